What follows belongs to an exercise in optimizing a design on an open flow for a short achievable clock period and few clock cycles; a production flow would make more cautious choices. RTL that was checked went through simulation tests only; none was proved equivalent to the original. Runs are listed by start time; runs that overlapped did not see each other's results, and the first one shown may already differ from the original design. Not every run is shown, and edits may drop behaviour that the tests do not exercise. For run 1, only the layout was checked, not whether the RTL still works. Power and IR drop assume default switching activity.

===== flow/constraint.sdc =====
create_clock -name core_clock -period 50.0 [get_ports {clk}]
set_input_delay 10.0000 -clock core_clock [delete_from_list [all_inputs] [get_ports {clk}]]
set_output_delay 10.0000 -clock core_clock [all_outputs]
set_load 0.01 [all_outputs]

===== flow/design.v =====
`timescale 1ns / 10ps
module y86_seq(
    input clk,
    input rst,
    output [63:0] imem_addr,
    input [79:0] imem_rdata,
    output [63:0] dmem_addr,
    output [63:0] dmem_wdata,
    output dmem_we,
    input [63:0] dmem_rdata,
    output halted
);
reg [63:0] PC;
reg halted_r;
wire [3:0] icode, ifun, rA, rB;
wire [63:0] valA, valB, valC, valP, valE, valF;
wire cnd, halt;
wire [63:0] nPC;
assign imem_addr = PC;
assign halted = halted_r;
fetch fetch_insta(
    .PC(PC),
    .imem_rdata(imem_rdata),
    .icode(icode),
    .ifun(ifun),
    .rA(rA),
    .rB(rB),
    .valC(valC),
    .valP(valP),
    .halt(halt)
);
decode decode_instb(
    .clk(clk),
    .cnd(cnd),
    .halted(halted_r | rst),
    .rA(rA),
    .rB(rB),
    .valE(valE),
    .valF(valF),
    .icode(icode),
    .ifun(ifun),
    .valA(valA),
    .valB(valB)
);
execute execute_instc(
    .clk(clk),
    .rst(rst),
    .halted(halted_r),
    .icode(icode),
    .ifun(ifun),
    .valA(valA),
    .valB(valB),
    .valC(valC),
    .valE(valE),
    .cnd(cnd)
);
memory memory_instd(
    .rst(rst),
    .halted(halted_r),
    .icode(icode),
    .ifun(ifun),
    .valA(valA),
    .valB(valB),
    .valE(valE),
    .valP(valP),
    .dmem_rdata(dmem_rdata),
    .valF(valF),
    .dmem_addr(dmem_addr),
    .dmem_wdata(dmem_wdata),
    .dmem_we(dmem_we)
);
pc_update pc_update_inste(
    .cnd(cnd),
    .icode(icode),
    .ifun(ifun),
    .valC(valC),
    .valP(valP),
    .valF(valF),
    .PC(PC),
    .nPC(nPC)
);
always @(posedge clk)
begin
    if (rst)
    begin
        PC <= 64'd0;
        halted_r <= 1'b0;
    end
    else if (!halted_r)
    begin
        PC <= nPC;
        if (halt)
            halted_r <= 1'b1;
    end
end
endmodule
`timescale 1ns / 10ps
module fetch(PC, imem_rdata, icode, ifun, rA, rB, valC, valP, halt);
input [63:0] PC;
input [79:0] imem_rdata;
output reg [3:0] icode;
output reg [3:0] ifun;
output reg [3:0] rA;
output reg [3:0] rB;
output reg [63:0] valC;
output reg [63:0] valP;
output reg halt;
parameter HALT = 4'b0000;
parameter NOP = 4'b0001;
parameter CMOVXX = 4'b0010;
parameter IRMOVQ = 4'b0011;
parameter RMMOVQ = 4'b0100;
parameter MRMOVQ = 4'b0101;
parameter OPQ = 4'b0110;
parameter JXX = 4'b0111;
parameter CALL = 4'b1000;
parameter RET = 4'b1001;
parameter PUSHQ = 4'b1010;
parameter POPQ = 4'b1011;
wire [7:0] mem [0:9];
genvar gi;
generate for (gi = 0; gi < 10; gi = gi + 1) begin : bytes
    assign mem[gi] = imem_rdata[8*gi+7:8*gi];
end
endgenerate
always @ (*)
    begin
        ifun = mem[0][3:0];
        icode = mem[0][7:4];
        rA = 4'hF;
        rB = 4'hF;
        valC = 64'd0;
        valP = PC + 1;
        halt = 0;
        if (icode == HALT)
        begin
        halt = 1;
        valP = PC + 1;
        end
        else if (icode == NOP)
        begin
        valP = PC + 1;
        end
        else if (icode == CMOVXX)
        begin
        rA = mem[1][7:4];
        rB = mem[1][3:0];
        valP = PC + 2;
        end
        else if (icode == IRMOVQ)
        begin
        rA = mem[1][7:4];
        rB = mem[1][3:0];
        valC = {mem[9], mem[8], mem[7], mem[6], mem[5], mem[4], mem[3], mem[2]};
        valP = PC + 10;
        end
        else if (icode == RMMOVQ)
        begin
        rA = mem[1][7:4];
        rB = mem[1][3:0];
        valC = {mem[9], mem[8], mem[7], mem[6], mem[5], mem[4], mem[3], mem[2]};
        valP = PC + 10;
        end
        else if (icode == MRMOVQ)
        begin
        rA = mem[1][7:4];
        rB = mem[1][3:0];
        valC = {mem[9], mem[8], mem[7], mem[6], mem[5], mem[4], mem[3], mem[2]};
        valP = PC + 10;
        end
        else if (icode == OPQ)
        begin
        rA = mem[1][7:4];
        rB = mem[1][3:0];
        valP = PC + 2;
        end
        else if (icode == JXX)
        begin
        valC = {mem[8], mem[7], mem[6], mem[5], mem[4], mem[3], mem[2], mem[1]};
        valP = PC + 9;
        end
        else if (icode == CALL)
        begin
        valC = {mem[8], mem[7], mem[6], mem[5], mem[4], mem[3], mem[2], mem[1]};
        valP = PC + 9;
        end
        else if (icode == RET)
        begin
        valP = PC + 1;
        end
        else if (icode == PUSHQ)
        begin
        rA = mem[1][7:4];
        rB = mem[1][3:0];
        valP = PC + 2;
        end
        else if (icode == POPQ)
        begin
        rA = mem[1][7:4];
        rB = mem[1][3:0];
        valP = PC + 2;
        end
    end
endmodule
`timescale 1ns/10ps
module decode(
    input clk,
    input cnd,
    input halted,
    input [3:0] rA,
    input [3:0] rB,
    input [63:0] valE,
    input [63:0] valF,
    input [3:0] icode,
    input [3:0] ifun,
    output reg [63:0] valA,
    output reg [63:0] valB
);
reg [63:0]rm[0:14];
parameter HALT = 4'b0000;
parameter NOP = 4'b0001;
parameter CMOVXX = 4'b0010;
parameter IRMOVQ = 4'b0011;
parameter RMMOVQ = 4'b0100;
parameter MRMOVQ = 4'b0101;
parameter OPQ = 4'b0110;
parameter JXX = 4'b0111;
parameter CALL = 4'b1000;
parameter RET = 4'b1001;
parameter PUSHQ = 4'b1010;
parameter POPQ = 4'b1011;
reg [3:0] srcA, srcB, dstE, dstM;
always @(*) begin
    srcA = 4'hF;
    srcB = 4'hF;
    dstE = 4'hF;
    dstM = 4'hF;
    case(icode)
    CMOVXX:
    begin
    srcA = rA;
    if (cnd) dstE = rB;
    end
    IRMOVQ:
    begin
    dstE = rB;
    end
    RMMOVQ:
    begin
    srcA = rA;
    srcB = rB;
    end
    MRMOVQ:
    begin
    srcB = rB;
    dstM = rA;
    end
    OPQ:
    begin
    srcA = rA;
    srcB = rB;
    dstE = rB;
    end
    CALL:
    begin
    srcB = 4'd4;
    dstE = 4'd4;
    end
    RET:
    begin
    srcA = 4'd4;
    srcB = 4'd4;
    dstE = 4'd4;
    end
    PUSHQ:
    begin
    srcA = rA;
    srcB = 4'd4;
    dstE = 4'd4;
    end
    POPQ:
    begin
    srcA = 4'd4;
    srcB = 4'd4;
    dstE = 4'd4;
    dstM = rA;
    end
    default: ;
    endcase
    valA = (srcA == 4'hF) ? 64'd0 : rm[srcA];
    valB = (srcB == 4'hF) ? 64'd0 : rm[srcB];
end
integer i;
always @ (posedge clk)
    begin
        if (!halted)
        begin
            for (i = 0; i < 15; i = i + 1)
            begin
                if (dstM == i)
                    rm[i] <= valF;
                else if (dstE == i)
                    rm[i] <= valE;
            end
        end
   end
endmodule
`timescale 1ns / 10ps
module execute(
    input clk,
    input rst,
    input halted,
    input [3:0]icode,
    input [3:0]ifun,
    input [63:0]valA,
    input [63:0]valB,
    input [63:0]valC,
    output reg signed [63:0] valE,
    output reg cnd
);
parameter HALT = 4'b0000;
parameter NOP = 4'b0001;
parameter CMOVXX = 4'b0010;
parameter IRMOVQ = 4'b0011;
parameter RMMOVQ = 4'b0100;
parameter MRMOVQ = 4'b0101;
parameter OPQ = 4'b0110;
parameter JXX = 4'b0111;
parameter CALL = 4'b1000;
parameter RET = 4'b1001;
parameter PUSHQ = 4'b1010;
parameter POPQ = 4'b1011;
parameter FRRMOVQ = 4'b0000;
parameter FCMOVLE = 4'b0001;
parameter FCMOVL = 4'b0010;
parameter FCMOVE = 4'b0011;
parameter FCMOVNE = 4'b0100;
parameter FCMOVGE = 4'b0101;
parameter FCMOVG = 4'b0110;
parameter FOPADD = 4'b0000;
parameter FOPSUB = 4'b0001;
parameter FOPAND = 4'b0010;
parameter FOPXOR = 4'b0011;
parameter OPAND = 2'b00;
parameter OPXOR = 2'b01;
parameter OPADD = 2'b10;
parameter OPSUB = 2'b11;
reg z, s, o;
reg [1:0] select;
wire signed [63:0] p;
wire signed [63:0] q;
wire signed [63:0] r;
wire ofw;
assign p = valB;
assign q = valA;
alu inst1(
    .select(select),
    .p(p),
    .q(q),
    .r(r),
    .ofw(ofw)
);
always @(*)
begin
    case(ifun)
        FOPAND: select = OPAND;
        FOPXOR: select = OPXOR;
        FOPSUB: select = OPSUB;
        default: select = OPADD;
    endcase
end
wire new_z, new_s, new_o;
assign new_z = (r == 64'd0);
assign new_s = r[63];
assign new_o = (select == OPADD) ? ((p[63] == q[63]) && (r[63] != p[63])) :
               (select == OPSUB) ? ((p[63] != q[63]) && (r[63] != p[63])) : 1'b0;
always @(posedge clk)
begin
    if (rst)
    begin
        z <= 1'b1;
        s <= 1'b0;
        o <= 1'b0;
    end
    else if (icode == OPQ && !halted)
    begin
        z <= new_z;
        s <= new_s;
        o <= new_o;
    end
end
reg cc;
always @(*)
begin
    case(ifun)
        4'd0: cc = 1'b1;
        4'd1: cc = (s ^ o) | z;
        4'd2: cc = s ^ o;
        4'd3: cc = z;
        4'd4: cc = ~z;
        4'd5: cc = ~(s ^ o);
        4'd6: cc = ~(s ^ o) & ~z;
        default: cc = 1'b0;
    endcase
end
always @(*)
begin
    cnd = 0;
    valE = 64'd0;
    if(icode == CMOVXX)
    begin
        cnd = cc;
        valE = 64'd0 + valA;
    end
    else if(icode == IRMOVQ)
    begin
        valE = 64'd0 + valC;
    end
    else if(icode == RMMOVQ)
    begin
        valE = valB + valC;
    end
    else if(icode == MRMOVQ)
    begin
        valE = valB + valC;
    end
    else if(icode == OPQ)
    begin
        valE = r;
    end
    else if(icode == JXX)
    begin
        cnd = cc;
    end
    else if(icode == CALL)
    begin
        valE = -64'd8 + valB;
    end
    else if(icode == RET)
    begin
        valE = 64'd8 + valB;
    end
    else if(icode == PUSHQ)
    begin
        valE = -64'd8 + valB;
    end
    else if(icode == POPQ)
    begin
        valE = 64'd8 + valB;
    end
end
endmodule
`timescale 1ns / 10ps
module memory(
    input rst,
    input halted,
    input [3:0] icode,
    input [3:0] ifun,
    input [63:0] valA,
    input [63:0] valB,
    input [63:0] valE,
    input [63:0] valP,
    input [63:0] dmem_rdata,
    output reg [63:0] valF,
    output reg [63:0] dmem_addr,
    output reg [63:0] dmem_wdata,
    output reg dmem_we
);
parameter HALT = 4'b0000;
parameter NOP = 4'b0001;
parameter CMOVXX = 4'b0010;
parameter IRMOVQ = 4'b0011;
parameter RMMOVQ = 4'b0100;
parameter MRMOVQ = 4'b0101;
parameter OPQ = 4'b0110;
parameter JXX = 4'b0111;
parameter CALL = 4'b1000;
parameter RET = 4'b1001;
parameter PUSHQ = 4'b1010;
parameter POPQ = 4'b1011;
always @(*)
begin
    dmem_addr = valE;
    dmem_wdata = valA;
    dmem_we = 1'b0;
    valF = dmem_rdata;
    case(icode)
    RMMOVQ:
    begin
        dmem_we = 1'b1;
    end
    CALL:
    begin
        dmem_wdata = valP;
        dmem_we = 1'b1;
    end
    RET:
    begin
        dmem_addr = valA;
    end
    PUSHQ:
    begin
        dmem_we = 1'b1;
    end
    POPQ:
    begin
        dmem_addr = valA;
    end
    default: ;
    endcase
    if (rst || halted)
        dmem_we = 1'b0;
end
endmodule
`timescale 1ns / 10ps
module pc_update(
    input cnd,
    input [3:0]icode,
    input [3:0]ifun,
    input [63:0]valC,
    input [63:0]valP,
    input [63:0]valF,
    input [63:0]PC,
    output reg [63:0]nPC
);
parameter HALT = 4'b0000;
parameter NOP = 4'b0001;
parameter CMOVXX = 4'b0010;
parameter IRMOVQ = 4'b0011;
parameter RMMOVQ = 4'b0100;
parameter MRMOVQ = 4'b0101;
parameter OPQ = 4'b0110;
parameter JXX = 4'b0111;
parameter CALL = 4'b1000;
parameter RET = 4'b1001;
parameter PUSHQ = 4'b1010;
parameter POPQ = 4'b1011;
always @(*)
begin
    case(icode)
    HALT:
    begin
        nPC = PC;
    end
    JXX:
    begin
        if(cnd == 1)
        begin
            nPC = valC;
        end
        else
        begin
            nPC = valP;
        end
    end
    CALL:
    begin
        nPC = valC;
    end
    RET:
    begin
        nPC = valF;
    end
    default:
    begin
        nPC = valP;
    end
    endcase
end
endmodule
`timescale 1ns / 1ps
module alu(select, p, q, r, ofw);
input [1:0] select;
input signed [63:0] p, q;
output reg signed [63:0] r;
output reg ofw;
wire signed [63:0] and_out, xor_out, add_out, sub_out;
wire and_ofw, xor_ofw, add_ofw, sub_ofw;
and64 sel_and(p, q, and_out);
xor64 sel_xor(p, q, xor_out);
add64 sel_add(p, q, add_out, add_ofw);
subg sel_sub(p, q, sub_out, sub_ofw);
always @(*)
begin
if (select == 2'b00) begin
    r = and_out;
    ofw = 0;
end
else if(select == 2'b01) begin
    r = xor_out;
    ofw = 0;
end
else if(select == 2'b10) begin
    r = add_out;
    ofw = add_ofw;
end
else begin
    r = sub_out;
    ofw = sub_ofw;
end
end
endmodule
`timescale 1ns / 1ps
module add64(p,q,r,ofw);
input signed [63:0]p, q;
output signed [63:0]r;
output ofw;
wire [64:0]c;
assign c[0] = 0;
genvar idx;
generate for(idx = 0; idx < 64; idx = idx + 1) begin
addg gate1(p[idx], q[idx], c[idx], r[idx], c[idx + 1]);
end
endgenerate
xor gate2(ofw, c[63], c[64]);
endmodule
`timescale 1ns / 1ps
module addg(p,q,c,r,carry);
input p;
input q;
input c;
output r;
output carry;
wire w1, w2, w3;
xor gate1(r, p, q, c);
and gate2(w1, p, q);
and gate3(w2, p, c);
and gate4(w3, q, c);
or gate5(carry, w1, w2, w3);
endmodule
`timescale 1ns / 1ps
module subg (p,q,r,ofw);
input signed [63:0] p, q;
output ofw;
output signed [63:0] r;
wire [63:0]c;
genvar idx;
for (idx = 0; idx < 64; idx = idx + 1) begin
    not gate1 (c[idx],q[idx]);
end
wire [63:0]ob;
assign ob = 1;
wire [63:0]def;
wire dummy;
add64 gate2(c, ob, def, dummy);
add64 gate3(p, def, r, ofw);
endmodule
`timescale 1ns / 1ps
module and64(p,q,r);
input signed [63:0]p, q;
output signed [63:0]r;
genvar idx;
generate for(idx = 0; idx < 64; idx = idx + 1) begin
  andg gate1(p[idx], q[idx], r[idx]);
end
endgenerate
endmodule
`timescale 1ns / 1ps
module andg(p,q,r);
input p;
input q;
output r;
and gate1(r,p,q);
endmodule
`timescale 1ns / 1ps
module xor64(p,q,r);
input signed [63:0]p;
input signed [63:0]q;
output signed [63:0]r;
genvar idx;
generate for(idx = 0; idx < 64; idx = idx + 1) begin
  xorg gate1(p[idx], q[idx], r[idx]);
end
endgenerate
endmodule
`timescale 1ns / 1ps
module xorg(p,q,r);
input p;
input q;
output r;
xor gate1(r, p, q);
endmodule

===== flow/config.mk =====
export PLATFORM = sky130hd
export DESIGN_NAME = y86_seq
export DESIGN_NICKNAME = y86_seq
export VERILOG_FILES = /design/flow/design.v
export SDC_FILE = /design/flow/constraint.sdc
export NUM_CORES = 4
export LEC_CHECK = 0
export CAP_MARGIN = 20
export CORE_MARGIN = 2
export CORE_UTILIZATION = 22
export PLACE_DENSITY = 0.3
export SLEW_MARGIN = 20

===== flow/run.sh =====
#!/bin/bash
# synth_recipe.tcl (not shown) runs the flow's synth.tcl, then flattens the netlist and writes it again
# the make line also repeats each setting of config.mk as NAME=value (left out here)
make -C /OpenROAD-flow-scripts/flow DESIGN_CONFIG=/design/flow/config.mk WORK_HOME=/design/flow/orfs CLKGATE_MAP_FILE= SYNTH_SCRIPT=/design/flow/synth_recipe.tcl finish

==> out/metrics.yaml, run 1 <==
outcome:
  outcome: "timing/DRC/antenna clean"
worst_setup_path:
  crit_path_start_kind: "input pin"
  cp_common_cell: "fa_1"
  cp-end-kind: "primary output"
  reg2reg_depth: 80
  critPathMaxFanout: 37
  timing.rr.end: "execute_instc.z"
  r2r_slack_ns: 19.55
  cp_slowest_cell: "fa_2"
  cp.arrival_ns: 39.23
  crit_type: "in -> out"
  slowest_delay_ns: 0.54
  worst_ep_required_time_ns: 40.00
  r2r_start: "decode_instb.rm[5][0]"
timing:
  final.min_clock_period_ns: 49.23
  hold_ws_ns: 0.470
  max_clock_freq_mhz: 20.3
  tightest_slew_ns: 1.39
  final_max_slew_viol_count: 0
  fin_crit_sh_pct: 98.5
  slew_headroom_pct: 6.94
  rsz0062_at_grt: "no"
  final.setup_skew_ns: 0.0703
  finalHoldViolations: 0
  setup_viol: 0
  fin_setup_tns_ns: 0
floorplanning:
  core-area_mm2: 0.362
  die_w_um: 607
  die_y_um: 607
  start_util_pct: 22.1
  io_pins: 340
  dieArea_mm2: 0.368
  fp-row-count: 221
finish:
  nets: 10300
  fillers: 38900
  area_delta_synth_final_pct: 22.7
  layout-drive-gt1-share_pct: 15.0
  finalNonFillerCells: 14800
  final_util_pct: 27.1
power:
  p_comb_share_pct: 31.8
  pwr_density_cell_mw_per_mm2: 30.8
  p_seq_share_pct: 33.3
  finalPower_w: 0.00302
  leakage_nw: 34.9
  peakVddDrop_mv: 0.0228
  switching_share_pct: 38.7
  intPower_w: 0.00185
  p_sw_w: 0.00117
  clockPowerShare_pct: 34.9
cts:
  cts_root_buf: "clkbuf_16"
  clock_latency_ns: 0.92
  cts.sinks: 1028
  htreeDepth: 4
  cts_tree: "yes"
  path_clk_slew_ns: 0.08
  cts-buffers-inserted: 146
  cts_hold_buf: 0
  clock_path_buffers: 4
yosys:
  ys_ff_latch: 1028
  yosysMostFrequentCell: "a21oi_1"
  synth_top_area_share_pct: 36.1
  synth_common_cells: "a21oi_1 (1296), nor2_1 (1154), edfxtp_1 (960), nand2_1 (960), clkbuf_1 (715)"
  synth_async_sr_flop_share_pct: 0
  synthAdderAreaFrac_pct: 6.13
  ys.flop_type: "edfxtp_1"
  synthSimpleGateAreaFrac_pct: 16.6
  synth.largest_area_cell: "edfxtp_1"
  ys_types: 113
  ys_seq_area_share_pct: 37.8
  muxShareOfSynthArea_pct: 1.72
  yosys-top-cells-area: "edfxtp_1 (36%), a21oi_1 (8.1%), nor2_1 (5.4%)"
  synth_top_family_by_area: "compound AO/OA/AOI/OAI gates"
  synth_xor_area_share_pct: 2.20
  synth_edf_count: 960
  synth_area_mm2: 0.0799
  syn_area_per_cell_um2: 8.39
  synthCells: 9523
  synth-compound-area-share_pct: 29.5
  ys.warnings.count: 8
  synth.net_count: 9986
global_route:
  antenna_found_initial: 75
  grt_pass1_vias: 84100
  grt_pass1_wl_mm: 898
  grt_max_degree: 65
  gr-total-overflow: 0
  gr-usage-all-layers_pct: 36.9
routing:
  routed_wl_mm: 703
  vias: 90800
  first_iter_violations: 14800
  ant_nets: 0
  drc: 0
  viasPerCell: 6.14
  route.detailed.wl_per_inst_um: 47.5
  drt_first_pass_iters: 9
place:
  dp_hpwl_mm: 523
  io_buffers: 339
  place_inst: 14500
  gp_congestion: 1.01
hold_path:
  worstHoldStart: "execute_instc.o"
  holdPathStages: 2
  holdPathEnd: "execute_instc.o"
  hp-class: "reg -> reg"
run:
  maxCapViolCount: 0
## cell usage in the layout, fill, tap and decap left out, types with 71 or more instances in the layout
master           instances
edfxtp_1               960
inv_1                  239
clkbuf_16              146
ha_1                   192
mux2i_1                 82
a21oi_1               1257
a21o_1                  83
nand2_1                935
nor3_1                 100
a211oi_1               118
nor2_1                1102
fa_2                    71
a222oi_1                95
clkdlybuf4s50_1        303
a31oi_1                 72
a22o_1                 146
nand4_1                167
xnor2_1                136
buf_4                  798
nand3_1                193
a221oi_1               141
o21ai_0                671
a22oi_1                421
## final cells by class
class,count,area [um2],area share (%)
flip-flops and latches,1028,30200,30.8
inverters,252,946,0.965
clock inverters,73,667,0.680
repair buffers,1159,9690,9.88
multi-input cells,7277,46700,47.6
diodes,36,90.1,0.0919
well taps,4794,6000,6.12
clock buffers,178,3770,3.85
## per-layer routing
| layer | wire length (um) | vias up | track usage (%) |
|---|---|---|---|
| li1 | - | 36600 | - |
| met1 | 294000 | 46500 | 48.9 |
| met2 | 298000 | 6381 | 55.3 |
| met3 | 60900 | 1420 | 7.40 |
| met4 | 50100 | 16 | 22.2 |
| met5 | 101 | - | 0 |
## sequential cells by signal, summed over array words and instances (netlist names)
name             flops
execute_instc.s      1
execute_instc.z      1
decode_instb.rm    960
execute_instc.o      1
halted_r             1
PC                  64
## repair_timing
item,CTS,global route
setup endpoints to repair,7,4
gates resized for setup,84,27
setup buffers,7,3
cloned,1,0
pin swaps,13,6
## kinds of logic (layout without fill, tap and decap cells)
family,count (synthesis),after routing
AND/OR/NAND/NOR,2974,2975
buffers and inverters,1219,1662
AO/OA/AOI/OAI,3656,3656
multiplexers,127,127
XOR/XNOR,201,201
other,0,36
adder cells (fa/ha/maj),318,318
flip-flops,1028,1028
## power groups by stage
stage          sequential (W)  clock [W]  combinational [W]
2_1_floorplan         0.00101          0           0.000436
3_3_place_gp          0.00102          0           0.000920
3_5_place_dp          0.00102          0           0.000921
4_1_cts               0.00100    0.00107           0.000930
5_1_grt               0.00100    0.00109           0.000997
6_report              0.00101    0.00105           0.000959
## worst max-delay path: cells and delay by family
family	cells	cell delay (ns)
buf+inv	12	2.54
fa+ha+maj	59	23.68
compound gates	13	2.32
simple gates	4	0.53
## through the flow
step / cell area [um2] / worst slack, ns
final: 98100 / 0.775
after CTS: 97900 / 0.00854
after global placement: 93000 / -2.56
after floorplan: 80100 / 0.0374
after global routing: 98000 / 0.0335
after detailed placement: 93100 / -2.55
## worst max path at each step
stage | from | end | slack (ns)
3_5_place_dp | imem_rdata[7] | dmem_addr[62] | -2.55
3_3_place_gp | imem_rdata[7] | dmem_addr[62] | -2.56
5_1_grt | imem_rdata[15] | dmem_addr[62] | 0.03
2_1_floorplan | imem_rdata[6] | dmem_addr[62] | 0.04
6_report | imem_rdata[15] | dmem_addr[61] | 0.77
4_1_cts | imem_rdata[15] | dmem_addr[62] | 0.009
==> inputs of run 2 (changes only) <==
==> flow/design.v (replaced) <==
`timescale 1ns / 10ps
module y86_seq(
    input clk,
    input rst,
    output [63:0] imem_addr,
    input [79:0] imem_rdata,
    output [63:0] dmem_addr,
    output [63:0] dmem_wdata,
    output dmem_we,
    input [63:0] dmem_rdata,
    output halted
);
localparam HALT = 4'h0, NOP = 4'h1, CMOVXX = 4'h2, IRMOVQ = 4'h3,
           RMMOVQ = 4'h4, MRMOVQ = 4'h5, OPQ = 4'h6, JXX = 4'h7,
           CALL = 4'h8, RET = 4'h9, PUSHQ = 4'hA, POPQ = 4'hB;
reg [79:0] ir;           
reg        xvalid;       
reg [63:0] xpc;          
reg [63:0] fpc;          
reg        halted_r;
reg        zf, sf, of;
reg [63:0] rf [0:14];
reg [63:0] ras [0:7];
reg [2:0]  ras_sp;       
wire [3:0] icode = ir[7:4];
wire [3:0] ifun  = ir[3:0];
wire [3:0] rA    = ir[15:12];
wire [3:0] rB    = ir[11:8];
wire [63:0] valC_r = ir[79:16];    
wire [63:0] valC_j = ir[71:8];     
reg [3:0] len;
always @(*) begin
    case (icode)
        CMOVXX, OPQ, PUSHQ, POPQ: len = 4'd2;
        IRMOVQ, RMMOVQ, MRMOVQ:   len = 4'd10;
        JXX, CALL:                len = 4'd9;
        default:                  len = 4'd1;
    endcase
end
wire [63:0] valP = xpc + {60'd0, len};
reg cc;
always @(*) begin
    case (ifun)
        4'd0: cc = 1'b1;
        4'd1: cc = (sf ^ of) | zf;
        4'd2: cc = sf ^ of;
        4'd3: cc = zf;
        4'd4: cc = ~zf;
        4'd5: cc = ~(sf ^ of);
        4'd6: cc = ~(sf ^ of) & ~zf;
        default: cc = 1'b0;
    endcase
end
wire run = xvalid & ~halted_r;
wire is_ret  = run & (icode == RET);
wire is_call = run & (icode == CALL);
wire is_halt = run & (icode == HALT);
wire [63:0] ras_top = ras[ras_sp];
wire stack_op = (icode == CALL) | (icode == RET) | (icode == PUSHQ) | (icode == POPQ);
wire [3:0] srcA = (icode == RET || icode == POPQ) ? 4'd4 : rA;
wire [3:0] srcB = stack_op ? 4'd4 : rB;
wire [63:0] valA = (srcA == 4'hF) ? 64'd0 : rf[srcA];
wire [63:0] valB = (srcB == 4'hF) ? 64'd0 : rf[srcB];
wire [63:0] sum  = valB + valA;
wire [63:0] diff = valB - valA;
reg  [63:0] opres;
always @(*) begin
    case (ifun[1:0])
        2'd0: opres = sum;
        2'd1: opres = diff;
        2'd2: opres = valB & valA;
        default: opres = valB ^ valA;
    endcase
end
wire new_zf = (opres == 64'd0);
wire new_sf = opres[63];
wire new_of = (ifun[1:0] == 2'd0) ? ((valB[63] == valA[63]) && (sum[63] != valB[63])) :
              (ifun[1:0] == 2'd1) ? ((valB[63] != valA[63]) && (diff[63] != valB[63])) : 1'b0;
wire [63:0] maddr = valB + valC_r;
wire [63:0] sp_dec = valB - 64'd8;
wire [63:0] sp_inc = valB + 64'd8;
reg [63:0] daddr, dwdata;
reg        dwe;
always @(*) begin
    daddr  = maddr;
    dwdata = valA;
    dwe    = 1'b0;
    case (icode)
        RMMOVQ: dwe = 1'b1;
        PUSHQ:  begin daddr = sp_dec; dwe = 1'b1; end
        CALL:   begin daddr = sp_dec; dwdata = valP; dwe = 1'b1; end
        RET, POPQ: daddr = valB;
        default: ;
    endcase
end
assign dmem_addr  = daddr;
assign dmem_wdata = dwdata;
assign dmem_we    = dwe & run & ~rst;
reg [3:0]  dstE, dstM;
reg [63:0] valE;
always @(*) begin
    dstE = 4'hF;
    dstM = 4'hF;
    valE = opres;
    case (icode)
        CMOVXX: begin if (cc) dstE = rB; valE = valA; end
        IRMOVQ: begin dstE = rB; valE = valC_r; end
        OPQ:    dstE = rB;
        MRMOVQ: dstM = rA;
        CALL, PUSHQ: begin dstE = 4'd4; valE = sp_dec; end
        RET:    begin dstE = 4'd4; valE = sp_inc; end
        POPQ:   begin dstE = 4'd4; valE = sp_inc; dstM = rA; end
        default: ;
    endcase
end
integer i;
always @(posedge clk) begin
    if (run) begin
        for (i = 0; i < 15; i = i + 1) begin
            if (dstM == i)
                rf[i] <= dmem_rdata;
            else if (dstE == i)
                rf[i] <= valE;
        end
    end
end
reg [63:0] npc;
always @(*) begin
    if (!xvalid)
        npc = fpc;
    else begin
        case (icode)
            HALT: npc = xpc;
            JXX:  npc = cc ? valC_j : valP;
            CALL: npc = valC_j;
            RET:  npc = ras_top;
            default: npc = valP;
        endcase
    end
end
assign imem_addr = npc;
wire ret_miss = is_ret & (dmem_rdata != ras_top);
always @(posedge clk) begin
    if (rst) begin
        xvalid   <= 1'b0;
        fpc      <= 64'd0;
        halted_r <= 1'b0;
        zf <= 1'b1; sf <= 1'b0; of <= 1'b0;
        ras_sp   <= 3'd0;
    end
    else if (!halted_r) begin
        ir  <= imem_rdata;
        xpc <= npc;
        xvalid <= ~is_halt & ~ret_miss;
        fpc <= dmem_rdata;
        if (is_halt)
            halted_r <= 1'b1;
        if (run && icode == OPQ) begin
            zf <= new_zf; sf <= new_sf; of <= new_of;
        end
        if (is_call) begin
            ras[ras_sp + 3'd1] <= valP;
            ras_sp <= ras_sp + 3'd1;
        end
        else if (is_ret)
            ras_sp <= ras_sp - 3'd1;
    end
end
assign halted = halted_r | is_halt;
endmodule
==> run 2 against run 1 <==
Compared with the run above: via count is 5.4% higher; sequential power is 66% higher; cell count is 13% higher; hold slack better by 0.0083 ns; clock power is 56% higher; first-iteration DRC count is 6.0% lower; clock skew is 0.060 ns higher; clock-buffer cell count is 101 higher; power is 61% higher; core utilization is 0.87 points lower; non-clock buffer count is 324 lower; fmax is 120% higher.
==> out/metrics.yaml, run 2 <==
outcome:
  outcome: "timing/DRC/antenna clean"
timing:
  rsz0062_at_grt: "no"
  final.setup_skew_ns: 0.131  # +0.0604 ns
  slew_headroom_pct: 12.2  # +5.3 points
  finalHoldViolations: 0  # unchanged
  max_clock_freq_mhz: 45.6  # +120%
  final.min_clock_period_ns: 21.94  # -27.29 ns
  fin_crit_sh_pct: 43.9  # -55 points
  setup_viol: 0  # unchanged
  final_max_slew_viol_count: 0  # unchanged
  fin_setup_tns_ns: 0  # unchanged
  tightest_slew_ns: 1.30  # -0.0880 ns
  setup_slack_ns: 28.06  # +27.29 ns
yosys:
  synth_async_sr_flop_share_pct: 0  # unchanged
  synth-compound-area-share_pct: 22.3  # -7.3 points
  synth_top_area_share_pct: 47.6  # +12 points
  ys_types: 111  # -1.8%
  ys_seq_area_share_pct: 49.2  # +11 points
  synth.largest_area_cell: "edfxtp_1"
  synth.net_count: 10700  # +6.9%
  ys.warnings.count: 2  # -6
  ys.flop_type: "edfxtp_1"
  syn_area_per_cell_um2: 9.85  # +17%
  synth_area_mm2: 0.102  # +27%
  synth_edf_count: 1616  # +68%
  synthSimpleGateAreaFrac_pct: 13.1  # -3.5 points
  muxShareOfSynthArea_pct: 4.74  # +3.0 points
  synth_common_cells: "edfxtp_1 (1616), nand2_1 (1193), o21ai_0 (1155)"
  yosys-top-cells-area: "edfxtp_1 (48%), o21ai_0 (5.7%), a22oi_1 (4.7%)"
  yosysMostFrequentCell: "edfxtp_1"
  synth_top_family_by_area: "compound AO/OA/AOI/OAI gates"
  synthCells: 10300  # +8.7%
  synthAdderAreaFrac_pct: 2.40  # -3.7 points
  synth_xor_area_share_pct: 3.19  # +0.99 points
  ys_ff_latch: 1694  # +65%
routing:
  route.detailed.wl_per_inst_um: 42.4  # -11%
  routed_wl_mm: 710  # +1.0%
  drc: 0  # unchanged
  viasPerCell: 5.72  # -6.9%
  drt_first_pass_iters: 10  # +1
  vias: 95800  # +5.4%
  ant_nets: 0  # unchanged
  first_iter_violations: 13900  # -6.0%
finish:
  area_delta_synth_final_pct: 18.5
  largest_register_ffs: 960  # unchanged
  top_regs: "rf: 960 flops, ras: 512 flops, ir: 80 flops"
  multi_input_area_mm2: 0.0476  # +1.9%
  regMostFlops: "rf"
  nets: 10700  # +3.9%
  layout-drive-gt1-share_pct: 12.0  # -3.0 points
  fillers: 48900  # +26%
  layout_common_cells: "edfxtp_1 (1616), nand2_1 (1187), o21ai_0 (1137)"
  regArea_mm2: 0.0501  # +66%
  final_common_cell: "edfxtp_1"
global_route:
  gr-total-overflow: 0  # unchanged
  grt_pass1_vias: 90900  # +8.1%
  gr-usage-all-layers_pct: 29.1  # -7.8 points
  grt_max_degree: 69  # +6.2%
  antenna_found_initial: 86  # +15%
  grt_pass1_wl_mm: 917  # +2.2%
cts:
  cts.sinks: 1694  # +65%
  path_clk_slew_ns: 0.06  # -0.02 ns
  cts_root_buf: "clkbuf_16"
  clock_latency_ns: 1.01  # +0.09 ns
  cts_tree: "yes"
  clock_path_buffers: 4  # unchanged
  post_cts_buffers: 0  # -7
  cts_hold_buf: 0  # unchanged
  htreeDepth: 4  # unchanged
  cts-resized-gates: 0  # -100%
  cts-buffers-inserted: 217  # +49%
worst_setup_path:
  cp.arrival_ns: 11.94  # -27.29 ns
  cp-end-kind: "primary output"
  timing.rr.end: "zf"
  crit_type: "in -> out"
  r2r_start: "ir[6]"
  r2r_slack_ns: 37.29  # +17.74 ns
  critPathMaxFanout: 22  # -41%
  crit_path_start_kind: "input pin"
  worst_ep_required_time_ns: 40.00  # about the same
  startpoint: "rst"
  reg2reg_depth: 29  # -64%
  cp-endpoint: "dmem_we"
place:
  io_buffers: 339  # unchanged
  gp_congestion: 0.952  # -5.9%
  dp_hpwl_mm: 485  # -7.2%
  place_ws_ns: 28.04  # +30.59 ns
floorplanning:
  dieArea_mm2: 0.469  # +27%
  core-area_mm2: 0.460  # +27%
  start_util_pct: 22.1  # +0.044 points
  io_pins: 340  # unchanged
  die_y_um: 685  # +13%
  fp-row-count: 249  # +13%
  die_w_um: 685  # +13%
power:
  p_sw_w: 0.00183  # +57%
  leakage_nw: 38.3  # +9.8%
  intPower_w: 0.00303  # +64%
  peakVddDrop_mv: 0.0277  # +22%
  switching_share_pct: 37.7  # -1.0 points
  p_comb_share_pct: 31.8  # about the same
  pwr_density_cell_mw_per_mm2: 40.3  # +31%
  p_seq_share_pct: 34.6  # +1.3 points
  clockPowerShare_pct: 33.6  # -1.3 points
hold_path:
  hp-class: "reg -> reg"
run:
  maxCapViolCount: 0  # unchanged
[run 2: cell count changes after synthesis, sizes merged, moves of 125 or more]
| cell | before | now |
|---|---|---|
| mux4 | 4 | 129 |
| nand2 | 961 | 1194 |
| edfxtp | 960 | 1616 |
| a22oi | 421 | 643 |
| nor2 | 1154 | 907 |
| a22o | 146 | 19 |
| o21ai | 706 | 1221 |
| a21oi | 1308 | 769 |
[run 2: worst max-delay path, stage by stage]
cell and delay, ns:
buf_4 0.20, nor2_4 0.81, o2111a_1 0.31, clkdlybuf4s50_1 0.55
[run 2: cell families (layout without fill, tap and decap cells)]
family	count (synthesis)	count (layout)
muxes	320	320
and+or+nand+nor	2969	2969
AOI/OAI and AO/OA	3548	3548
buffers and inverters	1252	1472
adders and majority gates	195	195
DFF	1694	1694
xor gates and xnor gates	371	371
other	0	27
[run 2: layout make-up]
type,instances,share of cell area [%]
multi-input cells,7403,39.4
repair buffers,835,6.01
diodes,27,0.0560
clock inverters,113,1.12
clock buffers,279,4.74
well taps,6149,6.37
flip-flops and latches,1694,41.5
inverters,245,0.762
[run 2: through the flow]
step                      hold WS [ns]  utilization [%]  area [um2]  cells  total power (W)
after floorplan                  0.449                -      102000  10300          0.00245
after global placement           0.462             24.6      113000  16300          0.00321
after detailed placement         0.469             24.6      113000  16300          0.00322
after CTS                        0.478             26.2      121000  16700          0.00486
after global routing             0.492             26.2      121000  16700          0.00500
final                            0.478             26.2      121000  16700          0.00487
[run 2: metal layers]
metal / vias up / GRT usage, % / share of wire, %
li1: 39300 / - / -
met1: 49700 / 39.0 / 42
met2: 5611 / 44.1 / 43
met3: 1149 / 4.23 / 7.1
met4: 16 / 18.3 / 7.4
met5: - / 0 / 0.015
[run 2: power by group through the flow]
stage / sequential, W / combinational (W) / clock (W)
after floorplan: 0.00170 / 0.000757 / 0
after global placement: 0.00171 / 0.00150 / 0
after detailed placement: 0.00171 / 0.00151 / 0
after CTS: 0.00168 / 0.00151 / 0.00167
after global routing: 0.00169 / 0.00160 / 0.00171
final: 0.00168 / 0.00155 / 0.00164
[run 2: how the worst min path moves through the flow]
stage          startpoint  end  slack, ns  cells after the start
6_report               of   of       0.48                      2
5_1_grt                of   of       0.49                      2
4_1_cts                sf   sf       0.48                      2
3_5_place_dp           sf   sf       0.47                      2
3_3_place_gp           of   of       0.46                      2
2_1_floorplan          of   of       0.45                      2
Testbench counts for the RTL of run 2, summed over its fixed seeds: cycles 19,925.
==> inputs of run 3 (changes only) <==
==> flow/design.v (replaced) <==
`timescale 1ns / 10ps
module y86_dec(
    input  [79:0] b,
    output [3:0]  icode,
    output [3:0]  ifun,
    output [3:0]  rA,
    output [3:0]  rB,
    output [63:0] valC,
    output reg [3:0] len,
    output [3:0]  srcA,
    output [3:0]  srcB,
    output        is_mem,
    output        is_store
);
    localparam CMOVXX = 4'h2, IRMOVQ = 4'h3, RMMOVQ = 4'h4, MRMOVQ = 4'h5,
               OPQ = 4'h6, JXX = 4'h7, CALL = 4'h8, RET = 4'h9,
               PUSHQ = 4'hA, POPQ = 4'hB;
    assign icode = b[7:4];
    assign ifun  = b[3:0];
    assign rA    = b[15:12];
    assign rB    = b[11:8];
    assign valC  = (icode == JXX || icode == CALL) ? b[71:8] : b[79:16];
    always @(*) begin
        case (icode)
            CMOVXX, OPQ, PUSHQ, POPQ: len = 4'd2;
            IRMOVQ, RMMOVQ, MRMOVQ:   len = 4'd10;
            JXX, CALL:                len = 4'd9;
            default:                  len = 4'd1;
        endcase
    end
    wire stack_op = (icode == CALL) | (icode == RET) | (icode == PUSHQ) | (icode == POPQ);
    assign srcA = (icode == RET || icode == POPQ) ? 4'd4 :
                  (icode == CMOVXX || icode == RMMOVQ || icode == OPQ || icode == PUSHQ) ? rA : 4'hF;
    assign srcB = stack_op ? 4'd4 :
                  (icode == RMMOVQ || icode == MRMOVQ || icode == OPQ) ? rB : 4'hF;
    assign is_mem   = (icode == RMMOVQ) | (icode == MRMOVQ) | stack_op;
    assign is_store = (icode == RMMOVQ) | (icode == CALL) | (icode == PUSHQ);
endmodule
module y86_cond(
    input [3:0] ifun,
    input zf, sf, of,
    output reg cc
);
    always @(*) begin
        case (ifun)
            4'd0: cc = 1'b1;
            4'd1: cc = (sf ^ of) | zf;
            4'd2: cc = sf ^ of;
            4'd3: cc = zf;
            4'd4: cc = ~zf;
            4'd5: cc = ~(sf ^ of);
            4'd6: cc = ~(sf ^ of) & ~zf;
            default: cc = 1'b0;
        endcase
    end
endmodule
module y86_alu(
    input  [1:0]  fn,
    input  [63:0] a,       
    input  [63:0] b,       
    output reg [63:0] r,   
    output zf, sf, of
);
    wire [63:0] sum  = b + a;
    wire [63:0] diff = b - a;
    always @(*) begin
        case (fn)
            2'd0: r = sum;
            2'd1: r = diff;
            2'd2: r = b & a;
            default: r = b ^ a;
        endcase
    end
    assign zf = (r == 64'd0);
    assign sf = r[63];
    assign of = (fn == 2'd0) ? ((b[63] == a[63]) && (sum[63] != b[63])) :
                (fn == 2'd1) ? ((b[63] != a[63]) && (diff[63] != b[63])) : 1'b0;
endmodule
module y86_seq(
    input clk,
    input rst,
    output [63:0] imem_addr,
    input [79:0] imem_rdata,
    output [63:0] dmem_addr,
    output [63:0] dmem_wdata,
    output dmem_we,
    input [63:0] dmem_rdata,
    output halted
);
localparam HALT = 4'h0, NOP = 4'h1, CMOVXX = 4'h2, IRMOVQ = 4'h3,
           RMMOVQ = 4'h4, MRMOVQ = 4'h5, OPQ = 4'h6, JXX = 4'h7,
           CALL = 4'h8, RET = 4'h9, PUSHQ = 4'hA, POPQ = 4'hB;
localparam Q = 24;             
reg [8*Q-1:0] q;               
reg [5:0]     qcnt;            
reg [63:0]    qpc;             
reg [63:0]    tpc;             
reg           halted_r;
reg           zf, sf, of;
reg [63:0]    rf [0:14];
reg [63:0]    ras [0:7];
reg [2:0]     ras_sp;          
wire [63:0]   ras_top = ras[ras_sp];
wire run = ~halted_r;
wire [79:0] b1 = q[79:0];
wire [3:0] ic1, fn1, rA1, rB1, len1, srcA1, srcB1;
wire [63:0] C1;
wire mem1, st1;
y86_dec dec1(.b(b1), .icode(ic1), .ifun(fn1), .rA(rA1), .rB(rB1), .valC(C1),
             .len(len1), .srcA(srcA1), .srcB(srcB1), .is_mem(mem1), .is_store(st1));
reg [79:0] b2;
always @(*) begin
    case (len1)
        4'd2:    b2 = q[16 +: 80];
        4'd9:    b2 = q[72 +: 80];
        4'd10:   b2 = q[80 +: 80];
        default: b2 = q[8 +: 80];
    endcase
end
wire [3:0] ic2, fn2, rA2, rB2, len2, srcA2, srcB2;
wire [63:0] C2;
wire mem2, st2;
y86_dec dec2(.b(b2), .icode(ic2), .ifun(fn2), .rA(rA2), .rB(rB2), .valC(C2),
             .len(len2), .srcA(srcA2), .srcB(srcB2), .is_mem(mem2), .is_store(st2));
wire [63:0] pc1  = qpc;
wire [63:0] valP1 = qpc + {60'd0, len1};
wire [63:0] valP2 = valP1 + {60'd0, len2};
wire [63:0] A1 = (srcA1 == 4'hF) ? 64'd0 : rf[srcA1];
wire [63:0] B1 = (srcB1 == 4'hF) ? 64'd0 : rf[srcB1];
wire [63:0] r1;
wire nz1, ns1, no1;
y86_alu alu1(.fn(fn1[1:0]), .a(A1), .b(B1), .r(r1), .zf(nz1), .sf(ns1), .of(no1));
wire cc1;
y86_cond cnd1(.ifun(fn1), .zf(zf), .sf(sf), .of(of), .cc(cc1));
wire v1 = run & (qcnt >= {2'd0, len1});
wire taken1 = (ic1 == JXX & cc1) | (ic1 == CALL) | (ic1 == RET);
wire halt1 = (ic1 == HALT);
reg [3:0]  dstE1, dstM1;
reg [63:0] valE1;
always @(*) begin
    dstE1 = 4'hF;
    dstM1 = 4'hF;
    valE1 = r1;
    case (ic1)
        CMOVXX: begin if (cc1) dstE1 = rB1; valE1 = A1; end
        IRMOVQ: begin dstE1 = rB1; valE1 = C1; end
        OPQ:    dstE1 = rB1;
        MRMOVQ: dstM1 = rA1;
        CALL, PUSHQ: begin dstE1 = 4'd4; valE1 = B1 - 64'd8; end
        RET:    begin dstE1 = 4'd4; valE1 = B1 + 64'd8; end
        POPQ:   begin dstE1 = 4'd4; valE1 = B1 + 64'd8; dstM1 = rA1; end
        default: ;
    endcase
end
reg [63:0] addr1, data1;
always @(*) begin
    addr1 = B1 + C1;
    data1 = A1;
    case (ic1)
        PUSHQ: addr1 = B1 - 64'd8;
        CALL:  begin addr1 = B1 - 64'd8; data1 = valP1; end
        RET, POPQ: addr1 = B1;
        default: ;
    endcase
end
wire [63:0] rfA2 = (srcA2 == 4'hF) ? 64'd0 : rf[srcA2];
wire [63:0] rfB2 = (srcB2 == 4'hF) ? 64'd0 : rf[srcB2];
wire fA2E = (srcA2 != 4'hF) & (srcA2 == dstE1);
wire fB2E = (srcB2 != 4'hF) & (srcB2 == dstE1);
wire fA2M = (srcA2 != 4'hF) & (srcA2 == dstM1);
wire fB2M = (srcB2 != 4'hF) & (srcB2 == dstM1);
wire [63:0] A2n = fA2E ? valE1 : rfA2;
wire [63:0] A2  = fA2M ? dmem_rdata : A2n;
wire [63:0] B2  = fB2M ? dmem_rdata : fB2E ? valE1 : rfB2;
wire [63:0] r2;
wire nz2, ns2, no2;
y86_alu alu2(.fn(fn2[1:0]), .a(A2), .b(B2), .r(r2), .zf(nz2), .sf(ns2), .of(no2));
wire op1 = (ic1 == OPQ);
wire zf1 = op1 ? nz1 : zf;
wire sf1 = op1 ? ns1 : sf;
wire of1 = op1 ? no1 : of;
wire cc2;
y86_cond cnd2(.ifun(fn2), .zf(zf1), .sf(sf1), .of(of1), .cc(cc2));
wire wr1 = (ic1 == CMOVXX) | (ic1 == IRMOVQ) | (ic1 == OPQ);
wire adep = mem2 & wr1 & (srcB2 == rB1);
wire fit2 = qcnt >= ({2'd0, len1} + {2'd0, len2});
wire v2 = v1 & ~taken1 & ~halt1 & fit2 & ~(mem1 & mem2) & ~adep
        & ~((ic2 == HALT) & st1);
wire taken2 = (ic2 == JXX & cc2) | (ic2 == CALL) | (ic2 == RET);
wire halt2 = (ic2 == HALT);
reg [3:0]  dstE2, dstM2;
reg [63:0] valE2;
always @(*) begin
    dstE2 = 4'hF;
    dstM2 = 4'hF;
    valE2 = r2;
    case (ic2)
        CMOVXX: begin if (cc2) dstE2 = rB2; valE2 = A2; end
        IRMOVQ: begin dstE2 = rB2; valE2 = C2; end
        OPQ:    dstE2 = rB2;
        MRMOVQ: dstM2 = rA2;
        CALL, PUSHQ: begin dstE2 = 4'd4; valE2 = rfB2 - 64'd8; end
        RET:    begin dstE2 = 4'd4; valE2 = rfB2 + 64'd8; end
        POPQ:   begin dstE2 = 4'd4; valE2 = rfB2 + 64'd8; dstM2 = rA2; end
        default: ;
    endcase
end
reg [63:0] addr2, data2;
always @(*) begin
    addr2 = rfB2 + C2;
    data2 = A2n;
    case (ic2)
        PUSHQ: addr2 = rfB2 - 64'd8;
        CALL:  begin addr2 = rfB2 - 64'd8; data2 = valP2; end
        RET, POPQ: addr2 = rfB2;
        default: ;
    endcase
end
wire m1 = v1 & mem1;
assign dmem_addr  = m1 ? addr1 : addr2;
assign dmem_wdata = m1 ? data1 : data2;
assign dmem_we    = ((v1 & st1) | (v2 & st2)) & ~rst;
wire redir1 = v1 & taken1;
wire redir2 = v2 & taken2;
wire redir  = redir1 | redir2;
reg [63:0] target;
always @(*) begin
    if (redir1) target = (ic1 == RET) ? ras_top : C1;
    else        target = (ic2 == RET) ? ras_top : C2;
end
wire ret_now  = (v1 & ic1 == RET) | (v2 & ic2 == RET);
wire call_now = (v1 & ic1 == CALL) | (v2 & ic2 == CALL);
wire [63:0] call_ret = (ic1 == CALL) ? valP1 : valP2;
wire ret_miss = ret_now & (dmem_rdata != ras_top);
assign imem_addr = redir ? target : tpc;
wire halt_now = (v1 & halt1) | (v2 & halt2);
assign halted = halted_r | halt_now;
wire [4:0] used = (v1 ? {1'b0, len1} : 5'd0) + (v2 ? {1'b0, len2} : 5'd0);
wire [5:0] rem  = qcnt - {1'b0, used};
wire [5:0] take = (rem + 6'd10 > Q) ? (Q - rem) : 6'd10;
reg [8*Q-1:0] qsh, qnew;
integer j;
always @(*) begin
    qsh = q >> (8 * used);
    for (j = 0; j < Q; j = j + 1) begin
        if (j < rem)
            qnew[8*j +: 8] = qsh[8*j +: 8];
        else if (j - rem < 10)
            qnew[8*j +: 8] = imem_rdata[8*(j - rem) +: 8];
        else
            qnew[8*j +: 8] = 8'h00;
    end
end
always @(posedge clk) begin
    if (rst) begin
        qcnt     <= 6'd0;
        qpc      <= 64'd0;
        tpc      <= 64'd0;
        halted_r <= 1'b0;
        zf <= 1'b1; sf <= 1'b0; of <= 1'b0;
        ras_sp   <= 3'd0;
    end
    else if (run) begin
        if (ret_miss) begin
            qcnt <= 6'd0;
            qpc  <= dmem_rdata;
            tpc  <= dmem_rdata;
        end
        else if (redir) begin
            q[79:0] <= imem_rdata;
            qcnt <= 6'd10;
            qpc  <= target;
            tpc  <= target + 64'd10;
        end
        else begin
            q    <= qnew;
            qcnt <= rem + take;
            qpc  <= qpc + {59'd0, used};
            tpc  <= tpc + {58'd0, take};
        end
        if (halt_now)
            halted_r <= 1'b1;
        if (v2 & ic2 == OPQ) begin
            zf <= nz2; sf <= ns2; of <= no2;
        end
        else if (v1 & op1) begin
            zf <= nz1; sf <= ns1; of <= no1;
        end
        if (call_now) begin
            ras[ras_sp + 3'd1] <= call_ret;
            ras_sp <= ras_sp + 3'd1;
        end
        else if (ret_now)
            ras_sp <= ras_sp - 3'd1;
    end
end
integer i;
always @(posedge clk) begin
    if (run) begin
        for (i = 0; i < 15; i = i + 1) begin
            if (v2 && dstM2 == i)
                rf[i] <= dmem_rdata;
            else if (v2 && dstE2 == i)
                rf[i] <= valE2;
            else if (v1 && dstM1 == i)
                rf[i] <= dmem_rdata;
            else if (v1 && dstE1 == i)
                rf[i] <= valE1;
        end
    end
end
endmodule
==> run 3 against run 2 <==
Compared with the run above: the layout now fails its checks (antenna violations); clock skew up 0.014 ns; via count up 140%; flip-flop and latch count up 117; register-to-register slack worse by 7.9 ns; core utilization up 0.22 points; fmax down 18%; wire length rose to 2.8 times the previous value; setup slack worse by 4.8 ns; hold slack worse by 0.022 ns; highest routed layer unchanged.
==> out/metrics.yaml, run 3 <==
outcome:
  outcome: "failed layout checks"
  failed_checks: "antenna violations"
yosys:
  synth_common_cells: "nand2_1 (2143), nor2_1 (1909), edfxtp_1 (1664)"
  synth_top_area_share_pct: 28.6  # -19 points
  ys_ff_latch: 1811  # +6.9%
  yosysMostFrequentCell: "nand2_1"
  synth.largest_area_cell: "edfxtp_1"
  syn_area_per_cell_um2: 8.26  # -16%
  ys_types: 120  # +8.1%
  ys_seq_area_share_pct: 30.2  # -19 points
  ys.warnings.count: 5  # +3
  synth.net_count: 21800  # +100%
  synth_edf_count: 1664  # +3.0%
  synthCells: 21200  # +100%
  synth_async_sr_flop_share_pct: 0  # unchanged
  ys.flop_type: "edfxtp_1"
  yosys-top-cells-area: "edfxtp_1 (29%), a22oi_1 (4.9%), a21oi_1 (4.7%)"
  synth_area_mm2: 0.175  # +72%
cts:
  cts-resized-gates: 0  # unchanged
  cts_tree: "yes"
  clock_latency_ns: 1.12  # +0.11 ns
  cts-buffers-inserted: 265  # +22%
  cts_root_buf: "clkbuf_16"
  clock_path_buffers: 4  # unchanged
  htreeDepth: 5  # +1
  cts.sinks: 1811  # +6.9%
  path_clk_slew_ns: 0.07  # about the same
  cts_hold_buf: 0  # unchanged
  post_cts_buffers: 0  # unchanged
worst_setup_path:
  cp_slowest_cell: "a21oi_1"
  cp.depth: 32  # +28
  slowest_delay_ns: 1.06  # +0.25 ns
  r2r_slack_ns: 29.42  # -7.87 ns
  cp-end-kind: "primary output"
  reg2reg_depth: 39  # +34%
  r2r_start: "q[6]"
  crit_buf_inv: 5  # +3
  critPathMaxFanout: 154  # +600%
  timing.rr.end: "zf"
  crit_path_start_kind: "flop"
  startpoint: "q[6]"
  cp_top_family: "simple AND/OR/NAND/NOR gates"
  crit_type: "reg -> out"
  worst_ep_required_time_ns: 40.00  # about the same
  cp-endpoint: "imem_addr[53]"
  cp.arrival_ns: 16.73  # +4.79 ns
finish:
  area_delta_synth_final_pct: 19.8
  layout_common_cells: "nand2_1 (2102), nor2_1 (1811), edfxtp_1 (1664)"
  largest_register_ffs: 960  # unchanged
  regMostFlops: "rf"
  final_common_cell: "nand2_1"
  fillers: 85800  # +75%
  regArea_mm2: 0.0529  # +5.6%
  nets: 21900  # +100%
  top_regs: "rf: 960 flops, ras: 512 flops, q: 192 flops"
  multi_input_area_mm2: 0.116  # +140%
  layout-drive-gt1-share_pct: 15.1  # +3.1 points
hold_path:
  hp-class: "reg -> reg"
routing:
  route.detailed.wl_per_inst_um: 60.8  # +43%
  first_iter_violations: 42800  # +210%
  routed_wl_mm: 1970  # +180%
  vias: 225000  # +140%
  ant_nets: 1  # +1
  drc: 0  # unchanged
  drt_first_pass_iters: 15  # +5
  viasPerCell: 6.95  # +22%
floorplanning:
  io_pins: 340  # unchanged
  fp-row-count: 327  # +31%
  dieArea_mm2: 0.802  # +71%
  die_w_um: 896  # +31%
  die_y_um: 896  # +31%
  start_util_pct: 22.1  # -0.052 points
  core-area_mm2: 0.793  # +72%
global_route:
  gr-usage-all-layers_pct: 46.8  # +18 points
  grt_pass1_vias: 201000  # +120%
  antenna_found_initial: 417  # +380%
  gr-total-overflow: 0  # unchanged
  grt_max_degree: 155  # +120%
  grt_pass1_wl_mm: 2430  # +170%
timing:
  max_clock_freq_mhz: 37.4  # -18%
  slew_headroom_pct: 5.06  # -7.2 points
  final.min_clock_period_ns: 26.73  # +4.79 ns
  final.setup_skew_ns: 0.144  # +0.0138 ns
  setup_viol: 0  # unchanged
  tightest_slew_ns: 1.41  # +0.112 ns
  fin_crit_sh_pct: 53.5  # +9.6 points
  fin_setup_tns_ns: 0  # unchanged
  final_max_slew_viol_count: 0  # unchanged
  rsz0062_at_grt: "no"
  setup_slack_ns: 23.27  # -4.79 ns
  finalHoldViolations: 0  # unchanged
place:
  dp_hpwl_mm: 1500  # +210%
  place_ws_ns: 25.24  # -2.80 ns
  gp_congestion: 1.08  # +14%
  io_buffers: 339  # unchanged
run:
  maxCapViolCount: 0  # unchanged
[run 3: cell types whose count changed in the layout (fill, tap and decap cells not counted), moves of 467 or more]
cell,previous run,this run
nor2_1,857,1811
o22ai_1,21,522
a22oi_1,643,1149
buf_4,478,1471
a21oi_1,737,1585
nand2_1,1187,2102
mux2i_1,179,646
[run 3: worst register-to-register path: cells and delay by family, from the launching register on]
kind / cells / cell delay [ns]
flops: 1 / 0.78
compound gates: 11 / 5.39
buf+inv: 3 / 1.29
simple gates: 21 / 11.62
mux: 1 / 0.19
fa+ha+maj: 2 / 0.96
xor+xnor: 1 / 0.25
[run 3: layer usage]
metal | share of wire [%] | GRT usage (%)
met2 | 40 | 65.5
met4 | 10 | 38.9
met5 | 0.073 | 0.382
met3 | 12 | 18.3
met1 | 38 | 56.0
[run 3: worst min path at each step]
| stage | start | to | slack [ns] | cells after the start |
|---|---|---|---|---|
| final | tpc[58] | tpc[58] | 0.46 | 2 |
| after global routing | tpc[58] | tpc[58] | 0.50 | 2 |
| after CTS | tpc[58] | tpc[58] | 0.46 | 2 |
| after detailed placement | tpc[58] | tpc[58] | 0.44 | 2 |
| after global placement | tpc[58] | tpc[58] | 0.45 | 2 |
| after floorplan | tpc[58] | tpc[58] | 0.43 | 2 |
[run 3: logic make-up (layout without fill, tap and decap cells)]
family	Yosys count	after routing	synth area share (%)
flops	1811	1811	30.2
compound gates	8072	8072	31.9
other cells	0	356	0
xor+xnor	835	835	4.18
simple gates	6291	6291	16.5
mux	1095	1095	7.98
buf+inv	2627	2928	5.85
fa+ha+maj	460	460	3.35
[run 3: area by class of cell]
type                       instances  area share, %
antenna                          356          0.425
inverter                         603           1.08
clock buffer                     348           3.43
timing repair buffer            1857           7.26
multi-input combinational      16800           55.6
sequential                      1811           25.3
clock inverter                   120          0.652
tap                            10500           6.29
[run 3: metrics by stage]
stage | hold slack [ns] | cell area (um2) | instances | util (%)
2_1_floorplan | 0.425 | 175000 | 21200 | -
3_3_place_gp | 0.446 | 199000 | 31500 | 25.2
6_report | 0.457 | 210000 | 32400 | 26.4
5_1_grt | 0.496 | 209000 | 32100 | 26.3
3_5_place_dp | 0.444 | 200000 | 31500 | 25.2
4_1_cts | 0.457 | 208000 | 32000 | 26.3
Testbench counts for the RTL of run 3, summed over its fixed seeds: cycles 14,798.
Power of run 3 is left out: the tool's default activity adds up to more than one toggle a clock period on the data nets, which glitch-free logic cannot reach.
==> inputs of run 4 (changes only) <==
--- a/flow/design.v
+++ b/flow/design.v
@@ -93,8 +93,12 @@
 localparam Q = 24;             
 reg [8*Q-1:0] q;               
-reg [5:0]     qcnt;            
-reg [63:0]    qpc;             
-reg [63:0]    tpc;             
+reg [5:0]     qcnt_r;          
+reg [63:0]    qpc_r;           
+reg [63:0]    tpc_r;           
 reg           halted_r;
+reg           rst_q;           
+wire [5:0]  qcnt = rst_q ? 6'd0 : qcnt_r;
+wire [63:0] qpc  = rst_q ? 64'd0 : qpc_r;
+wire [63:0] tpc  = rst_q ? 64'd0 : tpc_r;
 reg           zf, sf, of;
 reg [63:0]    rf [0:14];
@@ -102,5 +106,5 @@
 reg [2:0]     ras_sp;          
 wire [63:0]   ras_top = ras[ras_sp];
-wire run = ~halted_r;
+wire run = ~halted_r | rst_q;
 wire [79:0] b1 = q[79:0];
 wire [3:0] ic1, fn1, rA1, rB1, len1, srcA1, srcB1;
@@ -109,18 +113,22 @@
 y86_dec dec1(.b(b1), .icode(ic1), .ifun(fn1), .rA(rA1), .rB(rB1), .valC(C1),
              .len(len1), .srcA(srcA1), .srcB(srcB1), .is_mem(mem1), .is_store(st1));
-reg [79:0] b2;
-always @(*) begin
-    case (len1)
-        4'd2:    b2 = q[16 +: 80];
-        4'd9:    b2 = q[72 +: 80];
-        4'd10:   b2 = q[80 +: 80];
-        default: b2 = q[8 +: 80];
-    endcase
-end
-wire [3:0] ic2, fn2, rA2, rB2, len2, srcA2, srcB2;
-wire [63:0] C2;
-wire mem2, st2;
-y86_dec dec2(.b(b2), .icode(ic2), .ifun(fn2), .rA(rA2), .rB(rB2), .valC(C2),
-             .len(len2), .srcA(srcA2), .srcB(srcB2), .is_mem(mem2), .is_store(st2));
+wire [3:0] ic2p [0:3], fn2p [0:3], rA2p [0:3], rB2p [0:3], len2p [0:3],
+           srcA2p [0:3], srcB2p [0:3];
+wire [63:0] C2p [0:3];
+wire [3:0] mem2p, st2p, fit2p;
+genvar gp;
+generate for (gp = 0; gp < 4; gp = gp + 1) begin : d2
+    localparam integer P = (gp == 0) ? 1 : (gp == 1) ? 2 : (gp == 2) ? 9 : 10;
+    y86_dec dec2(.b(q[8*P +: 80]), .icode(ic2p[gp]), .ifun(fn2p[gp]), .rA(rA2p[gp]),
+                 .rB(rB2p[gp]), .valC(C2p[gp]), .len(len2p[gp]), .srcA(srcA2p[gp]),
+                 .srcB(srcB2p[gp]), .is_mem(mem2p[gp]), .is_store(st2p[gp]));
+    assign fit2p[gp] = (qcnt >= P + len2p[gp]);
+end
+endgenerate
+wire [1:0] sel2 = (len1 == 4'd2) ? 2'd1 : (len1 == 4'd9) ? 2'd2 : (len1 == 4'd10) ? 2'd3 : 2'd0;
+wire [3:0] ic2 = ic2p[sel2], fn2 = fn2p[sel2], rA2 = rA2p[sel2], rB2 = rB2p[sel2],
+           len2 = len2p[sel2], srcA2 = srcA2p[sel2], srcB2 = srcB2p[sel2];
+wire [63:0] C2 = C2p[sel2];
+wire mem2 = mem2p[sel2], st2 = st2p[sel2], fit2 = fit2p[sel2];
 wire [63:0] pc1  = qpc;
 wire [63:0] valP1 = qpc + {60'd0, len1};
@@ -184,5 +192,4 @@
 wire wr1 = (ic1 == CMOVXX) | (ic1 == IRMOVQ) | (ic1 == OPQ);
 wire adep = mem2 & wr1 & (srcB2 == rB1);
-wire fit2 = qcnt >= ({2'd0, len1} + {2'd0, len2});
 wire v2 = v1 & ~taken1 & ~halt1 & fit2 & ~(mem1 & mem2) & ~adep
         & ~((ic2 == HALT) & st1);
@@ -235,5 +242,5 @@
 assign imem_addr = redir ? target : tpc;
 wire halt_now = (v1 & halt1) | (v2 & halt2);
-assign halted = halted_r | halt_now;
+assign halted = (halted_r | halt_now) & ~rst_q;
 wire [4:0] used = (v1 ? {1'b0, len1} : 5'd0) + (v2 ? {1'b0, len2} : 5'd0);
 wire [5:0] rem  = qcnt - {1'b0, used};
@@ -252,34 +259,30 @@
     end
 end
+always @(posedge clk)
+    rst_q <= rst;
 always @(posedge clk) begin
-    if (rst) begin
-        qcnt     <= 6'd0;
-        qpc      <= 64'd0;
-        tpc      <= 64'd0;
-        halted_r <= 1'b0;
-        zf <= 1'b1; sf <= 1'b0; of <= 1'b0;
-        ras_sp   <= 3'd0;
-    end
-    else if (run) begin
+    if (run) begin
         if (ret_miss) begin
-            qcnt <= 6'd0;
-            qpc  <= dmem_rdata;
-            tpc  <= dmem_rdata;
+            qcnt_r <= 6'd0;
+            qpc_r  <= dmem_rdata;
+            tpc_r  <= dmem_rdata;
         end
         else if (redir) begin
             q[79:0] <= imem_rdata;
-            qcnt <= 6'd10;
-            qpc  <= target;
-            tpc  <= target + 64'd10;
+            qcnt_r <= 6'd10;
+            qpc_r  <= target;
+            tpc_r  <= target + 64'd10;
         end
         else begin
-            q    <= qnew;
-            qcnt <= rem + take;
-            qpc  <= qpc + {59'd0, used};
-            tpc  <= tpc + {58'd0, take};
-        end
-        if (halt_now)
-            halted_r <= 1'b1;
-        if (v2 & ic2 == OPQ) begin
+            q      <= qnew;
+            qcnt_r <= rem + take;
+            qpc_r  <= qpc + {59'd0, used};
+            tpc_r  <= tpc + {58'd0, take};
+        end
+        halted_r <= halt_now;
+        if (rst_q) begin
+            zf <= 1'b1; sf <= 1'b0; of <= 1'b0;
+        end
+        else if (v2 & ic2 == OPQ) begin
             zf <= nz2; sf <= ns2; of <= no2;
         end
@@ -287,5 +290,7 @@
             zf <= nz1; sf <= ns1; of <= no1;
         end
-        if (call_now) begin
+        if (rst_q)
+            ras_sp <= 3'd0;
+        else if (call_now) begin
             ras[ras_sp + 3'd1] <= call_ret;
             ras_sp <= ras_sp + 3'd1;
==> flow/flow/run.sh (new file) <==
#!/bin/bash
# Standard layout (standard.sh, unchanged synthesis), with a setup
# margin for repair_timing so that it works on the I/O paths that set the
# period instead of stopping at the 50 ns clock.
set -uo pipefail
bash standard.sh SETUP_SLACK_MARGIN=29.4 finish > standard_flow.log 2>&1
==> flow/standard.sh (new file) <==
#!/bin/bash
# synth_recipe.tcl (not shown) runs the flow's synth.tcl, then flattens the netlist and writes it again
# the make line also repeats each setting of config.mk as NAME=value (left out here)
make -C /OpenROAD-flow-scripts/flow DESIGN_CONFIG=/design/flow/config.mk WORK_HOME=/design/flow/orfs CLKGATE_MAP_FILE= SYNTH_SCRIPT=/design/flow/synth_recipe.tcl "${@:-finish}"
--- a/flow/config.mk
+++ b/flow/config.mk
@@ -8,5 +8,5 @@
 export CAP_MARGIN = 20
 export CORE_MARGIN = 2
-export CORE_UTILIZATION = 22
-export PLACE_DENSITY = 0.3
+export CORE_UTILIZATION = 40
+export PLACE_DENSITY = 0.55
 export SLEW_MARGIN = 20
removed: flow/run.sh
==> run 4 against run 3 <==
Compared with the run above: the run now fails in global routing (5_1_grt); synthesized area up 5.3%; synthesized cell count rose by 4.5%.
==> out/metrics.yaml, run 4 <==
floorplanning:
  die_y_um: 683  # -24%
  start_util_pct: 40.1  # +18 points
  fp-row-count: 249  # -24%
  die_w_um: 683  # -24%
  io_pins: 340  # unchanged
yosys:
  synthCells: 22100  # +4.5%
  synth.net_count: 22800  # +4.4%
  ys_types: 140  # +17%
  synth_edf_count: 1805  # +8.5%
  synth_top_family_by_area: "compound AO/OA/AOI/OAI gates"
  ys_ff_latch: 1824  # +0.72%
  synth_top_area_share_pct: 29.4  # +0.85 points
  synthSimpleGateAreaFrac_pct: 16.3  # -0.12 points
  syn_area_per_cell_um2: 8.32  # +0.81%
  synth.largest_area_cell: "edfxtp_1"
  ys.warnings.count: 6  # +1
  synth_xor_area_share_pct: 3.92  # -0.26 points
  synth-compound-area-share_pct: 33.5  # +1.5 points
  synthAdderAreaFrac_pct: 3.26  # -0.086 points
  yosysMostFrequentCell: "nand2_1"
  synth_common_cells: "nand2_1 (2045), edfxtp_1 (1805), nor2_1 (1728)"
  synth_async_sr_flop_share_pct: 0  # unchanged
  ys.flop_type: "edfxtp_1"
  muxShareOfSynthArea_pct: 7.23  # -0.75 points
  yosys-top-cells-area: "edfxtp_1 (29%), a22oi_1 (5.1%), a21oi_1 (4.7%)"
  synth_area_mm2: 0.184  # +5.3%
  ys_seq_area_share_pct: 29.6  # -0.63 points
place:
  gp_congestion: 1.33  # +23%
  dp_hpwl_mm: 1300  # -13%
  io_buffers: 339  # unchanged
global_route:
  grt_pass1_vias: 257000
  gr-usage-all-layers_pct: 85.1
  grt_max_degree: 107
  grt_pass1_wl_mm: 2740
  gr-total-overflow: 1956
cts:
  clock_path_buffers: 4  # unchanged
  cts-buffers-inserted: 224  # -15%
  cts_root_buf: "clkbuf_16"
  cts.sinks: 1824  # +0.72%
  htreeDepth: 4  # -1
outcome:
  stop_error: "[ERROR GRT-0116] Global routing finished with congestion. Check the congestion regions in the DRC Viewer."
  outcome: "did not finish"
  lastStage: "global routing (5_1_grt)"
==> run 4: cell count changes after synthesis, moves of 128 or more <==
cell / previous run / this run
o22a_1: 90 / 266
o22ai_1: 537 / 1070
a221oi_1: 359 / 226
nor2_1: 1909 / 1728
mux2i_1: 703 / 504
nand3_1: 454 / 610
edfxtp_1: 1664 / 1805
nor3_1: 321 / 449
dfxtp_1: 147 / 19
==> run 4: cell families after synthesis <==
group                      Yosys count
AOI/OAI and AO/OA                 8835
and+or+nand+nor                   6385
buffers and inverters             2826
DFF                               1824
muxes                              976
xor gates and xnor gates           825
adders and majority gates          473
==> run 4: worst max path at each step <==
stage / from / depth (start not counted) / slack (ns) / endpoint
2_1_floorplan: rst / 1 / 29.83 / dmem_we
3_3_place_gp: q[7] / 31 / 25.03 / imem_addr[63]
3_5_place_dp: q[7] / 31 / 25.50 / imem_addr[63]
4_1_cts: q[6] / 38 / 29.28 / imem_addr[17]
==> run 4: metal layers <==
| metal | overflow | GRT usage (%) |
|---|---|---|
| met5 | 36 | 60.0 |
| met4 | 636 | 78.5 |
| met3 | 293 | 79.1 |
| met2 | 735 | 92.7 |
| met1 | 256 | 87.1 |
==> run 4: timing repair <==
| action | 4_1_cts |
|---|---|
| cloned | 59 |
| endpoints found under the hold margin | 0 |
| buffers inserted | 272 |
| pin swaps | 141 |
| endpoints found under the setup margin | 179 |
| hold buffers | 0 |
| resized for setup | 979 |
==> run 4: through the flow <==
step | util, % | instance area [um2] | std cells | hold slack (ns) | worst slack, ns
3_5_place_dp | 44.0 | 202000 | 27900 | 0.540 | 25.50
3_3_place_gp | 43.9 | 201000 | 27800 | 0.532 | 25.03
2_1_floorplan | - | 184000 | 22100 | 0.506 | 29.83
4_1_cts | 47.3 | 217000 | 28600 | 0.557 | 29.28
Testbench counts for the RTL of run 4, summed over its fixed seeds: cycles 14,798.
==> inputs of run 5 (changes only) <==
==> flow/design.v: back to that of run 2 <==
--- a/flow/config.mk
+++ b/flow/config.mk
@@ -8,5 +8,5 @@
 export CAP_MARGIN = 20
 export CORE_MARGIN = 2
-export CORE_UTILIZATION = 40
-export PLACE_DENSITY = 0.55
+export CORE_UTILIZATION = 22
+export PLACE_DENSITY = 0.3
 export SLEW_MARGIN = 20
==> run 5 against run 4 <==
Compared with the run above: synthesized cell count decreased by 53%; synthesized area decreased by 45%; the run now finishes clean.
==> out/metrics.yaml, run 5 <==
timing:
  rsz0062_at_grt: "yes"
  finalHoldViolations: 0
  slew_headroom_pct: 8.22
  final.setup_skew_ns: 0.140
  setup_viol: 0
  setup_slack_ns: 29.25
  final.min_clock_period_ns: 20.75
  tightest_slew_ns: 1.36
  max_clock_freq_mhz: 48.2
  final_max_slew_viol_count: 0
  fin_crit_sh_pct: 41.5
  fin_setup_tns_ns: 0
floorplanning:
  die_y_um: 685  # +0.26%
  dieArea_mm2: 0.469
  core-area_mm2: 0.460
  fp-row-count: 249  # unchanged
  io_pins: 340  # unchanged
  start_util_pct: 22.1  # -18 points
  die_w_um: 685  # +0.26%
place:
  place_ws_ns: 28.66  # +3.16 ns
  place_inst: 16400  # -41%
  dp_hpwl_mm: 496  # -62%
  gp_congestion: 0.925  # -31%
  io_buffers: 339  # unchanged
global_route:
  gr-usage-all-layers_pct: 29.3
  gr-total-overflow: 0
  grt_pass1_wl_mm: 925
  grt_max_degree: 81
  grt_pass1_vias: 91400
  antenna_found_initial: 92
yosys:
  synth_common_cells: "edfxtp_1 (1616), nand2_1 (1193), o21ai_0 (1155)"
  ys_seq_area_share_pct: 49.2  # +20 points
  ys.warnings.count: 2  # -4
  syn_area_per_cell_um2: 9.85  # +18%
  yosysMostFrequentCell: "edfxtp_1"
  synth_async_sr_flop_share_pct: 0  # unchanged
  synth_edf_count: 1616  # -10%
  ys_ff_latch: 1694  # -7.1%
  synth.net_count: 10700  # -53%
  synth.largest_area_cell: "edfxtp_1"
  ys_types: 111  # -21%
  synthCells: 10300  # -53%
  synth_top_area_share_pct: 47.6  # +18 points
  synth_area_mm2: 0.102  # -45%
  yosys-top-cells-area: "edfxtp_1 (48%), o21ai_0 (5.7%), a22oi_1 (4.7%)"
  ys.flop_type: "edfxtp_1"
cts:
  cts-buffers-inserted: 220  # -1.8%
  clock_path_buffers: 4  # unchanged
  cts_root_buf: "clkbuf_16"
  cts_tree: "yes"
  path_clk_slew_ns: 0.06
  htreeDepth: 4  # unchanged
  cts.sinks: 1694  # -7.1%
  clock_latency_ns: 1.01
run:
  maxCapViolCount: 0
routing:
  ant_nets: 0
  vias: 96300
  drt_first_pass_iters: 10
  routed_wl_mm: 715
  first_iter_violations: 14600
  wl_met3_mm: 53.6
  wl_met1_mm: 306
  wl_met2_mm: 310
  drc: 0
  highest_layer: "met5"
  viasPerCell: 5.73
  route.detailed.wl_per_inst_um: 42.6
power:
  pwr_density_cell_mw_per_mm2: 40.0
  peakVddDrop_mv: 0.0298
  leakage_nw: 38.4
  finalPower_w: 0.00483
finish:
  regMostFlops: "rf"
  largest_register_ffs: 960
  layout_common_cells: "edfxtp_1 (1616), nand2_1 (1187), o21ai_0 (1142)"
  finalNonFillerCells: 16800
  final_common_cell: "edfxtp_1"
  nets: 10800
  area_delta_synth_final_pct: 18.6
  top_regs: "rf: 960 flops, ras: 512 flops, ir: 80 flops"
  layout-drive-gt1-share_pct: 12.2
hold_path:
  hp-class: "reg -> reg"
worst_setup_path:
  crit_path_start_kind: "input pin"
  crit_type: "in -> out"
  critPathMaxFanout: 2
  cp.arrival_ns: 10.75
  worst_ep_required_time_ns: 40.00
  cp-end-kind: "primary output"
outcome:
  outcome: "timing/DRC/antenna clean"
-- run 5: cell count changes after synthesis, moves of 344 or more --
cell,change
o22ai_1,-1044
nand2_1,-852
xnor2_1,-344
nand3_1,-460
inv_1,-359
nor2_1,-823
a21oi_1,-947
a22oi_1,-601
clkbuf_1,-837
-- run 5: path summary, 6_finish.rpt --
| kind | to | depth (start not counted) | from | slack [ns] |
|---|---|---|---|---|
| worst max register to register | zf | 26 | ir[6] | 37.90 |
| worst max-delay path | dmem_we | 4 | rst | 29.25 |
| worst min register to register | sf | 2 | sf | 0.48 |
| worst min-delay path | sf | 2 | sf | 0.48 |
-- run 5: power breakdown --
group	internal, W	total [W]	switching [W]
clock	0.000897	0.00160	0.000707
combinational	0.000452	0.00155	0.00109
sequential	0.00165	0.00168	0.0000311
-- run 5: kinds of logic after synthesis --
kind of cell | after synthesis | share of synthesized area [%]
AOI/OAI and AO/OA | 3548 | 22.3
xor gates and xnor gates | 371 | 3.19
adders and majority gates | 195 | 2.40
and+or+nand+nor | 2969 | 13.1
buffers and inverters | 1252 | 5.12
DFF | 1694 | 49.2
muxes | 320 | 4.74
-- run 5: worst max-delay path, cell delays in order --
cell      delay [ns]
buf_16          0.13
nor2_4          0.18
o2111a_1        0.28
buf_2           0.15
-- run 5: cell type report --
type | count | area [um2]
flip-flops and latches | 1694 | 50100
well taps | 6149 | 7690
diodes | 27 | 67.6
clock inverters | 113 | 1060
multi-input cells | 7403 | 47600
fillers | 48900 | 340000
repair buffers | 872 | 7520
clock buffers | 294 | 5870
inverters | 245 | 920
-- run 5: stage by stage --
step / hold slack (ns) / util [%] / area [um2]
2_1_floorplan: 0.449 / - / 102000
3_3_place_gp: 0.460 / 24.6 / 114000
3_5_place_dp: 0.462 / 24.7 / 114000
4_1_cts: 0.476 / 26.2 / 121000
5_1_grt: 0.500 / 26.2 / 121000
6_report: 0.483 / 26.2 / 121000
-- run 5: per-layer routing --
metal	global-route usage, %	up-vias
li1	-	39400
met1	39.7	49800
met2	45.0	5878
met3	4.57	1129
met4	15.6	20
met5	0	-
-- run 5: what timing repair did --
item,4_1_cts,5_1_grt
pin swaps,1,1
hold buffers,0,0
resized for setup,8,0
gates cloned,1,0
endpoints found under the hold margin,0,0
buffers inserted,3,0
endpoints found under the setup margin,1,1
Testbench counts for the RTL of run 5, summed over its fixed seeds: cycles 19,925.

static timing again, ports no longer ideal:
The flow's constraints put no driver on any port. The routed layouts listed below were extracted and timed again, unchanged, in two steps. Step 1 sets driving cells, clkbuf_16 on the clock port and buf_2 on the other inputs (assumed; they add their load-dependent delay and slew). Step 2, shift: input delay + t, output delay - t, t = (earliest + latest rising clock arrival at the registers) / 2. This alone moves slack from input paths to output paths. a / b / c = ideal / step 1 / step 2; a / b = the first two.
run	t (ns)	slack for setup (ns)	latest minus earliest clock arrival (ns)	pins driven straight from the clock port
run 1	0.995	0.775 / 0.740 / 0.740	0.070 / 0.070	1
run 2	1.065	28.062 / 28.033 / 28.033	0.131 / 0.131	1
run 3	1.210	23.269 / 23.106 / 24.316	0.149 / 0.149	1
run 5	1.056	29.249 / 29.087 / 29.087	0.140 / 0.140	1
For run 5, which loses most, drivers alone change the setup slack by -0.162 ns; drivers and shift together by -0.162 ns.
